This is an optimization exercise on Yosys and OpenROAD, whose aim is small area, not a production implementation. At most, simulation tests tie the RTL to the original design; equivalence was not proved. The runs stand in the order in which they began. Some may have run side by side, so a run need not build on the results above it, and the first need not be the original design. The series may have gaps, and a smaller design here may also do less where the tests do not look. No functional check of the RTL was part of run 3. Power figures rest on the tool's default switching activity, not on a simulated workload.

## flow/constraint.sdc

```tcl
create_clock -name core_clock -period 10.0 [get_ports {CLK}]
set_input_delay 2.0000 -clock core_clock [delete_from_list [all_inputs] [get_ports {CLK}]]
set_output_delay 2.0000 -clock core_clock [all_outputs]
set_load 0.01 [all_outputs]
```

## flow/config.mk

```make
export PLATFORM = sky130hd
export DESIGN_NAME = top
export DESIGN_NICKNAME = top
export VERILOG_FILES = /design/flow/design.v
export SDC_FILE = /design/flow/constraint.sdc
export NUM_CORES = 4
export LEC_CHECK = 0
export CAP_MARGIN = 20
export CORE_MARGIN = 2
export CORE_UTILIZATION = 40
export SLEW_MARGIN = 20
```

## flow/run.sh

```bash
#!/bin/bash
# synth_recipe.tcl (not shown) runs the flow's synth.tcl, then flattens the netlist and writes it again
# the make line also repeats each setting of config.mk as NAME=value (left out here)
make -C /OpenROAD-flow-scripts/flow DESIGN_CONFIG=/design/flow/config.mk WORK_HOME=/design/flow/orfs CLKGATE_MAP_FILE= SYNTH_SCRIPT=/design/flow/synth_recipe.tcl finish
```

## flow/design.v

```verilog
module prescaler(input clk_in, input rst, output clk_out, output tick);
reg [20:0] count3;
assign clk_out = count3[4];
assign tick = (count3[4:0] == 5'b11111);
always @(posedge(clk_in)) begin
  if (rst) count3 <= 0;
  else count3 <= count3 + 1;
end
endmodule
module tasty (CLK,rst,ce,pinin,load,gsclk1,bar);
input pinin;
input CLK;
input rst, ce;
output   load,gsclk1;
reg load, gsclk1;
output [0:31] bar ;
reg [0:31] bar ;
reg [7:0] cnt1,cntin;
always @(posedge CLK) begin
if (rst) begin
            gsclk1 <=1'b1;
            cnt1<=00;
            load<=1'b0;
            cntin<=00;
            bar <= 0;
         end
else if (ce) begin
if (cnt1 ==0) begin                       
                  gsclk1 <= 1'b0;
                  cnt1 <=cnt1+1;
                end
if (cnt1 ==1) begin
                  load<=1'b1;
                  bar[cntin]<=pinin;
                  cnt1 <=cnt1+1;
              end
if (cnt1 ==2) begin
                    gsclk1 <= 1'b1;
                    cnt1 <=cnt1+1;
                    cntin<=cntin+1;
              end
if (cnt1 ==3) begin
                    if (cntin >31) begin
                                        load<=1'b0;
                                        cntin<=00;
                                        cnt1<=00;
                                    end
                    else    cnt1<=00;
                end
end
end
endmodule
module graph(CLK, rst, ce, gsdo, gsclk, gload,val1,val2,val3,val4,val5,val6,val7,val8,str1,str2,str3,str4,str5,str6,str7,str8,tasty);
input CLK;
input rst, ce;
output gsdo,gsclk,gload;
reg gsdo,gsclk,gload;
input   [0:7] val1,val2,val3,val4,val5,val6,val7,val8;
input [8*4-1:0] str1,str2,str3,str4,str5,str6,str7,str8;
input [31:0]tasty;
reg [7:0] gcount ;
reg [31:0] regbar;
reg [7:0] cntspi,cnt,cntrl,valcnt,valcnv;
reg [0:47] barsend;
reg[7:0] ind;
reg[7:0] ser,drain,kio;
wire[0:7]val[7:0];                   
reg  [0:7] bar [0:31];
reg flag;
wire [7:0] graph1,graph2,graph3,graph4;
integer i;
always @(*) begin
  case (ind[2:0])
        0 :kio =0;
        1 :kio =4;
        2 :kio =8;
        3 :kio =12;
        4 :kio =16;
        5 :kio =20;
        6 :kio =24;
        7 :kio =28;
  endcase
end
always @(posedge CLK) begin
if (rst) begin
        ind<=00;
        gcount <=00;
        valcnt<=00;
        cntspi <=00;
        cnt <=00;
        gsclk <= 1'b0;
        gload <=1'b0;
        gsdo <= 1'b0;
        regbar <= 0;
        cntrl <= 0;
        valcnv <= 0;
        barsend <= 0;
        ser <= 0;
        drain <= 0;
        flag <= 1'b0;
        for (i = 0; i < 32; i = i + 1) bar[i] <= 0;
end
else if (ce) begin
if (flag ==1'b1)begin
                  bar[(kio)]<=graph1;
                  bar[(kio+1)]<=graph2;
                  bar[(kio+2)]<=graph3;
                  bar[(kio+3)]<=graph4;
                  flag <=1'b0;
              end
if (valcnt==0)begin
                  valcnv<=val[(ind[2:0])];
                  valcnt<=valcnt+1;
              end
if (valcnt==1)begin
                  if  (cntrl<32 )begin
                                      regbar[0] <=1'b1;
                                      if (valcnv >=cntrl) regbar[cntrl]<=1'b1;
                                      else  regbar[cntrl]<=1'b0;
                                      valcnt<=valcnt+1;
                                  end
                  else begin
                            valcnt<=3;
                            cntrl <=1;
                            flag <=1'b1;
                       end
              end
if (valcnt==2)begin
                  cntrl <=cntrl+1;
                  valcnt<=1;
              end
if(valcnt==3)begin
                  if (ind >= 7) ind <= 00;
                  else ind<=ind+1;
                  valcnt<=0;
             end
if (gcount >=4)ser<=12;
 else ser<=00;
            if (gcount==18) begin
                                gcount<=00;
                                drain <= 8'b00000001;
                            end
            if (gcount <8) begin
                    barsend[40:47]<=bar[(gcount+ser)];
                    barsend[32:39]<=bar[(gcount+4+ser)];
                    barsend[24:31]<=bar[(gcount+8+ser)];  
                    barsend[16:23]<=bar[(gcount+12+ser)];  
                    barsend[8:15] <=drain;
                    barsend[0:7]  <= 8'b00001000;  
                      end
            if (gcount ==8) begin
                            barsend[40:47]<=8'b00000000;
                            barsend[32:39]<=8'b00011111;
                            barsend[24:31]  <= 8'b01010010;
                            barsend[16:23] <=8'b01010010;
                            barsend[8:15] <= 8'b00000000;
                            barsend[0:7] <= 8'b00000000;
                    end
            if (gcount ==9) begin
                            barsend[40:47]<= str1[7:0];         
                            barsend[32:39]<= str2[7:0];         
                            barsend[24:31]<= str3[7:0];  
                            barsend[16:23] <= str4[7:0];  
                            barsend[8:15] <= 8'b00000000;
                            barsend[0:7] <= 8'b00000100;
                    end                       
            if (gcount ==10) begin
                            barsend[40:47]<= str5[7:0];                    
                            barsend[32:39]<= str6[7:0];
                            barsend[24:31]<= str7[7:0];
                            barsend[16:23]<= str8[7:0];
                            barsend[8:15] <= 8'b00000000;
                            barsend[0:7] <= 8'b00000000;
                    end
            if (gcount ==11) begin
                            barsend[40:47]<= str1[15:8];                   
                            barsend[32:39]<= str2[15:8];  
                            barsend[24:31]<= str3[15:8];  
                            barsend[16:23]<= str4[15:8];
                            barsend[8:15] <= 8'b00000000;
                            barsend[0:7]  <= 8'b00000101;
                    end
            if (gcount ==12) begin
                            barsend[40:47]<= str5[15:8];                    
                            barsend[32:39]<= str6[15:8];
                            barsend[24:31]<= str7[15:8];
                            barsend[16:23]<= str8[15:8];
                            barsend[8:15] <= 8'b00000000;
                            barsend[0:7]  <= 8'b00000001;
                    end
            if (gcount ==13) begin
                                barsend[40:47]<= {7'b 0011000,tasty[25]};    
                                barsend[32:39]<= str2[23:16];   
                                barsend[24:31]<= str3[23:16];   
                                barsend[16:23]<= str4[23:16];
                                barsend[8:15] <= 8'b00000000;
                                barsend[0:7]  <= 8'b00000110;
                        end
            if (gcount ==14) begin
                                  barsend[40:47]<= str5[23:16];                       
                                  barsend[32:39]<= str6[23:16];
                                  barsend[24:31]<= str7[23:16];
                                  barsend[16:23]<= str8[23:16];
                                  barsend[8:15] <= 8'b00000000;
                                  barsend[0:7]  <= 8'b00000010;
                          end
             if (gcount ==15) begin
                                   barsend[40:47]<={7'b 0011000,tasty[24]};    
                                   barsend[32:39]<= str2[31:24];    
                                   barsend[24:31]<= str3[31:24];  
                                   barsend[16:23] <= str4[31:24];
                                   barsend[8:15] <= 8'b00000000;
                                   barsend[0:7]  <= 8'b00000111;
                            end
            if (gcount ==16) begin
                                  barsend[40:47]<= str5[31:24];             
                                  barsend[32:39]<= str6[31:24];
                                  barsend[24:31]<= str7[31:24];
                                  barsend[16:23]<= str8[31:24];
                                  barsend[8:15] <= 8'b00000000;
                                  barsend[0:7]  <= 8'b00000011;
                          end
            if (gcount ==17) begin                                   
                                  barsend[8:15] <= 8'b00000000;
                                  barsend[0:7]  <= 8'b00001000;
                          end
              if (cnt ==0) begin                       
                                gsclk <= 1'b0;
                                cnt <=cnt+1;
                              end
              if (cnt==1) begin
                               gsdo <=    {barsend[cntspi]};
                               cnt <=cnt+1;
                            end
              if (cnt ==2) begin
                                gsclk <= 1'b1;
                                cnt <=cnt+1;
                            end
                if (cnt ==3) begin
                                    cntspi <=cntspi +1;
                                    if (cntspi ==47) begin
                                                          gload <=1'b0;
                                                          cnt <=cnt+1;
                                                      end
                                    else cnt <=00;
                              end
                if (cnt ==4) begin                       
                                  gload <=1'b1;
                                  cnt <= cnt+1;
                                  gcount <=gcount+1;
                                  cntspi <=00;
                                  drain<= drain<<1;
                              end
                  if (cnt ==5) begin                       
                                    gload <=1'b1;
                                    cnt <= 00;
                                    cntspi <=00;
                                end
      end
end
      assign graph1[0] =regbar[0]; 
      assign graph2[0] =regbar[1]; 
      assign graph3[0] =regbar[2];
      assign graph4[0] =regbar[3];
      assign graph1[1] =regbar[4];
      assign graph2[1] =regbar[5];
      assign graph3[1] =regbar[6];
      assign graph4[1] =regbar[7]; 
      assign graph1[2] =regbar[8];
      assign graph2[2] =regbar[9];
      assign graph3[2] =regbar[10];
      assign graph4[2] =regbar[11];
      assign graph1[3] =regbar[12];
      assign graph2[3] =regbar[13];
      assign graph3[3] =regbar[14];
      assign graph4[3] =regbar[15];
      assign graph1[4] =regbar[16];
      assign graph2[4] =regbar[17];
      assign graph3[4] =regbar[18];
      assign graph4[4] =regbar[19];
      assign graph1[5] =regbar[20];
      assign graph2[5] =regbar[21];
      assign graph3[5] =regbar[22];
      assign graph4[5] =regbar[23];
      assign graph1[6] =regbar[24];
      assign graph2[6] =regbar[25];
      assign graph3[6] =regbar[26];
      assign graph4[6] =regbar[27];
      assign graph1[7] =regbar[28];
      assign graph2[7] =regbar[29];
      assign graph3[7] =regbar[30];
      assign graph4[7] =regbar[31];
assign val[0] =val1;
assign val[1] =val2;
assign val[2] =val3;
assign val[3] =val4;
assign val[4] =val5;
assign val[5] =val6;
assign val[6] =val7;
assign val[7] =val8;
endmodule
module quad(clk, rst, quadA, quadB, count);
input clk, rst, quadA, quadB;
output [7:0] count;
reg [2:0] quadA_delayed, quadB_delayed;
always @(posedge clk) if (rst) quadA_delayed <= 0; else quadA_delayed <= {quadA_delayed[1:0], quadA};
always @(posedge clk) if (rst) quadB_delayed <= 0; else quadB_delayed <= {quadB_delayed[1:0], quadB};
wire count_enable = quadA_delayed[1] ^ quadA_delayed[2] ^ quadB_delayed[1] ^ quadB_delayed[2];
wire count_direction = quadA_delayed[1] ^ quadB_delayed[2];
reg [9:0] count1;
reg [7:0] count;
always @(posedge clk)
begin
  if (rst) begin
    count <= 7;
    count1 <= 100;
  end
  else begin
  if(count_enable)
  begin
    if(count_direction) count1<=count1+1; else count1<=count1-1;
  end
  count[7:0]<=count1[9:2];
  end
end
endmodule
module scopp(clk, quadA, quadB, tast);
input clk;
output quadA, quadB;
input [31:0] tast;
assign quadA =tast[25];
assign quadB =tast[24];
endmodule
module SPI_slave(CLK, RST, SCK, MOSI, MISO, SSEL, LED, VAL);
input CLK;
input RST;
input  [7:0] VAL;
input SCK, SSEL, MOSI;
output MISO;
output LED;
reg [2:0] SCKr;  always @(posedge CLK) if (RST) SCKr <= 0; else SCKr <= {SCKr[1:0], SCK};
wire SCK_risingedge = (SCKr[2:1]==2'b01);   
wire SCK_fallingedge = (SCKr[2:1]==2'b10);   
reg [2:0] SSELr;  always @(posedge CLK) if (RST) SSELr <= 0; else SSELr <= {SSELr[1:0], SSEL};
wire SSEL_active = ~SSELr[1];   
wire SSEL_startmessage = (SSELr[2:1]==2'b10);   
wire SSEL_endmessage = (SSELr[2:1]==2'b01);   
reg [1:0] MOSIr;  always @(posedge CLK) if (RST) MOSIr <= 0; else MOSIr <= {MOSIr[0], MOSI};
wire MOSI_data = MOSIr[1];
reg [2:0] bitcnt0;
reg [1:0] cnt0;
reg [1:0] cnt1;
reg byte_received;   
reg [7:0] byte_data_received;
reg [7:0] reg_data_rec0, reg_data_rec1;
always @(posedge CLK)
begin
  if (RST) begin
    bitcnt0 <= 3'b000;
    cnt0 <= 2'b00;
    byte_data_received <= 8'h00;
    byte_received <= 1'b0;
    reg_data_rec0 <= 8'h00;
    reg_data_rec1 <= 8'h00;
  end
  else begin
  if(~SSEL_active)begin
    bitcnt0 <= 3'b000;
    cnt0 <= 2'b00;
      end
  else
  if(SCK_risingedge)
  begin
    bitcnt0 <= bitcnt0 + 3'b001;
    byte_data_received <= {byte_data_received[6:0], MOSI_data};
  end
 byte_received <= SSEL_active && SCK_risingedge && (bitcnt0==3'b111);
 if (byte_received) begin
                          cnt0 <= cnt0 +8'h01;
                          if (cnt0 ==8'h00)reg_data_rec0 <= byte_data_received;
                            if (cnt0 ==8'h01)reg_data_rec1 <= byte_data_received;
                      end
  end
end
reg LED;
always @(posedge CLK) if (RST) LED <= 1'b0; else if(byte_received) LED <= byte_data_received[0];
reg [7:0] byte_data_sent;
always @(posedge CLK)
begin
  if (RST) begin
    byte_data_sent <= 8'h00;
    cnt1 <= 2'b00;
  end
  else
  if(SSEL_active)
                begin
                    if(SSEL_startmessage) byte_data_sent <=8'hce;
                    if(SSEL_startmessage) cnt1<=8'h00;
                    else
                        if(SCK_fallingedge)
                                          begin
                                              if(bitcnt0==3'b000) begin
                                                                        cnt1 <= cnt1 +8'h01;
                                                                        if (cnt1 ==8'h00)   byte_data_sent <=8'haa;
                                                                        if (cnt1 ==8'h01)   byte_data_sent <=reg_data_rec0 ;
                                                                        if (cnt1 ==8'h02)   byte_data_sent <=VAL;
                                                                  end
                                              else     byte_data_sent <= {byte_data_sent[6:0], 1'b0};
                                          end
                  end
end
assign MISO = byte_data_sent[7];   
endmodule
module top(CLK, RST, SCK, MOSI, MISO, SSEL,PIN_14,PIN_15,PIN_16,PIN_17,PIN_18,LED,PIN_13,PIN_12,PIN_20,PIN_10,PIN_8,PIN_9,PIN_7);
input CLK,PIN_8;
input RST;
output LED;
output PIN_10,PIN_20,PIN_12,PIN_13,PIN_14,PIN_15,PIN_16,PIN_17,PIN_18,PIN_9,PIN_7;
input SCK, SSEL, MOSI;
output MISO;
wire clkpresc;
wire tick;
assign PIN_18 = clkpresc;
assign LED =clkpresc;
assign PIN_10 = 1'b0;
assign PIN_14 = 1'b0;
assign PIN_15 = 1'b0;
assign PIN_16 = 1'b0;
assign PIN_17 = 1'b0;
wire   [0:31] intasty;
wire [7:0]bar2;
wire [7:0]bar3;
wire [7:0]bar4;
wire [7:0]bar5;
wire [7:0]bar6;
wire [7:0]bar7;
wire [0:8*4-1] st1;
wire [0:8*4-1] st2;
wire [0:8*4-1] st3;
wire [0:8*4-1] st4;
wire [0:8*4-1] st5;
wire [0:8*4-1] st6;
wire [0:8*4-1] st7;
wire [0:8*4-1] st8;
wire quadA,quadB;
wire [7:0] conn;
assign  bar2 =31;
assign  bar3 =2;
assign  bar4 =0;
assign  bar5 =0;
assign  bar6 =1;
assign  bar7 =22;
assign st1 ={"A","B",7'b 0011000,quadA,7'b 0011000,quadB};
assign st2 ={"A","B",7'b 0011000,quadA,7'b 0011000,quadB};
assign st3 ="ff#4";
assign st4 ="%$#4";
assign st5 ="Sen5";
assign st6 ="c@A6";
assign st7 ="^*{7";
assign st8 ="Pip8";
tasty miatastiera(.CLK(CLK), .rst(RST), .ce(tick), .pinin(PIN_8),.load(PIN_9),.gsclk1(PIN_7),.bar(intasty));
prescaler mioclk(.clk_in(CLK),.rst(RST),.clk_out(clkpresc),.tick(tick));
  graph miograph (.CLK(CLK), .rst(RST), .ce(tick), .gsdo(PIN_20), .gsclk(PIN_12), .gload(PIN_13),.val1(conn),.val2(conn),.val3(bar2),.val4(bar3),.val5(bar4),.val6(bar5),
  .val7(bar6),.val8(bar7),.str1(st1),.str2(st2),.str3(st3),.str4(st4),.str5(st5),.str6(st6),.str7(st7),.str8(st8) ,.tasty(intasty));
quad mio_quad(.clk(CLK), .rst(RST), .quadA(quadB), .quadB(quadA), .count(conn));
scopp mioscopp(.clk(CLK), .quadA(quadA), .quadB(quadB), .tast(intasty));
SPI_slave mio_spi(.CLK(CLK), .RST(RST), .SCK(SCK), .MOSI(MOSI), .MISO(MISO), .SSEL(SSEL), .LED(), .VAL(conn));
endmodule
```

==> reports/qor.yml, run 1 <==
sta:
  fin_crit_ns: 4.29
  hold_viol: 0
  setup_viol: 0
  final.setup_skew_ns: 0.0309
  hold_slack_ns: 0.440
  rsz0062_at_grt: "no"
  fin_crit_sh: 0.429
  setup_tns_ns: 0
  slew_headroom: 0.292
  worst_slew_pin_slew_ns: 1.06
  slew_violations: 0
  fmax_mhz: 233
final_layout:
  final_core_util: 0.444
  area_delta_synth_final_pct: 9.90
  layout_common_cells: "and2_1, edfxtp_1, dfxtp_1"
  final_common_cell: "and2_1"
  drive_above_1_share: 0.154
  nets: 2298
  nFillCells: 5829
critical_path:
  crit_top_cell: "ha_1"
  required_ns: 10.22
  r2r_end: "miograph.bar[7][7]"
  worstPathMaxFanout: 33
  reg2reg_slack_ns: 5.71
  slowest_delay_ns: 0.77
  path_class: "reg -> reg"
  start_kind: "flop"
  cp.arrival_ns: 4.51
  r2r-start: "mioclk.count3[0]"
  cp_cell_sequence: "ha_1 > and3_1 > ha_1 > inv_1 > nor2_1 > nand3_1 > nor3_2 > buf_4 > or2_2"
  crit_path_end_kind: "flop"
  slowest_stage: "ha_1"
  r2r_cells: 9
synthesis:
  synth_edf_count: 256
  ys_seq_elements: 493
  syn_area_um2: 26100
  yosysSeqAreaShare: 0.477
  synth-async-reset-ratio: 0
  yosysWarningCount: 5
  ys.flop_type: "edfxtp_1"
  synth_cell_types: 92
  syn_inst: 2270
  synth.avg_cell_area_um2: 11.5
die:
  num_rows: 93
  die-area_um2: 67200
  io_pins: 19
  start_util: 0.404
  core_um2: 64500
  die_h_um: 259
  die_w_um: 259
clocking:
  htree_levels: 2
  cts_post_setup_buffers_inserted: 0
  clk_path_buf_depth: 3
  numClockSinks: 493
  clk_pin_slew_worst_paths_ns: 0.06
  hold_buffers: 0
  cts_resized: 0
  cts_tree: "built"
  cts_made_buffers: 51
  root_buffer: "clkbuf_16"
  clk_latency_ns: 0.61
min_path:
  hold_path_class: "reg -> reg"
  min_to: "mio_spi.SSELr[1]"
  worstHoldPathCells: 1
  hp-start: "mio_spi.SSELr[0]"
global_routing:
  grt_pass1_vias: 17800
  grt_pass1_wl_mm: 105
  overflow: 0
  grt_usage: 0.200
  antenna_found_initial: 1
  grt_start_max_net_pins: 76
run:
  cap_violations: 0
placed_design:
  io_buffers: 13
  place_hpwl_mm: 46.5
  gp_congestion: 0.957
drt:
  routed-wl-met2_mm: 32.9
  first_pass_iters: 5
  wl_mm: 67.0
  drt_iter0_drc: 1551
  viasPerCell: 5.77
  avgRoutedWirePerCell_um: 21.5
  drc: 0
  wl_met3_mm: 4.08
  wirelength_met1_mm: 28.0
  ant_nets: 0
  vias: 18000
  highest_layer: "met4"
power:
  p_per_area_nw_per_um2: 148
  leakagePower_uw: 0.00962
  vdd_ir_drop_max_mv: 0.127
outcome:
  status: "timing/DRC/antenna clean"
==> sequential cells by signal (all words and copies together) (netlist names), 3 cells and up, named ones only <==
| register | cells |
|---|---|
| miograph.gcount | 8 |
| miograph.cntrl | 8 |
| mio_quad.count | 8 |
| miatastiera.cnt1 | 8 |
| mio_spi.byte_data_sent | 8 |
| miograph.barsend | 44 |
| miograph.ind | 8 |
| miograph.cnt | 8 |
| miograph.cntspi | 8 |
| mio_quad.count1 | 10 |
| miograph.valcnt | 8 |
| miatastiera.cntin | 8 |
| miograph.valcnv | 8 |
| mioclk.count3 | 5 |
| miograph.kio | 3 |
| mio_spi.byte_data_received | 8 |
| miograph.drain | 8 |
| mio_quad.quadB_delayed | 3 |
| mio_spi.SSELr | 3 |
| mio_quad.quadA_delayed | 3 |
| miograph.bar | 256 |
| mio_spi.SCKr | 3 |
| mio_spi.bitcnt0 | 3 |
| mio_spi.reg_data_rec0 | 8 |
==> final cells by class <==
class                      count  area (um2)  area share
timing repair buffer          47         427      0.0149
clock buffer                  70        1450      0.0505
tap                          855        1070      0.0374
sequential                   493       12400       0.434
clock inverter                24         225     0.00786
inverter                      58         218     0.00760
antenna                        1        2.50   0.0000874
multi-input combinational   1566       12800       0.447
==> stage by stage <==
| step | area [um2] | instances | total power (uW) | worst slack (ns) |
|---|---|---|---|---|
| after floorplan | 26100 | 2274 | 2330 | 4.72 |
| after global placement | 26900 | 3017 | 2370 | 5.63 |
| after detailed placement | 27000 | 3019 | 2380 | 5.52 |
| after CTS | 28600 | 3113 | 4280 | 5.64 |
| after global routing | 28600 | 3113 | 4370 | 5.35 |
| final | 28600 | 3114 | 4240 | 5.71 |
==> worst max-delay path by stage <==
stage                     cells after the start                   end          startpoint  slack (ns)
after floorplan                               4   miograph.bar[10][0]                 RST        4.72
after global placement                        6    miograph.bar[4][5]                 RST        5.63
after detailed placement                      6    miograph.bar[1][1]                 RST        5.52
after CTS                                     8  miograph.barsend[17]  miograph.gcount[1]        5.64
after global routing                          8  miograph.barsend[17]  miograph.gcount[1]        5.35
final                                         9    miograph.bar[7][7]    mioclk.count3[0]        5.71
==> Yosys cell counts (all sizes together) (8+ instances only) <==
cell / instances / share of area
or2: 10 / 0.0024
xnor2: 34 / 0.011
buf: 49 / 0.011
a211oi: 25 / 0.0080
nand4: 12 / 0.0029
nand2b: 13 / 0.0031
and3: 17 / 0.0041
inv: 57 / 0.0082
nor4: 15 / 0.0044
o21ai: 63 / 0.012
nand2: 123 / 0.018
o211ai: 17 / 0.0051
nor3: 56 / 0.012
nor2: 165 / 0.024
clkbuf: 107 / 0.017
edfxtp: 256 / 0.30
ha: 73 / 0.035
nand3: 67 / 0.013
nor2b: 48 / 0.012
a2111oi: 10 / 0.0056
a311oi: 28 / 0.0097
and2: 275 / 0.066
a22oi: 10 / 0.0029
a31oi: 11 / 0.0026
mux2: 14 / 0.0061
a21oi: 134 / 0.026
mux4: 159 / 0.14
o21bai: 8 / 0.0023
mux2i: 47 / 0.018
xor2: 15 / 0.0050
dfxtp: 237 / 0.18
==> worst max-delay path, delay by kind of cell, from the launching register on <==
kind,cells,cell delay (ns)
buf+inv,2,0.73
fa+ha+maj,2,0.96
simple gates,5,1.85
flops,1,0.36
==> per-layer routing <==
metal,up-vias,GRT usage
li1,8298,-
met2,553,0.341
met3,117,0.0359
met1,9007,0.257
met4,0,0.0677
met5,-,0
==> kinds of logic (layout without fill, tap and decap cells) <==
family | Yosys count | count (layout) | share of synthesized area
xor+xnor | 52 | 52 | 0.0191
buf+inv | 215 | 199 | 0.0365
simple gates | 833 | 833 | 0.171
compound gates | 381 | 381 | 0.0984
other cells | 1 | 6 | 0.000144
fa+ha+maj | 75 | 75 | 0.0366
flops | 493 | 493 | 0.477
mux | 220 | 220 | 0.162
==> report_power, final <==
part | switching (uW) | internal [uW] | leakage, uW
clock | 809 | 1090 | 0.000826
combinational | 80.7 | 57.2 | 0.00439
sequential | 26.4 | 2180 | 0.00440
==> inputs of run 2 (changes only) <==
==> flow/design.v (replaced) <==
module top(CLK, RST, SCK, MOSI, MISO, SSEL,PIN_14,PIN_15,PIN_16,PIN_17,PIN_18,LED,PIN_13,PIN_12,PIN_20,PIN_10,PIN_8,PIN_9,PIN_7);
input CLK,PIN_8;
input RST;
output LED;
output PIN_10,PIN_20,PIN_12,PIN_13,PIN_14,PIN_15,PIN_16,PIN_17,PIN_18,PIN_9,PIN_7;
input SCK, SSEL, MOSI;
output MISO;
assign PIN_10 = 1'b0;
assign PIN_14 = 1'b0;
assign PIN_15 = 1'b0;
assign PIN_16 = 1'b0;
assign PIN_17 = 1'b0;
reg [11:0] tc;
always @(posedge CLK) if (RST) tc <= 0; else tc <= tc + 1'b1;
wire tick = &tc[4:0];
assign LED = tc[4];
assign PIN_18 = tc[4];
assign PIN_7 = ~(tc[5] ^ tc[6]);
assign PIN_9 = |tc[11:6];
reg k6, k7, kold;
wire kwr = tick & (tc[6:5] == 2'b01);
always @(posedge CLK) begin
  if (RST) begin
    k6 <= 1'b0;
    k7 <= 1'b0;
  end else if (kwr) begin
    if (tc[11:7] == 5'd6) k6 <= PIN_8;
    if (tc[11:7] == 5'd7) k7 <= PIN_8;
  end
end
always @(posedge CLK) if (kwr) kold <= tc[7] ? k7 : k6;
reg [9:0] count1;
wire qapply = (tc[4:0] == 5'd1) & (tc[6:5] == 2'b10) & (tc[11:8] == 4'd3);
wire q_en  = tc[7] ? (k7 ^ kold) : (k6 ^ kold);
wire q_dir = tc[7] ? (k7 ^ k6) : (k7 ^ kold);
always @(posedge CLK) begin
  if (RST) count1 <= 10'd100;
  else if (qapply & q_en) count1 <= q_dir ? count1 + 1'b1 : count1 - 1'b1;
end
wire [7:0] conn = count1[9:2];
reg [6:0] s;
reg [2:0] ind;
reg R;
reg [4:0] V, B0, B1;
wire [4:0] connsat = (conn[7:5] != 0) ? 5'd31 : conn[4:0];
always @(posedge CLK) begin
  if (RST) begin
    s <= 7'd126;
    ind <= 3'd0;
    R <= 1'b0;
  end else if (tick) begin
    if (s == 7'd64) begin
      s <= 7'd0;
      ind <= ind + 1'b1;
      if (ind == 3'd7) R <= 1'b1;
    end else s <= s + 1'b1;
  end
end
always @(posedge CLK) begin
  if (tick & (s == 7'd0)) V <= connsat;
  if (tick & (s == 7'd64) & (ind == 3'd0)) B0 <= V;
  if (tick & (s == 7'd64) & (ind == 3'd1)) B1 <= V;
end
function [31:0] thermo(input [4:0] v);
  integer n;
  begin
    thermo[0] = 1'b1;
    for (n = 1; n < 32; n = n + 1) thermo[n] = (v >= n);
  end
endfunction
wire [31:0] rb0 = (R | (ind > 3'd0)) ? thermo(B0) : 32'd0;
wire [31:0] rb1 = (R | (ind > 3'd1)) ? thermo(B1) : 32'd0;
wire [31:0] rb2 = (R | (ind > 3'd2)) ? thermo(5'd31) : 32'd0;
wire [31:0] rb3 = (R | (ind > 3'd3)) ? thermo(5'd2) : 32'd0;
wire [31:0] rb4 = (R | (ind > 3'd4)) ? thermo(5'd0) : 32'd0;
wire [31:0] rb5 = (R | (ind > 3'd5)) ? thermo(5'd0) : 32'd0;
wire [31:0] rb6 = (R | (ind > 3'd6)) ? thermo(5'd1) : 32'd0;
wire [31:0] rb7 = R ? thermo(5'd22) : 32'd0;
function [0:7] barbyte(input [31:0] rb, input [1:0] j);
  begin
    barbyte = {rb[28+j], rb[24+j], rb[20+j], rb[16+j], rb[12+j], rb[8+j], rb[4+j], rb[j]};
  end
endfunction
reg [7:0] pos;
reg [4:0] gcount;
reg F;
reg nextbit;
reg gsdo;
always @(posedge CLK) begin
  if (RST) begin
    pos <= 8'd0;
    gcount <= 5'd0;
    F <= 1'b0;
    gsdo <= 1'b0;
  end else if (tick) begin
    if (pos == 8'd193) pos <= 8'd0;
    else pos <= pos + 1'b1;
    if (pos == 8'd192) begin
      if (gcount == 5'd17) begin
        gcount <= 5'd0;
        F <= 1'b1;
      end else gcount <= gcount + 1'b1;
    end
    if ((pos[1:0] == 2'd1) & ~(pos[7] & pos[6])) gsdo <= nextbit;
  end
end
wire first_word = (gcount == 5'd0) & ~F;
assign PIN_12 = ((pos[1] ~^ pos[0]) | (pos[7] & pos[6])) & ~(first_word & (pos == 8'd0));
assign PIN_13 = (pos != 8'd192) & ~first_word;
assign PIN_20 = gsdo;
reg [0:47] word;
wire [1:0] row = gcount[1:0];
wire [7:0] drain = (F & ~gcount[3]) ? (8'd1 << gcount[2:0]) : 8'd0;
wire [7:0] chA = {7'b0011000, k6};
wire [7:0] chB = {7'b0011000, k7};
always @(*) begin
  word = 48'd0;
  if (gcount < 5'd8) begin
    if (gcount[2]) begin
      word[40:47] = barbyte(rb4, row);
      word[32:39] = barbyte(rb5, row);
      word[24:31] = barbyte(rb6, row);
      word[16:23] = barbyte(rb7, row);
    end else begin
      word[40:47] = barbyte(rb0, row);
      word[32:39] = barbyte(rb1, row);
      word[24:31] = barbyte(rb2, row);
      word[16:23] = barbyte(rb3, row);
    end
    word[8:15] = drain;
    word[0:7]  = 8'b00001000;
  end else begin
    case (gcount)
      5'd8:  word = {8'b00000000, 8'b00000000, 8'b01010010, 8'b01010010, 8'b00011111, 8'b00000000};
      5'd9:  word = {8'b00000100, 8'b00000000, "4", "4", chB, chB};
      5'd10: word = {8'b00000000, 8'b00000000, "8", "7", "6", "5"};
      5'd11: word = {8'b00000101, 8'b00000000, "#", "#", chA, chA};
      5'd12: word = {8'b00000001, 8'b00000000, "p", "{", "A", "n"};
      5'd13: word = {8'b00000110, 8'b00000000, "$", "f", "B", chA};
      5'd14: word = {8'b00000010, 8'b00000000, "i", "*", "@", "e"};
      5'd15: word = {8'b00000111, 8'b00000000, "%", "f", "A", chB};
      5'd16: word = {8'b00000011, 8'b00000000, "P", "^", "c", "S"};
      default: word = {8'b00001000, 8'b00000000, "P", "^", "c", "S"};
    endcase
  end
end
always @(posedge CLK)
  if (tick & (pos[1:0] == 2'd0) & ~(pos[7] & pos[6])) nextbit <= word[pos[7:2]];
reg sck_q, ssel_q;
always @(posedge CLK) begin
  if (RST) begin
    sck_q <= 1'b0;
    ssel_q <= 1'b0;
  end else begin
    sck_q <= SCK;
    ssel_q <= SSEL;
  end
end
wire SCK_risingedge  = ~sck_q & SCK;
wire SCK_fallingedge = sck_q & ~SCK;
wire SSEL_active = ~SSEL;
wire SSEL_startmessage = ssel_q & ~SSEL;
wire MOSI_data = MOSI;
reg [2:0] bitcnt0;
reg [1:0] cnt0;
reg [1:0] cnt1;
reg byte_received;
reg [7:0] byte_data_received;
reg [7:0] reg_data_rec0;
reg [7:0] byte_data_sent;
reg miso1, miso2;
always @(posedge CLK) begin
  if (RST) begin
    bitcnt0 <= 3'b000;
    cnt0 <= 2'b00;
    byte_data_received <= 8'h00;
    byte_received <= 1'b0;
    reg_data_rec0 <= 8'h00;
  end else begin
    if (~SSEL_active) begin
      bitcnt0 <= 3'b000;
      cnt0 <= 2'b00;
    end else if (SCK_risingedge) begin
      bitcnt0 <= bitcnt0 + 3'b001;
      byte_data_received <= {byte_data_received[6:0], MOSI_data};
    end
    byte_received <= SSEL_active && SCK_risingedge && (bitcnt0 == 3'b111);
    if (byte_received) begin
      cnt0 <= cnt0 + 2'b01;
      if (cnt0 == 2'b00) reg_data_rec0 <= byte_data_received;
    end
  end
end
always @(posedge CLK) begin
  if (RST) begin
    byte_data_sent <= 8'h00;
    cnt1 <= 2'b00;
  end else if (SSEL_active) begin
    if (SSEL_startmessage) begin
      byte_data_sent <= 8'hce;
      cnt1 <= 2'b00;
    end else if (SCK_fallingedge) begin
      if (bitcnt0 == 3'b000) begin
        cnt1 <= cnt1 + 2'b01;
        if (cnt1 == 2'b00) byte_data_sent <= 8'haa;
        if (cnt1 == 2'b01) byte_data_sent <= reg_data_rec0;
        if (cnt1 == 2'b10) byte_data_sent <= conn;
      end else byte_data_sent <= {byte_data_sent[6:0], 1'b0};
    end
  end
end
always @(posedge CLK) begin
  if (RST) begin
    miso1 <= 1'b0;
    miso2 <= 1'b0;
  end else begin
    miso1 <= byte_data_sent[7];
    miso2 <= miso1;
  end
end
assign MISO = miso2;
endmodule
==> run 2 against run 1 <==
Still clean. Final area is 76% lower. Clock skew is 0.022 ns lower. Sequential power is 81% lower. Global-route usage is 1.6 points lower. Non-clock buffer count is 30 lower. Final cell count is 69% lower. Hold slack better by 0.0077 ns. Power is 80% lower. Clock-buffer cell count is 58 lower. Routed wire length is 77% lower. Highest routed layer unchanged.
==> reports/qor.yml, run 2 <==
clocking:
  cts_tree: "built"
  root_buffer: "clkbuf_16"
  clk_path_buf_depth: 2  # -1
  htree_levels: 3  # +1
  clk_latency_ns: 0.35  # -0.26 ns
  cts_resized: 0  # unchanged
  numClockSinks: 103  # -79%
  cts_post_setup_buffers_inserted: 0  # unchanged
  clk_pin_slew_worst_paths_ns: 0.07  # about the same
  hold_buffers: 0  # unchanged
  cts_made_buffers: 9  # -82%
drt:
  wl_mm: 15.4  # -77%
  drt_iter0_drc: 401  # -74%
  drc: 0  # unchanged
  ant_nets: 0  # unchanged
  vias: 5447  # -70%
  viasPerCell: 5.57  # -3.5%
  avgRoutedWirePerCell_um: 15.7  # -27%
  first_pass_iters: 5  # unchanged
die:
  die_w_um: 131  # -50%
  die_h_um: 131  # -50%
  io_pins: 19  # unchanged
  start_util: 0.407  # +0.00288
  num_rows: 46  # -51%
  die-area_um2: 17100  # -75%
  core_um2: 15800  # -76%
critical_path:
  cp.arrival_ns: 2.69  # -1.82 ns
  r2r_cells: 10  # +1
  reg2reg_slack_ns: 6.50  # +0.79 ns
  path_class: "reg -> out"
  start_kind: "flop"
  worstPathMaxFanout: 15  # -55%
  crit_path_end_kind: "output port"
  r2r-start: "gcount[1]"
  r2r_end: "nextbit"
  required_ns: 8.00  # -2.22 ns
min_path:
  worstHoldPathCells: 0  # -1
  min_to: "B0[1]"
  hp-start: "V[1]"
  hold_path_class: "reg -> reg"
synthesis:
  yosys.area.top_type: "dfxtp_1"
  synth_edf_count: 17  # -93%
  synth.avg_cell_area_um2: 8.27  # -28%
  synth_cell_types: 87  # -5.4%
  syn_area_um2: 6420  # -75%
  synth-async-reset-ratio: 0  # unchanged
  yosysWarningCount: 1  # -4
  synth.most_common_cell: "nor2_1"
  syn_inst: 776  # -66%
  synth_top_cell_area_share: 0.268  # -0.0268
  synthTopCellsByArea: "dfxtp_1, ha_1, edfxtp_1"
  yosysSeqAreaShare: 0.348  # -0.129
  ys_seq_elements: 103  # -79%
  ys.flop_type: "dfxtp_1"
  synth.top_cells.by_count: "nor2_1, dfxtp_1, nand2_1, a21oi_1, inv_1"
global_routing:
  overflow: 0  # unchanged
  antenna_found_initial: 0  # -1
  grt_pass1_wl_mm: 25.1  # -76%
  grt_start_max_net_pins: 70  # -7.9%
  grt_usage: 0.184  # -0.0161
  grt_pass1_vias: 5073  # -72%
placed_design:
  gp_congestion: 0.936  # -2.2%
  dpl_cell_area_um2: 6600  # -76%
  io_buffers: 13  # unchanged
  pre_cts_ws_ns: 5.57  # +0.0522 ns
  place_hpwl_mm: 11.0  # -76%
sta:
  setup_viol: 0  # unchanged
  hold_viol: 0  # unchanged
  worst_slew_pin_slew_ns: 1.08  # +0.0182 ns
  final.setup_skew_ns: 0.00842  # -0.0225 ns
  fin_crit_ns: 4.69  # +0.404 ns
  rsz0062_at_grt: "no"
  slew_violations: 0  # unchanged
  fin_crit_sh: 0.469  # +0.0404
  layout_setup_ws_ns: 5.31  # -0.404 ns
  setup_tns_ns: 0  # unchanged
  slew_headroom: 0.280  # -0.0122
  fmax_mhz: 213  # -8.6%
power:
  leakagePower_uw: 0.00251  # -74%
  vdd_ir_drop_max_mv: 0.118  # -6.9%
  p_per_area_nw_per_um2: 121  # -18%
final_layout:
  drive_above_1_share: 0.0512  # -0.103
  design_area_um2: 6920  # -76%
  diodes: 0  # -1
  layout_common_cells: "nor2_1, dfxtp_1, nand2_1"
  regArea_um2: 2230  # -82%
  nets: 805  # -65%
  multiInputGateArea_um2: 3770  # -71%
  largest_reg_flops: 12  # -95%
  area_delta_synth_final_pct: 7.80
  largest-register: "tc"
  reg_top3: "tc x12, count1 x10"
  final_common_cell: "nor2_1"
  nFillCells: 1562  # -73%
run:
  cap_violations: 0  # unchanged
outcome:
  status: "timing/DRC/antenna clean"
-- run 2: cell count changes after synthesis, moves of 34 or more --
cell	previous run	this run
and2_1	271	2
edfxtp_1	256	17
mux4_2	159	0
dfxtp_1	237	86
clkbuf_1	103	17
a21oi_1	133	60
nor2_1	164	94
nand2_1	123	64
nand3_1	67	26
o21ai_0	62	26
nor2b_1	48	14
nor3_1	53	19
-- run 2: critical path: stages (launching register included) --
cell and delay (ns):
dfxtp_1 0.43, inv_1 0.19, ha_1 0.57, nand2b_1 0.19
nor3_1 0.30, a41oi_1 0.16, clkdlybuf4s50_1 0.50
-- run 2: report_power, final --
group | internal [uW] | switching (uW) | total, uW
Clock | 228 | 153 | 381
Combinational | 11.0 | 19.8 | 30.9
Sequential | 424 | 3.12 | 427
-- run 2: worst max-delay path by stage --
| stage | start | endpoint | slack [ns] | depth (start not counted) |
|---|---|---|---|---|
| floorplan | SSEL | byte_data_sent[5] | 6.65 | 7 |
| global placement | SSEL | byte_data_sent[7] | 5.70 | 7 |
| detailed placement | SSEL | byte_data_sent[0] | 5.57 | 7 |
| CTS | gcount[1] | PIN_12 | 5.26 | 6 |
| global route | gcount[1] | PIN_12 | 5.13 | 6 |
| finish | gcount[1] | PIN_12 | 5.31 | 6 |
-- run 2: logic make-up (layout without fill, tap and decap cells) --
family	count (synthesis)	after routing	share of synthesized area
other	1	5	0.000584
adder cells (fa/ha/maj)	43	43	0.0846
flip-flops	103	103	0.348
AO/OA/AOI/OAI	193	193	0.203
XOR/XNOR	26	26	0.0355
multiplexers	22	22	0.0347
buffers and inverters	95	77	0.0668
AND/OR/NAND/NOR	293	293	0.227
-- run 2: cell type report --
cell class,count,area share
clock inverter,4,0.0112
multi-input combinational,582,0.545
sequential,103,0.323
clock buffer,12,0.0356
inverter,44,0.0239
tap,216,0.0391
timing repair buffer,17,0.0224
-- run 2: metal layers --
layer,global-route usage,vias to the layer above,routed length [um]
met5,0,-,0
met4,0.0613,0,294
met3,0.0257,25,663
met2,0.303,135,7160
met1,0.249,2563,7280
li1,-,2724,-
-- run 2: through the flow --
| step | utilization | hold slack, ns | cells | total power, uW |
|---|---|---|---|---|
| global route | 0.439 | 0.463 | 978 | 869 |
| detailed placement | 0.418 | 0.431 | 962 | 467 |
| floorplan | - | 0.414 | 780 | 461 |
| finish | 0.439 | 0.448 | 978 | 839 |
| CTS | 0.439 | 0.441 | 978 | 849 |
| global placement | 0.418 | 0.426 | 962 | 466 |
==> inputs of run 3 (changes only) <==
--- a/flow/design.v
+++ b/flow/design.v
@@ -63,22 +63,2 @@
 end
-function [31:0] thermo(input [4:0] v);
-  integer n;
-  begin
-    thermo[0] = 1'b1;
-    for (n = 1; n < 32; n = n + 1) thermo[n] = (v >= n);
-  end
-endfunction
-wire [31:0] rb0 = (R | (ind > 3'd0)) ? thermo(B0) : 32'd0;
-wire [31:0] rb1 = (R | (ind > 3'd1)) ? thermo(B1) : 32'd0;
-wire [31:0] rb2 = (R | (ind > 3'd2)) ? thermo(5'd31) : 32'd0;
-wire [31:0] rb3 = (R | (ind > 3'd3)) ? thermo(5'd2) : 32'd0;
-wire [31:0] rb4 = (R | (ind > 3'd4)) ? thermo(5'd0) : 32'd0;
-wire [31:0] rb5 = (R | (ind > 3'd5)) ? thermo(5'd0) : 32'd0;
-wire [31:0] rb6 = (R | (ind > 3'd6)) ? thermo(5'd1) : 32'd0;
-wire [31:0] rb7 = R ? thermo(5'd22) : 32'd0;
-function [0:7] barbyte(input [31:0] rb, input [1:0] j);
-  begin
-    barbyte = {rb[28+j], rb[24+j], rb[20+j], rb[16+j], rb[12+j], rb[8+j], rb[4+j], rb[j]};
-  end
-endfunction
 reg [7:0] pos;
@@ -110,40 +90,49 @@
 assign PIN_20 = gsdo;
-reg [0:47] word;
-wire [1:0] row = gcount[1:0];
-wire [7:0] drain = (F & ~gcount[3]) ? (8'd1 << gcount[2:0]) : 8'd0;
-wire [7:0] chA = {7'b0011000, k6};
-wire [7:0] chB = {7'b0011000, k7};
+wire [2:0] bi = pos[4:2];
+wire [2:0] by = pos[7:5];
+wire [2:0] grp = {gcount[2], by[1:0] ^ 2'b01};
+wire [4:0] nidx = {~bi, gcount[1:0]};
+reg [4:0] gv;
 always @(*) begin
-  word = 48'd0;
-  if (gcount < 5'd8) begin
-    if (gcount[2]) begin
-      word[40:47] = barbyte(rb4, row);
-      word[32:39] = barbyte(rb5, row);
-      word[24:31] = barbyte(rb6, row);
-      word[16:23] = barbyte(rb7, row);
-    end else begin
-      word[40:47] = barbyte(rb0, row);
-      word[32:39] = barbyte(rb1, row);
-      word[24:31] = barbyte(rb2, row);
-      word[16:23] = barbyte(rb3, row);
-    end
-    word[8:15] = drain;
-    word[0:7]  = 8'b00001000;
-  end else begin
-    case (gcount)
-      5'd8:  word = {8'b00000000, 8'b00000000, 8'b01010010, 8'b01010010, 8'b00011111, 8'b00000000};
-      5'd9:  word = {8'b00000100, 8'b00000000, "4", "4", chB, chB};
-      5'd10: word = {8'b00000000, 8'b00000000, "8", "7", "6", "5"};
-      5'd11: word = {8'b00000101, 8'b00000000, "#", "#", chA, chA};
-      5'd12: word = {8'b00000001, 8'b00000000, "p", "{", "A", "n"};
-      5'd13: word = {8'b00000110, 8'b00000000, "$", "f", "B", chA};
-      5'd14: word = {8'b00000010, 8'b00000000, "i", "*", "@", "e"};
-      5'd15: word = {8'b00000111, 8'b00000000, "%", "f", "A", chB};
-      5'd16: word = {8'b00000011, 8'b00000000, "P", "^", "c", "S"};
-      default: word = {8'b00001000, 8'b00000000, "P", "^", "c", "S"};
-    endcase
-  end
+  case (grp)
+    3'd0: gv = B0;
+    3'd1: gv = B1;
+    3'd2: gv = 5'd31;
+    3'd3: gv = 5'd2;
+    3'd4: gv = 5'd0;
+    3'd5: gv = 5'd0;
+    3'd6: gv = 5'd1;
+    default: gv = 5'd22;
+  endcase
+end
+wire gvalid = R | (ind > grp);
+wire barbit = gvalid & (nidx <= gv);
+reg [0:7] ctl;
+reg [0:31] chars;
+always @(*) begin
+  ctl = 8'b00001000;
+  chars = 32'd0;
+  case (gcount)
+    5'd8:  begin ctl = 8'b00000000; chars = {8'b01010010, 8'b01010010, 8'b00011111, 8'b00000000}; end
+    5'd9:  begin ctl = 8'b00000100; chars = {"4", "4", 7'b0011000, k7, 7'b0011000, k7}; end
+    5'd10: begin ctl = 8'b00000000; chars = {"8", "7", "6", "5"}; end
+    5'd11: begin ctl = 8'b00000101; chars = {"#", "#", 7'b0011000, k6, 7'b0011000, k6}; end
+    5'd12: begin ctl = 8'b00000001; chars = {"p", "{", "A", "n"}; end
+    5'd13: begin ctl = 8'b00000110; chars = {"$", "f", "B", 7'b0011000, k6}; end
+    5'd14: begin ctl = 8'b00000010; chars = {"i", "*", "@", "e"}; end
+    5'd15: begin ctl = 8'b00000111; chars = {"%", "f", "A", 7'b0011000, k7}; end
+    5'd16: begin ctl = 8'b00000011; chars = {"P", "^", "c", "S"}; end
+    5'd17: begin ctl = 8'b00001000; chars = {"P", "^", "c", "S"}; end
+    default: ;
+  endcase
+end
+reg wbit;
+always @(*) begin
+  if (by == 3'd0) wbit = ctl[bi];
+  else if (by == 3'd1) wbit = F & ~gcount[4] & ~gcount[3] & (bi == ~gcount[2:0]);
+  else if (gcount[4] | gcount[3]) wbit = chars[{by[1:0] ^ 2'b10, bi}];
+  else wbit = barbit;
 end
 always @(posedge CLK)
-  if (tick & (pos[1:0] == 2'd0) & ~(pos[7] & pos[6])) nextbit <= word[pos[7:2]];
+  if (tick & (pos[1:0] == 2'd0) & ~(pos[7] & pos[6])) nextbit <= wbit;
 reg sck_q, ssel_q;
==> flow/flow/run.sh (new file) <==
#!/bin/bash
# Layout flow: the standard synthesis, then an area-oriented re-mapping of the
# combinational logic only (every register instance is kept as synthesis made it),
# then the standard layout steps on the re-mapped netlist.
set -euo pipefail
WORK=$(pwd)
R=$WORK/orfs/results/${FLOW_PLATFORM}/top/base
LIB=$FLOW_HOME/platforms/${FLOW_PLATFORM}/lib/sky130_fd_sc_hd__tt_025C_1v80.lib
YOSYS=$FLOW_HOME/../tools/install/yosys/bin/yosys
[[ -x $YOSYS ]] || YOSYS=yosys

# 1. standard synthesis
bash standard.sh synth > $WORK/flow_1_synth.log 2>&1

# 2. re-map the combinational logic for area
cp $R/1_2_yosys.v $WORK/1_2_yosys.std.v
LIB=$LIB IN=$WORK/1_2_yosys.std.v OUT=$WORK/1_2_yosys.remap.v \
  ABCSCRIPT=$WORK/flow/area.abc \
  $YOSYS -c $WORK/flow/remap.tcl > $WORK/flow_2_remap.log 2>&1
LIB=$LIB OUT=$WORK/1_2_yosys.remap.v $YOSYS -c $WORK/flow/check.tcl > $WORK/flow_2_check.log 2>&1
cp $WORK/1_2_yosys.remap.v $R/1_2_yosys.v
rm -f $R/1_synth.odb $R/1_synth.sdc

# 3. standard layout from the re-mapped netlist
bash standard.sh finish > $WORK/flow_3_layout.log 2>&1
==> flow/flow/area.abc (new file) <==
strash
&get -n
&deepsyn -T 60
&put
dch -f
amap
topo
==> flow/flow/check.tcl (new file) <==
# Sanity check of the re-mapped netlist, read back with the cells as black boxes.
yosys read_liberty -lib $::env(LIB)
yosys read_verilog $::env(OUT)
yosys hierarchy -check -top top
yosys check -assert -mapped
==> flow/flow/remap.tcl (new file) <==
# Re-map the combinational logic of a mapped netlist; registers stay as they are.
yosys read_liberty -ignore_miss_func $::env(LIB)
yosys read_verilog $::env(IN)
yosys hierarchy -top top
# sequential cells stay black boxes, so their instances and names are untouched
yosys blackbox sky130_fd_sc_hd__df* sky130_fd_sc_hd__edf* sky130_fd_sc_hd__sdf* sky130_fd_sc_hd__sedf* sky130_fd_sc_hd__dlx* sky130_fd_sc_hd__dlr* sky130_fd_sc_hd__dlclkp* sky130_fd_sc_hd__sdlclkp* sky130_fd_sc_hd__lpflow_inputisolatch*
yosys flatten
yosys opt_clean
yosys tee -o $::env(OUT).before.stat stat -liberty $::env(LIB)
yosys abc -liberty $::env(LIB) -dont_use sky130_fd_sc_hd__lpflow_* -dont_use sky130_fd_sc_hd__probe* -script $::env(ABCSCRIPT)
yosys opt_clean -purge
yosys hilomap -singleton -hicell sky130_fd_sc_hd__conb_1 HI -locell sky130_fd_sc_hd__conb_1 LO
yosys splitnets
yosys opt_clean -purge
yosys insbuf -buf sky130_fd_sc_hd__buf_4 A X
yosys tee -o $::env(OUT).stat stat -liberty $::env(LIB)
yosys write_verilog -noattr -nohex -nodec $::env(OUT)
==> flow/standard.sh (new file) <==
#!/bin/bash
# synth_recipe.tcl (not shown) runs the flow's synth.tcl, then flattens the netlist and writes it again
# the make line also repeats each setting of config.mk as NAME=value (left out here)
make -C /OpenROAD-flow-scripts/flow DESIGN_CONFIG=/design/flow/config.mk WORK_HOME=/design/flow/orfs CLKGATE_MAP_FILE= SYNTH_SCRIPT=/design/flow/synth_recipe.tcl "${@:-finish}"
removed: flow/run.sh
==> run 3 against run 2 <==
Sequential share of layout area up 12 points. Setup slack better by 0.32 ns. Non-clock buffer count down 3. First-iteration DRC count down 37%. Clock-buffer cell count down 2. Largest cell class is now sequential cells.
==> reports/qor.yml, run 3 <==
outcome:
  status: "timing/DRC/antenna clean"
final_layout:
  final_core_util: 0.460  # +0.0212
  diodes: 0  # unchanged
  drive_above_1_share: 0.0276  # -0.0235
  reg_top3: "tc x12, count1 x10"
  largest_reg_flops: 12  # unchanged
  nets: 580  # -28%
  final_common_cell: "nor2_1"
  instances_no_fill: 719  # -26%
  area_delta_synth_final_pct: 11.4
  layout_common_cells: "nor2_1, dfxtp_1, clkinv_1"
  largest-register: "tc"
  nFillCells: 1074  # -31%
critical_path:
  cp.arrival_ns: 2.38  # -0.31 ns
  crit_path_end_kind: "output port"
  start_kind: "flop"
  critPathLaunch: "pos[2]"
  r2r-start: "tc[0]"
  path_class: "reg -> out"
  required_ns: 8.00  # about the same
  worstPathMaxFanout: 9  # -6
global_routing:
  antenna_found_initial: 0  # unchanged
  grt_start_max_net_pins: 37  # -47%
  overflow: 0  # unchanged
  grt_pass1_wl_mm: 16.5  # -34%
  grt_pass1_vias: 3506  # -31%
  grt_usage: 0.172  # -0.0116
clocking:
  cts_tree: "built"
  hold_buffers: 0  # unchanged
  cts_post_setup_buffers_inserted: 0  # unchanged
  cts_made_buffers: 9  # unchanged
  cts_resized: 0  # unchanged
  root_buffer: "clkbuf_8"
  clk_latency_ns: 0.35  # about the same
  numClockSinks: 103  # unchanged
  htree_levels: 3  # unchanged
  clk_path_buf_depth: 2  # unchanged
  clk_pin_slew_worst_paths_ns: 0.10  # +0.03 ns
sta:
  worst_slew_pin_slew_ns: 0.929  # -0.147 ns
  setup_tns_ns: 0  # unchanged
  hold_viol: 0  # unchanged
  fin_crit_sh: 0.438  # -0.0317
  fin_crit_ns: 4.38  # -0.317 ns
  slew_violations: 0  # unchanged
  hold_slack_ns: 0.425  # -0.0228 ns
  fmax_mhz: 228  # +7.2%
  rsz0062_at_grt: "no"
  layout_setup_ws_ns: 5.62  # +0.317 ns
  final.setup_skew_ns: 0.0127  # +0.00427 ns
  slew_headroom: 0.365  # +0.0847
  setup_viol: 0  # unchanged
die:
  die-area_um2: 12100  # -29%
  start_util: 0.413  # +0.00592
  die_h_um: 110  # -16%
  num_rows: 38  # -17%
  die_w_um: 110  # -16%
  core_um2: 10900  # -31%
  io_pins: 19  # unchanged
drt:
  wl_mm: 9.60  # -38%
  avgRoutedWirePerCell_um: 13.3  # -15%
  viasPerCell: 5.41  # -2.9%
  vias: 3889  # -29%
  drt_iter0_drc: 253  # -37%
  ant_nets: 0  # unchanged
  drc: 0  # unchanged
  first_pass_iters: 5  # unchanged
synthesis:
  syn_area_um2: 4500  # -30%
  synth.avg_cell_area_um2: 8.18  # -1.2%
  yosysWarningCount: 1  # unchanged
  syn_inst: 550  # -29%
min_path:
  hold_path_class: "reg -> reg"
  hp-start: "byte_data_sent[7]"
placed_design:
  dp_cells: 703  # -27%
  pre_cts_ws_ns: 5.37  # -0.196 ns
  io_buffers: 13  # unchanged
  gp_congestion: 0.944  # +0.89%
  place_hpwl_mm: 7.01  # -36%
run:
  cap_violations: 0  # unchanged
power:
  p_per_area_nw_per_um2: 144  # +19%
  leakagePower_uw: 0.00166  # -34%
  vdd_ir_drop_max_mv: 0.0792  # -33%
## run 3: final timing paths
path | cells past startpoint | end | slack (ns)
setup / recovery | 7 | PIN_13 | 5.62
hold reg to reg | 2 | miso1 | 0.43
hold / removal | 2 | miso1 | 0.43
setup reg to reg | 10 | B1[0] | 6.59
## run 3: final cells by class
cell class	count	area (um2)	share of cell area
Inverter	82	308	0.0615
Timing Repair Buffer	14	138	0.0275
Sequential cell	103	2230	0.446
Tap cell	140	175	0.0350
Clock buffer	10	149	0.0297
Multi-Input combinational cell	364	1940	0.387
Clock inverter	6	66.3	0.0132
## run 3: through the flow
step / power [uW] / instance area (um2)
2_1_floorplan: 448 / 4510
3_3_place_gp: 455 / 4790
3_5_place_dp: 456 / 4790
4_1_cts: 730 / 5000
5_1_grt: 750 / 5010
6_report: 720 / 5010
## run 3: worst max-delay path, cell delays in order, from the launching register on
cell and delay (ns):
dfxtp_1 0.43, nor2_1 0.19, clkinv_1 0.14, nor4_1 0.44
nand2_1 0.12, nor2_1 0.16, nor2_1 0.07, clkdlybuf4s50_1 0.48
## run 3: per-layer routing
layer  GRT usage  up-vias  routed length (um)
met4      0.0615        0                  89
met2       0.267       70                4360
met1       0.242     1778                4840
li1            -     2033                   -
met5           0        -                   0
met3      0.0282        8                 300
## run 3: power by group
group	switching [uW]	internal (uW)	total, uW
registers	2.21	423	425
logic	14.0	6.80	20.8
clock network	142	132	274
==> inputs of run 4 (changes only) <==
--- a/flow/design.v
+++ b/flow/design.v
@@ -19,4 +19,5 @@
 assign PIN_9 = |tc[11:6];
-reg k6, k7, kold;
+reg k6, k7, kpend;
 wire kwr = tick & (tc[6:5] == 2'b01);
+wire kupd = tick & (tc[6:5] == 2'b10) & (tc[11:8] == 4'd3);
 always @(posedge CLK) begin
@@ -25,12 +26,12 @@
     k7 <= 1'b0;
-  end else if (kwr) begin
-    if (tc[11:7] == 5'd6) k6 <= PIN_8;
-    if (tc[11:7] == 5'd7) k7 <= PIN_8;
-  end
-end
-always @(posedge CLK) if (kwr) kold <= tc[7] ? k7 : k6;
+  end else if (kupd) begin
+    if (tc[7]) k7 <= kpend;
+    else k6 <= kpend;
+  end
+end
+always @(posedge CLK) if (kwr) kpend <= PIN_8;
 reg [9:0] count1;
 wire qapply = (tc[4:0] == 5'd1) & (tc[6:5] == 2'b10) & (tc[11:8] == 4'd3);
-wire q_en  = tc[7] ? (k7 ^ kold) : (k6 ^ kold);
-wire q_dir = tc[7] ? (k7 ^ k6) : (k7 ^ kold);
+wire q_en  = tc[7] ? (k7 ^ kpend) : (k6 ^ kpend);
+wire q_dir = tc[7] ? (kpend ^ k6) : (k7 ^ k6);
 always @(posedge CLK) begin
@@ -47,3 +48,3 @@
   if (RST) begin
-    s <= 7'd126;
+    s <= 7'd125;
     ind <= 3'd0;
@@ -59,3 +60,4 @@
 always @(posedge CLK) begin
-  if (tick & (s == 7'd0)) V <= connsat;
+  if (RST) V <= 5'd25;
+  else if (tick & (s == 7'd64)) V <= connsat;
   if (tick & (s == 7'd64) & (ind == 3'd0)) B0 <= V;
@@ -66,3 +68,2 @@
 reg F;
-reg nextbit;
 reg gsdo;
@@ -73,3 +74,2 @@
     F <= 1'b0;
-    gsdo <= 1'b0;
   end else if (tick) begin
@@ -83,3 +83,2 @@
     end
-    if ((pos[1:0] == 2'd1) & ~(pos[7] & pos[6])) gsdo <= nextbit;
   end
@@ -135,4 +134,6 @@
 end
-always @(posedge CLK)
-  if (tick & (pos[1:0] == 2'd0) & ~(pos[7] & pos[6])) nextbit <= wbit;
+always @(posedge CLK) begin
+  if (RST) gsdo <= 1'b0;
+  else if (tick & (pos[1:0] == 2'd1) & ~(pos[7] & pos[6])) gsdo <= wbit;
+end
 reg sck_q, ssel_q;
--- a/flow/flow/run.sh
+++ b/flow/flow/run.sh
@@ -24,2 +24,3 @@
 # 3. standard layout from the re-mapped netlist
-bash standard.sh finish > $WORK/flow_3_layout.log 2>&1
+CTS="-sink_clustering_enable -repair_clock_nets -dont_use_dummy_load -buf_list sky130_fd_sc_hd__clkbuf_8"
+bash standard.sh finish "CTS_ARGS=$CTS" > $WORK/flow_3_layout.log 2>&1
==> run 4 against run 3 <==
Via count increased by 2.4%. Clock-buffer cell count shrank 1. Final area fell by 2.0%. Clock skew grew 0.029 ns. Sequential share of layout area decreased by 0.72 points. Hold slack gained 0.023 ns. Global-route usage rose by 0.77 points. Final cell count grew 1.4%. Core utilization shrank 0.92 points. Synthesized cell count rose by 3.1%. Largest cell class unchanged.
==> reports/qor.yml, run 4 <==
outcome:
  status: "timing/DRC/antenna clean"
critical_path:
  cp.arrival_ns: 2.53  # +0.15 ns
  path_class: "reg -> out"
  r2r_cells: 16  # +6
  reg2reg_slack_ns: 6.75  # +0.16 ns
  start_kind: "flop"
  required_ns: 8.00  # about the same
  r2r-start: "gcount[2]"
  worstPathMaxFanout: 13  # +4
  r2r_end: "gsdo"
  crit_path_end_kind: "output port"
sta:
  fin_crit_sh: 0.453  # +0.0154
  final.setup_skew_ns: 0.0416  # +0.0289 ns
  worst_slew_pin_slew_ns: 0.936  # +0.00675 ns
  fin_crit_ns: 4.53  # +0.154 ns
  fmax_mhz: 221  # -3.4%
  hold_viol: 0  # unchanged
  setup_tns_ns: 0  # unchanged
  rsz0062_at_grt: "no"
  slew_headroom: 0.370  # +0.00576
  setup_viol: 0  # unchanged
  slew_violations: 0  # unchanged
  layout_setup_ws_ns: 5.47  # -0.154 ns
run:
  cap_violations: 0  # unchanged
clocking:
  root_buffer: "clkbuf_8"
  cts_made_buffers: 9  # unchanged
  numClockSinks: 102  # -0.97%
  cts_post_setup_buffers_inserted: 0  # unchanged
  clk_pin_slew_worst_paths_ns: 0.09  # about the same
  cts_tree: "built"
  clk_latency_ns: 0.38  # +0.03 ns
  cts_resized: 0  # unchanged
  hold_buffers: 0  # unchanged
  clk_path_buf_depth: 2  # unchanged
  htree_levels: 3  # unchanged
global_routing:
  grt_start_max_net_pins: 48  # +30%
  antenna_found_initial: 0  # unchanged
  grt_pass1_vias: 3779  # +7.8%
  overflow: 0  # unchanged
  grt_pass1_wl_mm: 17.5  # +5.5%
  grt_usage: 0.180  # +0.00767
final_layout:
  area_delta_synth_final_pct: 9.09
  layout_common_cells: "nor2_1, dfxtp_1, clkinv_1"
  diodes: 0  # unchanged
  reg_top3: "tc x12, count1 x10"
  final_common_cell: "nor2_1"
  largest_reg_flops: 12  # unchanged
  instances_no_fill: 729  # +1.4%
  nFillCells: 1130  # +5.2%
  nets: 597  # +2.9%
  largest-register: "tc"
  final_core_util: 0.451  # -0.00919
  drive_above_1_share: 0.0187  # -0.00896
  design_area_um2: 4910  # -2.0%
min_path:
  min_to: "miso2"
  hp-start: "miso1"
  worstHoldPathCells: 1  # -1
  hold_path_class: "reg -> reg"
synthesis:
  syn_area_um2: 4500  # about the same
  syn_inst: 567  # +3.1%
  synth.avg_cell_area_um2: 7.94  # -2.9%
  yosysWarningCount: 1  # unchanged
die:
  die_w_um: 110  # about the same
  core_um2: 10900  # unchanged
  die-area_um2: 12100  # about the same
  die_h_um: 110  # about the same
  num_rows: 38  # unchanged
  start_util: 0.413  # about the same
  io_pins: 19  # unchanged
power:
  leakagePower_uw: 0.00154  # -7.2%
  p_per_area_nw_per_um2: 130  # -9.5%
  vdd_ir_drop_max_mv: 0.0782  # -1.3%
drt:
  vias: 3983  # +2.4%
  viasPerCell: 5.46  # +1.0%
  ant_nets: 0  # unchanged
  first_pass_iters: 4  # -1
  drc: 0  # unchanged
  drt_iter0_drc: 293  # +16%
  avgRoutedWirePerCell_um: 13.6  # +1.6%
  wl_mm: 9.89  # +3.0%
placed_design:
  pre_cts_ws_ns: 5.31  # -0.0664 ns
  io_buffers: 13  # unchanged
  dp_cells: 720  # +2.4%
  gp_congestion: 0.898  # -4.9%
  dpl_cell_area_um2: 4780  # about the same
  place_hpwl_mm: 7.21  # +2.9%
## run 4: cell type report
cell class	count	area, um2	area share
clock buffer	9	124	0.0252
timing repair buffer	14	133	0.0270
multi-input combinational	384	2020	0.412
inverter	80	300	0.0612
tap	140	175	0.0357
sequential	102	2150	0.438
## run 4: how the worst max path moves through the flow
stage               startpoint  cells past startpoint               endpoint  slack [ns]
floorplan                  RST                      7       reg_data_rec0[7]        6.69
global placement           RST                      5  byte_data_received[0]        5.40
detailed placement         RST                      5  byte_data_received[6]        5.31
CTS                     pos[3]                      7                 PIN_13        5.49
global route            pos[3]                      7                 PIN_13        5.27
finish                  pos[3]                      7                 PIN_13        5.47
## run 4: worst max-delay path: stages, from the launching register on
cell,delay [ns]
dfxtp_1,0.62
clkinv_1,0.36
nand2_1,0.19
nor3_1,0.08
nand3_1,0.12
nor2_1,0.07
nor2_1,0.16
clkdlybuf4s50_1,0.57
## run 4: per-layer routing
| metal | GRT usage | vias to the layer above | wire length (um) |
|---|---|---|---|
| met5 | 0 | - | 0 |
| met4 | 0.0741 | 0 | 181 |
| met3 | 0.0270 | 16 | 273 |
| met2 | 0.291 | 57 | 4580 |
| met1 | 0.240 | 1841 | 4860 |
| li1 | - | 2069 | - |
## run 4: where the power goes
group	internal (uW)	leakage, uW	switching [uW]	total (uW)
clock network	81.0	0.0000647	120	201
registers	416	0.000825	2.37	418
logic	6.08	0.000653	12.8	18.9
## run 4: metrics by stage
stage / total power [uW] / hold WS [ns]
after floorplan: 440 / 0.414
after global placement: 446 / 0.442
after detailed placement: 447 / 0.435
after CTS: 646 / 0.455
after global routing: 665 / 0.466
final: 638 / 0.448
==> inputs of run 5 (changes only) <==
==> flow/flow/run.sh (replaced) <==
#!/bin/bash
# Layout flow: the standard synthesis, then an area-oriented re-mapping of the
# combinational logic only (every register instance is kept as synthesis made it),
# then the standard layout steps on the re-mapped netlist.
set -euo pipefail
WORK=$(pwd)
R=$WORK/orfs/results/${FLOW_PLATFORM}/top/base
LIB=$FLOW_HOME/platforms/${FLOW_PLATFORM}/lib/sky130_fd_sc_hd__tt_025C_1v80.lib
YOSYS=$FLOW_HOME/../tools/install/yosys/bin/yosys
[[ -x $YOSYS ]] || YOSYS=yosys

# 1. standard synthesis
bash standard.sh synth > $WORK/flow_1_synth.log 2>&1

# 2. re-map the combinational logic for area: a few ABC runs with different
#    seeds, keeping the smallest result
cp $R/1_2_yosys.v $WORK/1_2_yosys.std.v
SEEDS="1 2 3 4"
for s in $SEEDS; do
  sed "s/@SEED@/$s/" $WORK/flow/area.abc > $WORK/area_$s.abc
  LIB=$LIB IN=$WORK/1_2_yosys.std.v OUT=$WORK/remap_$s.v ABCSCRIPT=$WORK/area_$s.abc \
    $YOSYS -c $WORK/flow/remap.tcl > $WORK/flow_2_remap_$s.log 2>&1 &
done
wait
best=""
bestarea=""
for s in $SEEDS; do
  if LIB=$LIB OUT=$WORK/remap_$s.v $YOSYS -c $WORK/flow/check.tcl > $WORK/flow_2_check_$s.log 2>&1; then
    a=$(awk '/Chip area/ {print $NF}' $WORK/remap_$s.v.stat)
    echo "seed $s area $a" >> $WORK/flow_2_remap_pick.log
    if [[ -z $best ]] || awk -v a=$a -v b=$bestarea 'BEGIN{exit !(a<b)}'; then best=$s; bestarea=$a; fi
  fi
done
echo "picked seed $best area $bestarea" >> $WORK/flow_2_remap_pick.log
[[ -n $best ]]
cp $WORK/remap_$best.v $R/1_2_yosys.v
rm -f $R/1_synth.odb $R/1_synth.sdc

# 3. standard layout from the re-mapped netlist, with a lighter clock tree and
#    small port buffers
CTS="-sink_clustering_enable -repair_clock_nets -dont_use_dummy_load -buf_list sky130_fd_sc_hd__clkbuf_8"
bash standard.sh finish "CTS_ARGS=$CTS" "BUFFER_PORTS_ARGS=-buffer_cell sky130_fd_sc_hd__buf_1" > $WORK/flow_3_layout.log 2>&1
==> flow/flow/area.abc (replaced) <==
strash
&get -n
&deepsyn -T 60 -S @SEED@
&put
dch -f
amap
topo
==> run 5 against run 4 <==
Setup slack gained 0.41 ns. Synthesized cell count fell by 3.0%. Sequential share of layout area increased by 1.2 points. Sequential cell count unchanged. Critical path type unchanged. Critical endpoint is now PIN_12.
==> reports/qor.yml, run 5 <==
final_layout:
  multiInputGateArea_um2: 1980  # -2.1%
  largest_reg_flops: 12  # unchanged
  final_core_util: 0.441  # -0.00991
  diodes: 0  # unchanged
  area_delta_synth_final_pct: 7.70
  largest-register: "tc"
  nFillCells: 1127  # -0.27%
  layout_common_cells: "nor2_1, dfxtp_1, clkinv_1"
  regArea_um2: 2150  # unchanged
  design_area_um2: 4780  # -2.6%
  final_common_cell: "nor2_1"
  drive_above_1_share: 0.0209  # +0.00227
  nets: 581  # -2.7%
  reg_top3: "tc x12, count1 x10"
min_path:
  hold_path_class: "reg -> reg"
die:
  core_um2: 10800  # -0.44%
  io_pins: 19  # unchanged
  start_util: 0.409  # -0.00384
  die-area_um2: 12000  # -1.3%
  die_w_um: 109  # -0.66%
  die_h_um: 109  # -0.66%
  num_rows: 38  # unchanged
power:
  switching_share: 0.210  # -0.00198
  vdd_ir_drop_max_mv: 0.0895  # +14%
  clockPowerShare: 0.312  # -0.003
  seq_power_share: 0.658  # +0.003
  power.switching_uw: 133  # -1.3%
  leakagePower_uw: 0.00150  # -2.8%
  p_int_uw: 502  # about the same
  p_comb_frac: 0.030  # about the same
  p_per_area_nw_per_um2: 133  # +2.3%
sta:
  fin_crit_ns: 4.12  # -0.414 ns
  fin_crit_sh: 0.412  # -0.0414
  setup_viol: 0  # unchanged
  rsz0062_at_grt: "no"
  fmax_mhz: 243  # +10%
  final.setup_skew_ns: 0.0214  # -0.0202 ns
  setup_tns_ns: 0  # unchanged
  layout_setup_ws_ns: 5.88  # +0.414 ns
  slew_violations: 0  # unchanged
  hold_viol: 0  # unchanged
  worst_slew_pin_slew_ns: 0.995  # +0.0591 ns
  slew_headroom: 0.331  # -0.0398
critical_path:
  start_kind: "flop"
  path_class: "reg -> out"
  crit_path_end_kind: "output port"
  required_ns: 8.00  # about the same
  worstPathMaxFanout: 12  # -1
  cp.arrival_ns: 2.12  # -0.41 ns
clocking:
  cts_made_buffers: 9  # unchanged
  clk_pin_slew_worst_paths_ns: 0.09  # about the same
  cts_post_setup_buffers_inserted: 0  # unchanged
  root_buffer: "clkbuf_8"
  clk_path_buf_depth: 2  # unchanged
  numClockSinks: 102  # unchanged
  hold_buffers: 0  # unchanged
  clk_latency_ns: 0.35  # -0.03 ns
  cts_resized: 0  # unchanged
  htree_levels: 3  # unchanged
  cts_tree: "built"
outcome:
  status: "timing/DRC/antenna clean"
synthesis:
  syn_inst: 550  # -3.0%
  syn_area_um2: 4440  # -1.4%
  yosysWarningCount: 1  # unchanged
  synth.avg_cell_area_um2: 8.07  # +1.7%
global_routing:
  antenna_found_initial: 0  # unchanged
  grt_use_met1: 0.244  # +0.00418
  grt.busiest_layer: "met2"
  overflow: 0  # unchanged
  use_met3: 0.0385  # +0.0115
  grt_pass1_vias: 3524  # -6.7%
  grt_usage: 0.179  # -0.00141
  grt_pass1_wl_mm: 16.9  # -3.3%
  grt_use_met2: 0.282  # -0.00967
  grt_start_max_net_pins: 42  # -13%
drt:
  wl_mm: 10.1  # +2.2%
  first_pass_iters: 5  # +1
  viasPerCell: 5.56  # +1.8%
  ant_nets: 0  # unchanged
  drt_iter0_drc: 245  # -16%
  vias: 3967  # -0.40%
  drc: 0  # unchanged
  avgRoutedWirePerCell_um: 14.2  # +4.5%
placed_design:
  place_hpwl_mm: 7.42  # +2.8%
  pre_cts_ws_ns: 6.15  # +0.839 ns
  gp_congestion: 0.896  # -0.20%
  dpl_cell_area_um2: 4660  # -2.7%
  io_buffers: 13  # unchanged
run:
  cap_violations: 0  # unchanged
[run 5: layout make-up]
class                   instances  share of cell area
clock buffers                   9              0.0259
inverters                      75              0.0589
multi-input cells             372               0.415
flip-flops and latches        102               0.450
well taps                     140              0.0366
repair buffers                 15              0.0136
[run 5: worst max-delay path, cell delays in order, from the launching register on]
cell and delay [ns]:
dfxtp_1 0.61, clkinv_1 0.35, nor2_1 0.30, a221oi_1 0.09, a31oi_1 0.23, buf_1 0.18
[run 5: path summary, 6_finish.rpt]
kind	startpoint	end	slack [ns]	depth (start not counted)
worst max-delay path	pos[6]	PIN_12	5.88	5
worst max register to register	tc[7]	count1[9]	6.92	14
worst min-delay path	miso1	miso2	0.46	1
worst min register to register	miso1	miso2	0.46	1
[run 5: metal layers]
layer	share of wire	vias up	routed length [um]
li1	-	2009	-
met1	0.48	1856	4840
met2	0.46	87	4630
met3	0.049	15	500
met4	0.014	0	139
met5	0	-	0
[run 5: power by group through the flow]
| stage | clock network, uW | logic, uW | registers, uW |
|---|---|---|---|
| final | 199 | 18.9 | 418 |
| after global routing | 222 | 21.5 | 419 |
| after CTS | 206 | 18.9 | 418 |
| after detailed placement | 0 | 18.8 | 428 |
| after global placement | 0 | 18.3 | 428 |
| after floorplan | 0 | 12.7 | 427 |
[run 5: through the flow]
stage	instances	power (uW)	hold slack (ns)
6_report	713	636	0.456
5_1_grt	713	662	0.468
4_1_cts	713	644	0.456
3_5_place_dp	704	447	0.423
3_3_place_gp	704	446	0.432
2_1_floorplan	554	440	0.414
==> inputs of run 6 (changes only) <==
--- a/flow/design.v
+++ b/flow/design.v
@@ -48,3 +48,3 @@
   if (RST) begin
-    s <= 7'd125;
+    s <= 7'd80;
     ind <= 3'd0;
@@ -52,7 +52,7 @@
   end else if (tick) begin
-    if (s == 7'd64) begin
-      s <= 7'd0;
+    if (s == 7'd127) begin
+      s <= 7'd7;
       ind <= ind + 1'b1;
       if (ind == 3'd7) R <= 1'b1;
-    end else s <= s + 1'b1;
+    end else s <= {s[5:0], s[6] ^ s[5]};
   end
@@ -61,5 +61,5 @@
   if (RST) V <= 5'd25;
-  else if (tick & (s == 7'd64)) V <= connsat;
-  if (tick & (s == 7'd64) & (ind == 3'd0)) B0 <= V;
-  if (tick & (s == 7'd64) & (ind == 3'd1)) B1 <= V;
+  else if (tick & (s == 7'd127)) V <= connsat;
+  if (tick & (s == 7'd127) & (ind == 3'd0)) B0 <= V;
+  if (tick & (s == 7'd127) & (ind == 3'd1)) B1 <= V;
 end
--- a/flow/flow/run.sh
+++ b/flow/flow/run.sh
@@ -14,10 +14,17 @@
 
-# 2. re-map the combinational logic for area: a few ABC runs with different
-#    seeds, keeping the smallest result
+# 2. re-map the combinational logic for area: ABC runs with different seeds,
+#    each fed back into the next round, keeping the smallest result
 cp $R/1_2_yosys.v $WORK/1_2_yosys.std.v
 SEEDS="1 2 3 4"
+ROUNDS="1 2 3"
 for s in $SEEDS; do
-  sed "s/@SEED@/$s/" $WORK/flow/area.abc > $WORK/area_$s.abc
-  LIB=$LIB IN=$WORK/1_2_yosys.std.v OUT=$WORK/remap_$s.v ABCSCRIPT=$WORK/area_$s.abc \
-    $YOSYS -c $WORK/flow/remap.tcl > $WORK/flow_2_remap_$s.log 2>&1 &
+  (
+    in=$WORK/1_2_yosys.std.v
+    for r in $ROUNDS; do
+      sed "s/@SEED@/$((s * 10 + r))/" $WORK/flow/area.abc > $WORK/area_${s}_$r.abc
+      LIB=$LIB IN=$in OUT=$WORK/remap_${s}_$r.v ABCSCRIPT=$WORK/area_${s}_$r.abc \
+        $YOSYS -c $WORK/flow/remap.tcl > $WORK/flow_2_remap_${s}_$r.log 2>&1 || break
+      in=$WORK/remap_${s}_$r.v
+    done
+  ) &
 done
@@ -27,9 +34,12 @@
 for s in $SEEDS; do
-  if LIB=$LIB OUT=$WORK/remap_$s.v $YOSYS -c $WORK/flow/check.tcl > $WORK/flow_2_check_$s.log 2>&1; then
-    a=$(awk '/Chip area/ {print $NF}' $WORK/remap_$s.v.stat)
-    echo "seed $s area $a" >> $WORK/flow_2_remap_pick.log
-    if [[ -z $best ]] || awk -v a=$a -v b=$bestarea 'BEGIN{exit !(a<b)}'; then best=$s; bestarea=$a; fi
-  fi
+  for r in $ROUNDS; do
+    [[ -f $WORK/remap_${s}_$r.v.stat ]] || continue
+    if LIB=$LIB OUT=$WORK/remap_${s}_$r.v $YOSYS -c $WORK/flow/check.tcl > $WORK/flow_2_check_${s}_$r.log 2>&1; then
+      a=$(awk '/Chip area/ {print $NF}' $WORK/remap_${s}_$r.v.stat)
+      echo "seed $s round $r area $a" >> $WORK/flow_2_remap_pick.log
+      if [[ -z $best ]] || awk -v a=$a -v b=$bestarea 'BEGIN{exit !(a<b)}'; then best=${s}_$r; bestarea=$a; fi
+    fi
+  done
 done
-echo "picked seed $best area $bestarea" >> $WORK/flow_2_remap_pick.log
+echo "picked $best area $bestarea" >> $WORK/flow_2_remap_pick.log
 [[ -n $best ]]
==> run 6 against run 5 <==
Fmax decreased by 2.6%. Clock-buffer cell count unchanged. Largest power group unchanged. Synthesized cell count is 0.73% lower. Sequential cell count unchanged. Still clean. First-iteration DRC count decreased by 27%. Routed wire length shrank 2.6%. Register-to-register slack got worse by 0.03 ns.
==> reports/qor.yml, run 6 <==
global_routing:
  grt_use_met1: 0.234  # -0.0104
  grt_use_met2: 0.293  # +0.0115
  grt.busiest_layer: "met2"
  overflow: 0  # unchanged
  grt_pass1_wl_mm: 16.8  # -0.28%
  antenna_found_initial: 0  # unchanged
  grt_pass1_vias: 3569  # +1.3%
  grt_start_max_net_pins: 47  # +12%
  grt_usage: 0.179  # +0.000658
  use_met3: 0.0287  # -0.00984
drt:
  wl_mm: 9.84  # -2.6%
  drc: 0  # unchanged
  vias: 3878  # -2.2%
  drt_iter0_drc: 179  # -27%
  ant_nets: 0  # unchanged
  viasPerCell: 5.48  # -1.6%
  first_pass_iters: 4  # -1
  avgRoutedWirePerCell_um: 13.9  # -1.9%
final_layout:
  nets: 576  # -0.86%
  reg_top3: "tc x12, count1 x10"
  area_delta_synth_final_pct: 7.57
  largest-register: "tc"
  layout_common_cells: "nor2_1, dfxtp_1, clkinv_1"
  final_common_cell: "nor2_1"
  largest_reg_flops: 12  # unchanged
  diodes: 0  # unchanged
  drive_above_1_share: 0.0194  # -0.00158
placed_design:
  place_hpwl_mm: 7.20  # -3.0%
  gp_congestion: 0.928  # +3.6%
  pre_cts_ws_ns: 5.49  # -0.657 ns
  io_buffers: 13  # unchanged
critical_path:
  start_kind: "flop"
  critPathTopFamily: "simple AND/OR/NAND/NOR gates"
  slowest_delay_ns: 0.44  # -0.17 ns
  crit_top_cell: "clkinv_1"
  worstPathMaxFanout: 11  # -1
  slowest_stage: "dfxtp_1"
  cp.arrival_ns: 2.23  # +0.11 ns
  path_class: "reg -> out"
  crit_path_end_kind: "output port"
  cp_cell_sequence: "clkinv_1 > nand2_1 > nor2_1 > clkinv_1 > nor3_1 > a31oi_1 > buf_1"
  crit_buf_inv: 3  # +1
  required_ns: 8.00  # about the same
synthesis:
  syn_area_um2: 4410  # -0.54%
  yosysWarningCount: 1  # unchanged
  synth.avg_cell_area_um2: 8.08  # +0.19%
  syn_inst: 546  # -0.73%
outcome:
  status: "timing/DRC/antenna clean"
clocking:
  clk_latency_ns: 0.37  # +0.02 ns
  numClockSinks: 102  # unchanged
  cts_post_setup_buffers_inserted: 0  # unchanged
  clk_pin_slew_worst_paths_ns: 0.10  # about the same
  clk_path_buf_depth: 2  # unchanged
  root_buffer: "clkbuf_8"
  cts_tree: "built"
  hold_buffers: 0  # unchanged
  cts_resized: 0  # unchanged
  htree_levels: 3  # unchanged
  cts_made_buffers: 9  # unchanged
sta:
  rsz0062_at_grt: "no"
  hold_viol: 0  # unchanged
  worst_slew_pin_slew_ns: 1.03  # +0.0329 ns
  setup_tns_ns: 0  # unchanged
  fmax_mhz: 237  # -2.6%
  slew_headroom: 0.309  # -0.0222
  setup_viol: 0  # unchanged
  final.setup_skew_ns: 0.0278  # +0.00637 ns
  slew_violations: 0  # unchanged
  fin_crit_ns: 4.23  # +0.108 ns
  fin_crit_sh: 0.423  # +0.0108
  layout_setup_ws_ns: 5.77  # -0.108 ns
die:
  die-area_um2: 11900  # -0.51%
  io_pins: 19  # unchanged
  die_h_um: 109  # -0.26%
  die_w_um: 109  # -0.26%
  core_um2: 10800  # -0.44%
  num_rows: 38  # unchanged
  start_util: 0.409  # about the same
min_path:
  hold_path_class: "reg -> reg"
power:
  vdd_ir_drop_max_mv: 0.0709  # -21%
  leakagePower_uw: 0.00150  # -0.12%
  p_per_area_nw_per_um2: 134  # +0.80%
run:
  cap_violations: 0  # unchanged
run 6: final cells by class:
type	instances	area [um2]
inverters	77	289
multi-input cells	366	1950
repair buffers	14	57.6
fillers	1095	6040
clock buffers	9	124
flip-flops and latches	102	2150
well taps	140	175
run 6: worst paths after layout:
kind	start	to	slack (ns)	cells after the start
min reg2reg	miso1	miso2	0.44	1
max reg2reg	tc[6]	count1[9]	6.89	12
max	gcount[2]	PIN_12	5.77	7
min	miso1	miso2	0.44	1
run 6: report_power, final:
group / internal (uW) / switching, uW / leakage (uW)
combinational: 4.96 / 13.3 / 0.000608
clock: 81.0 / 120 / 0.0000647
sequential: 416 / 2.10 / 0.000824
total: 502 / 135 / 0.00150
run 6: per-stage QoR:
stage | hold WS [ns] | total power [uW] | utilization | area, um2 | instances
CTS | 0.447 | 644 | 0.440 | 4750 | 708
global placement | 0.421 | 445 | 0.428 | 4620 | 699
finish | 0.444 | 637 | 0.440 | 4750 | 708
global route | 0.464 | 662 | 0.440 | 4750 | 708
detailed placement | 0.422 | 446 | 0.428 | 4620 | 699
floorplan | 0.414 | 440 | - | 4430 | 550
run 6: metal layers:
layer / up-vias / part of all wire
li1: 2014 / -
met1: 1771 / 0.48
met3: 17 / 0.034
met5: - / 0
met2: 76 / 0.47
met4: 0 / 0.019
==> inputs of run 7 (changes only) <==
--- a/flow/design.v
+++ b/flow/design.v
@@ -41,6 +41,8 @@
 wire [7:0] conn = count1[9:2];
-reg [6:0] s;
-reg [2:0] ind;
+reg [5:0] e;
+reg cp;
 reg R;
 reg [4:0] V, B0, B1;
+wire [2:0] ind = e[2:0] - 3'd3;
+wire cend = tick & (tc[10:5] == e) & ~cp & (tc[11] | R | (e != 6'd3));
 wire [4:0] connsat = (conn[7:5] != 0) ? 5'd31 : conn[4:0];
@@ -48,11 +50,11 @@
   if (RST) begin
-    s <= 7'd80;
-    ind <= 3'd0;
+    e <= 6'd3;
+    cp <= 1'b0;
     R <= 1'b0;
-  end else if (tick) begin
-    if (s == 7'd127) begin
-      s <= 7'd7;
-      ind <= ind + 1'b1;
+  end else begin
+    if (tick) cp <= cend;
+    if (cend) begin
+      e <= e + 1'b1;
       if (ind == 3'd7) R <= 1'b1;
-    end else s <= {s[5:0], s[6] ^ s[5]};
+    end
   end
@@ -61,7 +63,7 @@
   if (RST) V <= 5'd25;
-  else if (tick & (s == 7'd127)) V <= connsat;
-  if (tick & (s == 7'd127) & (ind == 3'd0)) B0 <= V;
-  if (tick & (s == 7'd127) & (ind == 3'd1)) B1 <= V;
-end
-reg [7:0] pos;
+  else if (cend) V <= connsat;
+  if (cend & (ind == 3'd0)) B0 <= V;
+  if (cend & (ind == 3'd1)) B1 <= V;
+end
+reg [5:0] q;
 reg [4:0] gcount;
@@ -69,5 +71,8 @@
 reg gsdo;
-always @(posedge CLK) begin
-  if (RST) begin
-    pos <= 8'd0;
+wire [1:0] ph = {tc[6] ^ gcount[0], tc[5]};
+wire qlast = q[5] & q[4];
+wire latch1 = qlast & (ph == 2'd0);
+always @(posedge CLK) begin
+  if (RST) begin
+    q <= 6'd0;
     gcount <= 5'd0;
@@ -75,5 +80,4 @@
   end else if (tick) begin
-    if (pos == 8'd193) pos <= 8'd0;
-    else pos <= pos + 1'b1;
-    if (pos == 8'd192) begin
+    if (ph == 2'd3) q <= qlast ? 6'd0 : q + 1'b1;
+    if (latch1) begin
       if (gcount == 5'd17) begin
@@ -86,7 +90,7 @@
 wire first_word = (gcount == 5'd0) & ~F;
-assign PIN_12 = ((pos[1] ~^ pos[0]) | (pos[7] & pos[6])) & ~(first_word & (pos == 8'd0));
-assign PIN_13 = (pos != 8'd192) & ~first_word;
+assign PIN_12 = (ph[1] ~^ ph[0]) & ~(first_word & (q == 6'd0) & (ph == 2'd0));
+assign PIN_13 = ~latch1 & ~first_word;
 assign PIN_20 = gsdo;
-wire [2:0] bi = pos[4:2];
-wire [2:0] by = pos[7:5];
+wire [2:0] bi = q[2:0];
+wire [2:0] by = q[5:3];
 wire [2:0] grp = {gcount[2], by[1:0] ^ 2'b01};
@@ -136,3 +140,3 @@
   if (RST) gsdo <= 1'b0;
-  else if (tick & (pos[1:0] == 2'd1) & ~(pos[7] & pos[6])) gsdo <= wbit;
+  else if (tick & (ph == 2'd1) & ~qlast) gsdo <= wbit;
 end
==> run 7 against run 6 <==
Sequential power decreased by 5%. Still clean. Synthesized cell count up 0.73%. Critical path depth up 3. Global-route usage increased by 1.2 points.
==> reports/qor.yml, run 7 <==
drt:
  first_pass_iters: 5  # +1
  ant_nets: 0  # unchanged
  drc: 0  # unchanged
  vias: 3940  # +1.6%
  wl_mm: 10.6  # +7.9%
  drt_iter0_drc: 369  # +110%
  avgRoutedWirePerCell_um: 14.9  # +7.4%
  viasPerCell: 5.54  # +1.2%
die:
  die-area_um2: 11700  # -1.6%
  num_rows: 38  # unchanged
  die_w_um: 108  # -0.82%
  die_h_um: 108  # -0.82%
  io_pins: 19  # unchanged
  start_util: 0.406  # -0.00338
  core_um2: 10700  # -0.88%
final_layout:
  reg_top3: "tc x12, count1 x10"
  area_delta_synth_final_pct: 7.53  # about the same
  largest_reg_flops: 12  # unchanged
  nets: 579  # +0.52%
  diodes: 0  # unchanged
  largest-register: "tc"
  instances_no_fill: 711  # +0.42%
  drive_above_1_share: 0.0175  # -0.00185
  design_area_um2: 4670  # -1.7%
  multiInputGateArea_um2: 2000  # +2.4%
  layout_common_cells: "nor2_1, dfxtp_1, clkinv_1"
  regArea_um2: 2050  # -4.7%
  nFillCells: 1117  # +2.0%
  final_common_cell: "nor2_1"
sta:
  hold_viol: 0  # unchanged
  fin_crit_ns: 4.98  # +0.758 ns
  worst_slew_pin_slew_ns: 0.849  # -0.179 ns
  slew_headroom: 0.431  # +0.122
  rsz0062_at_grt: "no"
  setup_tns_ns: 0  # unchanged
  slew_violations: 0  # unchanged
  fin_crit_sh: 0.498  # +0.0758
  setup_viol: 0  # unchanged
  final.setup_skew_ns: 0.0397  # +0.0119 ns
  fmax_mhz: 201  # -15%
power:
  power_uw: 618  # -3.0%
  p_per_area_nw_per_um2: 132  # -1.3%
  leakagePower_uw: 0.00155  # +3.3%
  vdd_ir_drop_max_mv: 0.0716  # +1.1%
global_routing:
  grt_pass1_vias: 3728  # +4.5%
  antenna_found_initial: 0  # unchanged
  grt_pass1_wl_mm: 17.7  # +5.4%
  overflow: 0  # unchanged
  grt_usage: 0.191  # +0.0120
  grt_start_max_net_pins: 37  # -21%
run:
  cap_violations: 0  # unchanged
synthesis:
  syn_inst: 550  # +0.73%
  yosysWarningCount: 1  # unchanged
  syn_area_um2: 4340  # -1.7%
  synth.avg_cell_area_um2: 7.89  # -2.4%
critical_path:
  required_ns: 8.00  # about the same
  crit_path_end_kind: "output port"
  start_kind: "flop"
  cp.arrival_ns: 2.98  # +0.75 ns
  worstPathMaxFanout: 11  # unchanged
  path_class: "reg -> out"
clocking:
  numClockSinks: 97  # -4.9%
  cts_made_buffers: 9  # unchanged
  clk_pin_slew_worst_paths_ns: 0.10  # about the same
  clk_latency_ns: 0.38  # about the same
  htree_levels: 3  # unchanged
  cts_tree: "built"
  cts_post_setup_buffers_inserted: 0  # unchanged
  clk_path_buf_depth: 2  # unchanged
  hold_buffers: 0  # unchanged
  cts_resized: 0  # unchanged
  root_buffer: "clkbuf_8"
placed_design:
  place_hpwl_mm: 7.81  # +8.6%
  gp_congestion: 0.905  # -2.5%
  dp_cells: 702  # +0.43%
  io_buffers: 13  # unchanged
  dpl_cell_area_um2: 4540  # -1.8%
outcome:
  status: "timing/DRC/antenna clean"
min_path:
  hold_path_class: "reg -> reg"
run 7: path summary, 6_finish.rpt:
kind | from | to | slack (ns) | cells after the start
setup / recovery | q[0] | PIN_12 | 5.02 | 10
hold / removal | miso1 | miso2 | 0.45 | 1
setup reg to reg | gcount[2] | gsdo | 6.96 | 13
hold reg to reg | miso1 | miso2 | 0.45 | 1
run 7: per-layer routing:
metal  part of all wire  track usage  vias up
met5                  0            0        -
met4              0.026       0.0815        0
met3              0.041       0.0338       24
met2               0.48        0.323       96
met1               0.46        0.241     1821
li1                   -            -     1999
run 7: power breakdown:
part / internal [uW] / switching, uW / leakage (uW)
combinational: 5.71 / 14.0 / 0.000688
clock: 80.8 / 119 / 0.0000647
sequential: 396 / 2.19 / 0.000794
total: 483 / 135 / 0.00155
run 7: through the flow:
stage               utilization  hold WS, ns  setup slack, ns
floorplan                     -        0.407             6.12
global placement          0.425        0.429             5.06
detailed placement        0.425        0.428             4.90
CTS                       0.436        0.452             5.12
global route              0.436        0.469             4.69
finish                    0.436        0.447             5.02
run 7: layout make-up:
cell class / instances / share of cell area
clock buffers: 9 / 0.0265
inverters: 71 / 0.0571
multi-input cells: 381 / 0.428
flip-flops and latches: 97 / 0.440
well taps: 140 / 0.0375
repair buffers: 13 / 0.0107
run 7: critical path, stage by stage (launching register included):
cell	delay, ns
dfxtp_1	0.47
clkinv_1	0.36
nor2_1	0.30
clkinv_1	0.18
nand4_1	0.15
o21a_1	0.14
nor2_1	0.05
o31ai_1	0.41
nor2_1	0.12
o32ai_1	0.26
buf_1	0.18
==> inputs of run 8 (changes only) <==
--- a/flow/flow/run.sh
+++ b/flow/flow/run.sh
@@ -17,4 +17,4 @@
 cp $R/1_2_yosys.v $WORK/1_2_yosys.std.v
-SEEDS="1 2 3 4"
-ROUNDS="1 2 3"
+SEEDS="1"
+ROUNDS="1"
 for s in $SEEDS; do
@@ -50,3 +50,3 @@
 #    small port buffers
-CTS="-sink_clustering_enable -repair_clock_nets -dont_use_dummy_load -buf_list sky130_fd_sc_hd__clkbuf_8"
+CTS="-sink_clustering_enable -repair_clock_nets -dont_use_dummy_load -buf_list sky130_fd_sc_hd__clkbuf_4 -root_buf sky130_fd_sc_hd__clkbuf_16"
 bash standard.sh finish "CTS_ARGS=$CTS" "BUFFER_PORTS_ARGS=-buffer_cell sky130_fd_sc_hd__buf_1" > $WORK/flow_3_layout.log 2>&1
==> flow/flow/area.abc (replaced) <==
strash
&get -n
&deepsyn -T 10 -S @SEED@
&put
dch -f
amap
topo
==> run 8 against run 7 <==
Still clean on timing, DRC and antenna. Combinational power rose by 5%. Die area up 1.0%. Final area grew 3.3%. Sequential power hardly changed. Clock power rose by 43%. Critical path depth increased by 1. Final cell count is 0.28% higher. Synthesized cell count up 0.18%. Setup slack gained 0.077 ns. Global-route usage is 0.45 points lower. Largest cell class unchanged.
==> reports/qor.yml, run 8 <==
drt:
  viasPerCell: 5.66  # +2.2%
  vias: 4039  # +2.5%
  drc: 0  # unchanged
  drt_iter0_drc: 363  # -1.6%
  ant_nets: 0  # unchanged
  avgRoutedWirePerCell_um: 15.0  # +0.23%
  wl_mm: 10.7  # +0.51%
  first_pass_iters: 5  # unchanged
power:
  p_int_uw: 561  # +16%
  clockPowerShare: 0.405  # +0.082
  switching_share: 0.204  # -0.0140
  p_per_area_nw_per_um2: 146  # +10%
  seq_power_share: 0.566  # -0.079
  leakagePower_uw: 0.00157  # +1.7%
  power.switching_uw: 144  # +6.8%
  power_uw: 705  # +14%
  vdd_ir_drop_max_mv: 0.0817  # +14%
  p_comb_frac: 0.029  # -0.003
sta:
  fin_crit_ns: 4.91  # -0.0774 ns
  final.setup_skew_ns: 0.0140  # -0.0257 ns
  slew_headroom: 0.274  # -0.157
  hold_slack_ns: 0.435  # -0.0122 ns
  setup_tns_ns: 0  # unchanged
  fmax_mhz: 204  # +1.6%
  worst_slew_pin_slew_ns: 1.06  # +0.213 ns
  hold_viol: 0  # unchanged
  setup_viol: 0  # unchanged
  rsz0062_at_grt: "no"
  fin_crit_sh: 0.491  # -0.00774
  slew_violations: 0  # unchanged
final_layout:
  nets: 581  # +0.35%
  diodes: 0  # unchanged
  design_area_um2: 4820  # +3.3%
  final_common_cell: "nor2_1"
  largest-register: "tc"
  area_delta_synth_final_pct: 9.90
  layout_common_cells: "nor2_1, clkinv_1, dfxtp_1"
  drive_above_1_share: 0.0175  # -0.0000611
  largest_reg_flops: 12  # unchanged
  reg_top3: "tc x12, count1 x10"
clocking:
  cts_made_buffers: 9  # unchanged
  root_buffer: "clkbuf_16"
  clk_pin_slew_worst_paths_ns: 0.06  # -0.04 ns
  numClockSinks: 97  # unchanged
  htree_levels: 3  # unchanged
  clk_latency_ns: 0.34  # -0.04 ns
  cts_tree: "built"
  cts_resized: 0  # unchanged
  cts_post_setup_buffers_inserted: 0  # unchanged
  clk_path_buf_depth: 2  # unchanged
  hold_buffers: 0  # unchanged
synthesis:
  syn_area_um2: 4390  # +1.1%
  syn_inst: 551  # +0.18%
  synth.avg_cell_area_um2: 7.96  # +0.91%
  yosysWarningCount: 1  # unchanged
critical_path:
  crit_buf_inv: 3  # unchanged
  start_kind: "flop"
  r2r-start: "tc[7]"
  cp.arrival_ns: 2.91  # -0.07 ns
  r2r_cells: 13  # unchanged
  slowest_stage: "dfxtp_1"
  critPathTopFamily: "simple AND/OR/NAND/NOR gates"
  crit_path_end_kind: "output port"
  path_class: "reg -> out"
  worstPathMaxFanout: 15  # +4
  reg2reg_slack_ns: 6.35  # -0.61 ns
  r2r_end: "count1[9]"
  slowest_delay_ns: 0.62  # +0.15 ns
  cp_cell_sequence: "clkinv_1 > nand3_1 > nor2_1 > clkinv_1 > nor2_1 > nor3_1 > o2111ai_1 > o2111ai_1 > nand3b_1 > a31o_1 > buf_1"
  required_ns: 8.00  # about the same
global_routing:
  grt_start_max_net_pins: 38  # +2.7%
  antenna_found_initial: 0  # unchanged
  grt_pass1_wl_mm: 17.1  # -3.3%
  grt_pass1_vias: 3555  # -4.6%
  overflow: 0  # unchanged
  grt_usage: 0.187  # -0.00446
die:
  start_util: 0.406  # +0.000832
  die_w_um: 109  # +0.52%
  io_pins: 19  # unchanged
  num_rows: 38  # unchanged
  die-area_um2: 11800  # +1.0%
  core_um2: 10800  # +0.89%
  die_h_um: 109  # +0.52%
min_path:
  hp-start: "byte_data_sent[7]"
  worstHoldPathCells: 2  # +1
  min_to: "miso1"
  hold_path_class: "reg -> reg"
run:
  cap_violations: 0  # unchanged
placed_design:
  place_hpwl_mm: 7.81  # -0.11%
  dpl_cell_area_um2: 4600  # +1.2%
  io_buffers: 13  # unchanged
  gp_congestion: 0.922  # +1.8%
outcome:
  status: "timing/DRC/antenna clean"
[run 8: worst reg2reg max path: cells and delay by family (launching register included)]
kind | cells | cell delay, ns
flip-flops | 1 | 0.44
AO/OA/AOI/OAI | 9 | 2.32
AND/OR/NAND/NOR | 2 | 0.53
buffers and inverters | 2 | 0.30
[run 8: area by class of cell]
type                            count  area [um2]
Clock buffer                        9         225
Timing Repair Buffer               14        56.3
Fill cell                        1089        5970
Multi-Input combinational cell    365        1980
Sequential cell                    97        2050
Tap cell                          140         175
Inverter                           88         330
[run 8: how the worst max path moves through the flow]
| stage | start | to | slack, ns | cells past startpoint |
|---|---|---|---|---|
| floorplan | gcount[2] | PIN_12 | 6.04 | 10 |
| global placement | gcount[2] | PIN_12 | 5.56 | 11 |
| detailed placement | gcount[2] | PIN_12 | 5.51 | 11 |
| CTS | gcount[2] | PIN_12 | 5.16 | 11 |
| global route | gcount[2] | PIN_12 | 4.81 | 11 |
| finish | gcount[2] | PIN_12 | 5.09 | 11 |
[run 8: power groups by stage]
stage               clock network (uW)  logic (uW)  registers [uW]
global placement                     0        20.2             407
floorplan                            0        14.5             407
CTS                                292        20.7             399
global route                       307        23.4             399
finish                             286        20.7             399
detailed placement                   0        20.7             407
[run 8: stage by stage]
stage          worst slack, ns  cells   util
3_5_place_dp              5.51    704  0.426
4_1_cts                   5.16    713  0.447
6_report                  5.09    713  0.447
3_3_place_gp              5.56    704  0.426
2_1_floorplan             6.04    555      -
5_1_grt                   4.81    713  0.447
[run 8: layer usage]
layer / track usage / routed length (um) / vias to the layer above
met3: 0.0305 / 557 / 27
li1: - / - / 2031
met4: 0.0879 / 282 / 0
met1: 0.255 / 5000 / 1847
met5: 0 / 0 / -
met2: 0.289 / 4830 / 134
==> inputs of run 9 (changes only) <==
--- a/flow/design.v
+++ b/flow/design.v
@@ -32,11 +32,8 @@
 always @(posedge CLK) if (kwr) kpend <= PIN_8;
-reg [9:0] count1;
-wire qapply = (tc[4:0] == 5'd1) & (tc[6:5] == 2'b10) & (tc[11:8] == 4'd3);
-wire q_en  = tc[7] ? (k7 ^ kpend) : (k6 ^ kpend);
-wire q_dir = tc[7] ? (kpend ^ k6) : (k7 ^ k6);
-always @(posedge CLK) begin
-  if (RST) count1 <= 10'd100;
-  else if (qapply & q_en) count1 <= q_dir ? count1 + 1'b1 : count1 - 1'b1;
-end
-wire [7:0] conn = count1[9:2];
+reg [7:0] conn;
+wire qapply = (tc[4:0] == 5'd1) & (tc[6:5] == 2'b10) & (tc[11:7] == 5'd6);
+always @(posedge CLK) begin
+  if (RST) conn <= 8'd25;
+  else if (qapply & ~k7 & (k6 ^ kpend)) conn <= k6 ? conn + 1'b1 : conn - 1'b1;
+end
 reg [5:0] e;
@@ -112,19 +109,15 @@
 wire barbit = gvalid & (nidx <= gv);
-reg [0:7] ctl;
-reg [0:31] chars;
+reg [0:47] cw;
 always @(*) begin
-  ctl = 8'b00001000;
-  chars = 32'd0;
   case (gcount)
-    5'd8:  begin ctl = 8'b00000000; chars = {8'b01010010, 8'b01010010, 8'b00011111, 8'b00000000}; end
-    5'd9:  begin ctl = 8'b00000100; chars = {"4", "4", 7'b0011000, k7, 7'b0011000, k7}; end
-    5'd10: begin ctl = 8'b00000000; chars = {"8", "7", "6", "5"}; end
-    5'd11: begin ctl = 8'b00000101; chars = {"#", "#", 7'b0011000, k6, 7'b0011000, k6}; end
-    5'd12: begin ctl = 8'b00000001; chars = {"p", "{", "A", "n"}; end
-    5'd13: begin ctl = 8'b00000110; chars = {"$", "f", "B", 7'b0011000, k6}; end
-    5'd14: begin ctl = 8'b00000010; chars = {"i", "*", "@", "e"}; end
-    5'd15: begin ctl = 8'b00000111; chars = {"%", "f", "A", 7'b0011000, k7}; end
-    5'd16: begin ctl = 8'b00000011; chars = {"P", "^", "c", "S"}; end
-    5'd17: begin ctl = 8'b00001000; chars = {"P", "^", "c", "S"}; end
-    default: ;
+    5'd8:  cw = {8'b00000000, 8'b00000000, 8'b01010010, 8'b01010010, 8'b00011111, 8'b00000000};
+    5'd9:  cw = {8'b00000100, 8'b00000000, "4", "4", 7'b0011000, k7, 7'b0011000, k7};
+    5'd10: cw = {8'b00000000, 8'b00000000, "8", "7", "6", "5"};
+    5'd11: cw = {8'b00000101, 8'b00000000, "#", "#", 7'b0011000, k6, 7'b0011000, k6};
+    5'd12: cw = {8'b00000001, 8'b00000000, "p", "{", "A", "n"};
+    5'd13: cw = {8'b00000110, 8'b00000000, "$", "f", "B", 7'b0011000, k6};
+    5'd14: cw = {8'b00000010, 8'b00000000, "i", "*", "@", "e"};
+    5'd15: cw = {8'b00000111, 8'b00000000, "%", "f", "A", 7'b0011000, k7};
+    5'd16: cw = {8'b00000011, 8'b00000000, "P", "^", "c", "S"};
+    default: cw = {8'b00001000, 8'b00000000, "P", "^", "c", "S"};
   endcase
@@ -133,5 +126,5 @@
 always @(*) begin
-  if (by == 3'd0) wbit = ctl[bi];
-  else if (by == 3'd1) wbit = F & ~gcount[4] & ~gcount[3] & (bi == ~gcount[2:0]);
-  else if (gcount[4] | gcount[3]) wbit = chars[{by[1:0] ^ 2'b10, bi}];
+  if (gcount[4] | gcount[3]) wbit = cw[q];
+  else if (by == 3'd0) wbit = (bi == 3'd4);
+  else if (by == 3'd1) wbit = F & (bi == ~gcount[2:0]);
   else wbit = barbit;
--- a/flow/flow/run.sh
+++ b/flow/flow/run.sh
@@ -17,4 +17,4 @@
 cp $R/1_2_yosys.v $WORK/1_2_yosys.std.v
-SEEDS="1"
-ROUNDS="1"
+SEEDS="1 2 3 4"
+ROUNDS="1 2 3 4"
 for s in $SEEDS; do
@@ -50,3 +50,3 @@
 #    small port buffers
-CTS="-sink_clustering_enable -repair_clock_nets -dont_use_dummy_load -buf_list sky130_fd_sc_hd__clkbuf_4 -root_buf sky130_fd_sc_hd__clkbuf_16"
+CTS="-sink_clustering_enable -repair_clock_nets -dont_use_dummy_load -buf_list sky130_fd_sc_hd__clkbuf_8"
 bash standard.sh finish "CTS_ARGS=$CTS" "BUFFER_PORTS_ARGS=-buffer_cell sky130_fd_sc_hd__buf_1" > $WORK/flow_3_layout.log 2>&1
==> flow/flow/area.abc (replaced) <==
strash
&get -n
&deepsyn -T 60 -S @SEED@
&put
dch -f
amap
topo
==> run 9 against run 8 <==
Sequential cell count shrank 2. Setup slack improved by 0.83 ns. Sequential share of layout area up 1.6 points. Critical path depth fell by 2. Sequential power shrank 2%. Hold slack better by 0.0027 ns. Register-to-register slack better by 0.70 ns. Critical endpoint unchanged.
==> reports/qor.yml, run 9 <==
placed_design:
  place_hpwl_mm: 7.31  # -6.4%
  io_buffers: 13  # unchanged
  gp_congestion: 0.947  # +2.8%
drt:
  drc: 0  # unchanged
  viasPerCell: 5.53  # -2.4%
  drt_iter0_drc: 251  # -31%
  ant_nets: 0  # unchanged
  avgRoutedWirePerCell_um: 14.5  # -2.9%
  vias: 3800  # -5.9%
  first_pass_iters: 5  # unchanged
  wl_mm: 9.98  # -6.5%
die:
  num_rows: 37  # -2.6%
  die-area_um2: 11400  # -3.8%
  io_pins: 19  # unchanged
  start_util: 0.410  # +0.00346
  die_h_um: 107  # -1.9%
  die_w_um: 107  # -1.9%
  core_um2: 10300  # -4.8%
global_routing:
  grt_pass1_vias: 3409  # -4.1%
  grt_pass1_wl_mm: 17.0  # -0.76%
  overflow: 0  # unchanged
  antenna_found_initial: 0  # unchanged
  grt_start_max_net_pins: 31  # -18%
  grt_usage: 0.187  # +0.000243
final_layout:
  final_common_cell: "nor2_1"
  largest_reg_flops: 12  # unchanged
  area_delta_synth_final_pct: 8.14
  nets: 559  # -3.8%
  drive_above_1_share: 0.0218  # +0.00433
  nFillCells: 1046  # -3.9%
  multiInputGateArea_um2: 1890  # -4.7%
  final_core_util: 0.443  # -0.00340
  largest-register: "tc"
  regArea_um2: 2010  # -2.0%
  diodes: 0  # unchanged
  layout_common_cells: "nor2_1, dfxtp_1, clkinv_1"
power:
  p_per_area_nw_per_um2: 134  # -8.1%
  vdd_ir_drop_max_mv: 0.0730  # -11%
  leakagePower_uw: 0.00147  # -6.7%
clocking:
  clk_latency_ns: 0.37  # +0.03 ns
  clk_path_buf_depth: 2  # unchanged
  cts_made_buffers: 9  # unchanged
  root_buffer: "clkbuf_8"
  cts_resized: 0  # unchanged
  hold_buffers: 0  # unchanged
  numClockSinks: 95  # -2.1%
  htree_levels: 3  # unchanged
  cts_post_setup_buffers_inserted: 0  # unchanged
  clk_pin_slew_worst_paths_ns: 0.07  # about the same
  cts_tree: "built"
synthesis:
  synth.avg_cell_area_um2: 7.99  # +0.41%
  syn_area_um2: 4210  # -4.0%
  yosysWarningCount: 1  # unchanged
  syn_inst: 527  # -4.4%
sta:
  slew_violations: 0  # unchanged
  hold_viol: 0  # unchanged
  final.setup_skew_ns: 0.0347  # +0.0207 ns
  fin_crit_sh: 0.408  # -0.0827
  setup_viol: 0  # unchanged
  worst_slew_pin_slew_ns: 0.690  # -0.372 ns
  rsz0062_at_grt: "no"
  setup_tns_ns: 0  # unchanged
  slew_headroom: 0.535  # +0.261
  hold_slack_ns: 0.437  # +0.00269 ns
  fin_crit_ns: 4.08  # -0.827 ns
  fmax_mhz: 245  # +20%
critical_path:
  start_kind: "flop"
  required_ns: 8.00  # about the same
  worstPathMaxFanout: 9  # -6
  crit_path_end_kind: "output port"
  r2r_cells: 17  # +4
  path_class: "reg -> out"
  cp.arrival_ns: 2.08  # -0.83 ns
outcome:
  status: "timing/DRC/antenna clean"
min_path:
  worstHoldPathCells: 1  # -1
  hold_path_class: "reg -> reg"
run:
  cap_violations: 0  # unchanged
==> run 9: worst max-delay path, cell delays in order (launching register included) <==
cell	delay, ns
dfxtp_1	0.42
nor2_1	0.29
clkinv_1	0.18
nor2_1	0.17
nand3_1	0.14
nor2_1	0.15
nand2_1	0.07
nand3_1	0.09
o21ai_0	0.08
buf_1	0.14
==> run 9: final timing paths <==
check	startpoint	to	slack (ns)
worst min register to register	miso1	miso2	0.44
worst min-delay path	miso1	miso2	0.44
worst max-delay path	q[4]	PIN_12	5.92
worst max register to register	gcount[0]	gsdo	7.05
==> run 9: cell type report <==
class	count	share of cell area
tap	136	0.0374
inverter	77	0.0634
clock buffer	9	0.0272
timing repair buffer	16	0.0157
sequential	95	0.442
multi-input combinational	354	0.415
==> run 9: layer usage <==
layer  GRT usage  share of wire  vias up
li1            -              -     1937
met1       0.280           0.51     1757
met2       0.268           0.43       97
met3      0.0383          0.048        9
met4      0.0612          0.012        0
met5           0              0        -
==> run 9: stage by stage <==
step	cell area, um2	worst slack, ns	std cells	total power (uW)
global placement	4430	6.17	678	425
CTS	4560	5.94	687	616
floorplan	4230	6.72	531	418
finish	4560	5.92	687	613
global route	4560	5.79	687	638
detailed placement	4430	6.11	678	425
==> run 9: where the power goes <==
part	switching [uW]	internal, uW
sequential	2.69	389
combinational	16.8	7.61
clock	115	80.8
total	135	478
==> inputs of run 10 (changes only) <==
--- a/flow/design.v
+++ b/flow/design.v
@@ -40,3 +40,4 @@
 reg cp;
-reg R;
+reg F;
+wire R = F | (e >= 6'd11);
 reg [4:0] V, B0, B1;
@@ -49,3 +50,2 @@
     cp <= 1'b0;
-    R <= 1'b0;
   end else begin
@@ -54,3 +54,2 @@
       e <= e + 1'b1;
-      if (ind == 3'd7) R <= 1'b1;
     end
@@ -66,3 +65,2 @@
 reg [4:0] gcount;
-reg F;
 reg gsdo;
==> run 10 against run 9 <==
Fmax increased by 1.7%. Via count shrank 1.0%. Synthesized cell count is 1.7% lower. Power decreased by 2.2%. Largest cell class unchanged. Hold slack improved by 0.00082 ns. Still clean on timing, DRC and antenna.
==> reports/qor.yml, run 10 <==
clocking:
  cts_tree: "built"
  htree_levels: 3  # unchanged
  clk_pin_slew_worst_paths_ns: 0.07  # about the same
  cts_post_setup_buffers_inserted: 0  # unchanged
  clk_latency_ns: 0.36  # about the same
  clk_path_buf_depth: 2  # unchanged
  root_buffer: "clkbuf_8"
  cts_resized: 0  # unchanged
  hold_buffers: 0  # unchanged
  numClockSinks: 94  # -1.1%
  cts_made_buffers: 9  # unchanged
sta:
  fin_crit_sh: 0.401  # -0.00672
  fin_crit_ns: 4.01  # -0.0672 ns
  final.setup_skew_ns: 0.0248  # -0.00987 ns
  layout_setup_ws_ns: 5.99  # +0.0672 ns
  setup_tns_ns: 0  # unchanged
  worst_slew_pin_slew_ns: 0.787  # +0.0966 ns
  fmax_mhz: 249  # +1.7%
  setup_viol: 0  # unchanged
  hold_slack_ns: 0.438  # +0.000824 ns
  slew_violations: 0  # unchanged
  rsz0062_at_grt: "no"
  hold_viol: 0  # unchanged
  slew_headroom: 0.471  # -0.0636
final_layout:
  instances_no_fill: 676  # -1.6%
  nFillCells: 1007  # -3.7%
  regArea_um2: 1990  # -1.0%
  nets: 548  # -2.0%
  area_delta_synth_final_pct: 7.86
  drive_above_1_share: 0.0204  # -0.00141
  design_area_um2: 4510  # -0.93%
  final_common_cell: "nor2_1"
  largest-register: "tc"
  layout_common_cells: "nor2_1, dfxtp_1, clkinv_1"
  largest_reg_flops: 12  # unchanged
  multiInputGateArea_um2: 1940  # +2.9%
  diodes: 0  # unchanged
global_routing:
  grt_start_max_net_pins: 42  # +35%
  grt_pass1_vias: 3392  # -0.50%
  grt_pass1_wl_mm: 16.0  # -5.6%
  antenna_found_initial: 0  # unchanged
  grt_usage: 0.177  # -0.00996
  overflow: 0  # unchanged
die:
  start_util: 0.409  # -0.000958
  die-area_um2: 11300  # -0.66%
  core_um2: 10200  # -0.45%
  die_h_um: 106  # -0.33%
  io_pins: 19  # unchanged
  die_w_um: 106  # -0.33%
  num_rows: 37  # unchanged
critical_path:
  r2r_cells: 12  # -5
  required_ns: 8.00  # about the same
  crit_buf_inv: 2  # unchanged
  cp.arrival_ns: 2.01  # -0.07 ns
  cp_cell_sequence: "clkinv_1 > nand3_1 > nor3_1 > nand2_1 > a21oi_1 > a21oi_1 > buf_1"
  critPathTopFamily: "buffers and inverters"
  start_kind: "flop"
  crit_path_end_kind: "output port"
  path_class: "reg -> out"
  slowest_stage: "dfxtp_1"
  worstPathMaxFanout: 12  # +3
  slowest_delay_ns: 0.50  # +0.08 ns
  crit_top_cell: "a21oi_1"
  cp.depth: 7  # -2
  reg2reg_slack_ns: 7.00  # -0.05 ns
min_path:
  hold_path_class: "reg -> reg"
  worstHoldPathCells: 1  # unchanged
power:
  leakagePower_uw: 0.00153  # +4.0%
  vdd_ir_drop_max_mv: 0.0829  # +14%
  p_int_uw: 470  # -1.7%
  p_comb_frac: 0.029  # -0.011
  p_per_area_nw_per_um2: 133  # -1.2%
  clockPowerShare: 0.327  # +0.007
  seq_power_share: 0.644  # +0.004
  power.switching_uw: 130  # -3.9%
  switching_share: 0.216  # -0.00384
synthesis:
  syn_area_um2: 4180  # -0.68%
  yosysWarningCount: 1  # unchanged
  synth.avg_cell_area_um2: 8.08  # +1.0%
  syn_inst: 518  # -1.7%
run:
  cap_violations: 0  # unchanged
placed_design:
  io_buffers: 13  # unchanged
  dp_cells: 667  # -1.6%
  gp_congestion: 0.910  # -3.9%
  pre_cts_ws_ns: 5.68  # -0.431 ns
  dpl_cell_area_um2: 4390  # -0.96%
  place_hpwl_mm: 7.05  # -3.5%
drt:
  avgRoutedWirePerCell_um: 14.1  # -2.7%
  drc: 0  # unchanged
  vias: 3762  # -1.0%
  drt_iter0_drc: 240  # -4.4%
  first_pass_iters: 5  # unchanged
  viasPerCell: 5.57  # +0.61%
  ant_nets: 0  # unchanged
  wl_mm: 9.55  # -4.3%
outcome:
  status: "timing/DRC/antenna clean"
run 10: cell type report:
class / instances / area share
flip-flops and latches: 94 / 0.441
clock buffers: 9 / 0.0274
repair buffers: 14 / 0.0128
well taps: 136 / 0.0377
multi-input cells: 363 / 0.431
inverters: 60 / 0.0499
run 10: power by group through the flow:
stage / clock, uW / combinational (uW) / sequential, uW
detailed placement: 0 / 17.6 / 395
global placement: 0 / 17.1 / 395
floorplan: 0 / 12.1 / 394
finish: 196 / 17.4 / 386
CTS: 200 / 17.6 / 386
global route: 216 / 19.9 / 387
run 10: stage by stage:
step           utilization  power, uW
2_1_floorplan            -        406
3_3_place_gp         0.429        412
3_5_place_dp         0.429        412
4_1_cts              0.441        604
5_1_grt              0.441        622
6_report             0.441        600
run 10: worst paths after layout:
check / to / from
hold reg to reg: miso2 / miso1
setup / recovery: PIN_12 / gcount[2]
setup reg to reg: gsdo / q[3]
hold / removal: miso2 / miso1
run 10: worst register-to-register path, cell delays in order, from the launching register on:
cell and delay [ns]:
dfxtp_1 0.58, clkinv_1 0.35, nor2_1 0.36, clkinv_1 0.20
nor2_1 0.13, a21oi_1 0.07, a222oi_1 0.32, nor2_1 0.09
a211oi_1 0.24, a2111oi_0 0.11, a31oi_1 0.23, nor2_1 0.07
a211oi_1 0.17
run 10: per-layer routing:
metal  wire [um]  global-route usage
met2        4280               0.273
met1        4720               0.242
met4         112              0.0780
met3         437              0.0325
met5           0                   0
==> inputs of run 11 (changes only) <==
==> flow/flow/run.sh (replaced) <==
#!/bin/bash
# Layout flow: the standard synthesis, then an area-oriented re-mapping of the
# combinational logic only (every register instance is kept as synthesis made it),
# then the standard layout steps on the re-mapped netlist.
set -euo pipefail
WORK=$(pwd)
R=$WORK/orfs/results/${FLOW_PLATFORM}/top/base
LIB=$FLOW_HOME/platforms/${FLOW_PLATFORM}/lib/sky130_fd_sc_hd__tt_025C_1v80.lib
YOSYS=$FLOW_HOME/../tools/install/yosys/bin/yosys
[[ -x $YOSYS ]] || YOSYS=yosys

# 1. standard synthesis
bash standard.sh synth > $WORK/flow_1_synth.log 2>&1

# 2. re-map the combinational logic for area.  Each round runs ABC with four
#    seeds from the best netlist so far and keeps the smallest result.
cp $R/1_2_yosys.v $WORK/1_2_yosys.std.v
SEEDS="1 2 3 4"
ROUNDS="1 2 3 4 5 6"
cur=$WORK/1_2_yosys.std.v
curarea=""
for r in $ROUNDS; do
  for s in $SEEDS; do
    sed "s/@SEED@/$((r * 10 + s))/" $WORK/flow/area.abc > $WORK/area_${r}_$s.abc
    LIB=$LIB IN=$cur OUT=$WORK/remap_${r}_$s.v ABCSCRIPT=$WORK/area_${r}_$s.abc \
      $YOSYS -c $WORK/flow/remap.tcl > $WORK/flow_2_remap_${r}_$s.log 2>&1 &
  done
  wait
  for s in $SEEDS; do
    [[ -f $WORK/remap_${r}_$s.v.stat ]] || continue
    if LIB=$LIB OUT=$WORK/remap_${r}_$s.v $YOSYS -c $WORK/flow/check.tcl > $WORK/flow_2_check_${r}_$s.log 2>&1; then
      a=$(awk '/Chip area/ {print $NF}' $WORK/remap_${r}_$s.v.stat)
      echo "round $r seed $s area $a" >> $WORK/flow_2_remap_pick.log
      if [[ -z $curarea ]] || awk -v a=$a -v b=$curarea 'BEGIN{exit !(a<b)}'; then
        cur=$WORK/remap_${r}_$s.v; curarea=$a
      fi
    fi
  done
  echo "after round $r: $cur area $curarea" >> $WORK/flow_2_remap_pick.log
done
[[ -n $curarea ]]
cp $cur $R/1_2_yosys.v
rm -f $R/1_synth.odb $R/1_synth.sdc

# 3. standard layout from the re-mapped netlist, with a lighter clock tree and
#    small port buffers
CTS="-sink_clustering_enable -repair_clock_nets -dont_use_dummy_load -buf_list sky130_fd_sc_hd__clkbuf_8"
bash standard.sh finish "CTS_ARGS=$CTS" "BUFFER_PORTS_ARGS=-buffer_cell sky130_fd_sc_hd__buf_1" > $WORK/flow_3_layout.log 2>&1
==> run 11 against run 10 <==
Die area up 0.23%. Clock skew about the same. First-iteration DRC count down 12%. Largest power group unchanged. Still clean on timing, DRC and antenna. Hold slack worse by 0.012 ns. Highest routed layer unchanged. Power up 0.77%. Area after synthesis is 0.24% higher. Non-clock buffer count is 2 higher. Global-route usage increased by 1.1 points. Final cell count grew 0.59%. Sequential cell count unchanged. Routed wire length is 4.1% higher. Combinational power rose by 29%.
==> reports/qor.yml, run 11 <==
placed_design:
  dpl_cell_area_um2: 4410  # +0.54%
  place_hpwl_mm: 7.25  # +2.9%
  pre_cts_ws_ns: 5.69  # +0.0141 ns
  gp_congestion: 0.938  # +3.1%
  io_buffers: 13  # unchanged
critical_path:
  reg2reg_slack_ns: 7.02  # +0.02 ns
  r2r_cells: 11  # -1
  r2r_end: "gsdo"
  r2r-start: "q[3]"
  crit_path_end_kind: "output port"
  path_class: "reg -> out"
  required_ns: 8.00  # about the same
  worstPathMaxFanout: 14  # +2
  cp.arrival_ns: 2.18  # +0.17 ns
  start_kind: "flop"
global_routing:
  antenna_found_initial: 0  # unchanged
  grt_usage: 0.188  # +0.0112
  grt_pass1_vias: 3636  # +7.2%
  overflow: 0  # unchanged
  grt_pass1_wl_mm: 17.1  # +6.6%
  grt_start_max_net_pins: 32  # -24%
final_layout:
  diodes: 0  # unchanged
  final_core_util: 0.443  # +0.00232
  final_common_cell: "nor2_1"
  largest-register: "tc"
  nFillCells: 1026  # +1.9%
  area_delta_synth_final_pct: 8.17
  drive_above_1_share: 0.0221  # +0.00169
  layout_common_cells: "nor2_1, dfxtp_1, clkinv_1"
  nets: 552  # +0.73%
  largest_reg_flops: 12  # unchanged
  design_area_um2: 4540  # +0.53%
die:
  die-area_um2: 11300  # +0.23%
  start_util: 0.410  # +0.000978
  die_h_um: 106  # +0.11%
  io_pins: 19  # unchanged
  core_um2: 10200  # unchanged
  num_rows: 37  # unchanged
  die_w_um: 106  # +0.11%
clocking:
  hold_buffers: 0  # unchanged
  cts_made_buffers: 9  # unchanged
  htree_levels: 3  # unchanged
  clk_path_buf_depth: 2  # unchanged
  numClockSinks: 94  # unchanged
  cts_post_setup_buffers_inserted: 0  # unchanged
  clk_pin_slew_worst_paths_ns: 0.08  # about the same
  cts_tree: "built"
  cts_resized: 0  # unchanged
  clk_latency_ns: 0.37  # about the same
  root_buffer: "clkbuf_8"
drt:
  first_pass_iters: 5  # unchanged
  drc: 0  # unchanged
  drt_iter0_drc: 211  # -12%
  avgRoutedWirePerCell_um: 14.6  # +3.5%
  viasPerCell: 5.55  # -0.24%
  wl_mm: 9.94  # +4.1%
  ant_nets: 0  # unchanged
  vias: 3775  # +0.35%
sta:
  layout_setup_ws_ns: 5.82  # -0.164 ns
  hold_viol: 0  # unchanged
  fin_crit_sh: 0.418  # +0.0164
  slew_violations: 0  # unchanged
  final.setup_skew_ns: 0.0243  # -0.000472 ns
  setup_tns_ns: 0  # unchanged
  fin_crit_ns: 4.18  # +0.164 ns
  setup_viol: 0  # unchanged
  slew_headroom: 0.395  # -0.0759
  worst_slew_pin_slew_ns: 0.901  # +0.114 ns
  fmax_mhz: 239  # -3.9%
  rsz0062_at_grt: "no"
power:
  leakagePower_uw: 0.00148  # -2.8%
  p_per_area_nw_per_um2: 133  # +0.24%
  vdd_ir_drop_max_mv: 0.105  # +27%
outcome:
  status: "timing/DRC/antenna clean"
synthesis:
  synth.avg_cell_area_um2: 8.07  # -0.15%
  syn_inst: 520  # +0.39%
  syn_area_um2: 4190  # +0.24%
  yosysWarningCount: 1  # unchanged
min_path:
  hold_path_class: "reg -> reg"
  hp-start: "miso1"
  worstHoldPathCells: 1  # unchanged
  min_to: "miso2"
run:
  cap_violations: 0  # unchanged
==> run 11: routing by layer <==
layer  routed length [um]  track usage
met5                    0            0
met4                  159       0.0836
met3                  409       0.0349
met2                 4470        0.299
met1                 4900        0.250
==> run 11: worst max path at each step <==
| stage | startpoint | to | slack (ns) |
|---|---|---|---|
| 6_report | gcount[2] | PIN_12 | 5.82 |
| 5_1_grt | gcount[2] | PIN_12 | 5.64 |
| 4_1_cts | gcount[2] | PIN_12 | 5.86 |
| 3_5_place_dp | RST | reg_data_rec0[5] | 5.69 |
| 3_3_place_gp | RST | reg_data_rec0[7] | 5.81 |
| 2_1_floorplan | RST | byte_data_sent[4] | 6.58 |
==> run 11: stage by stage <==
| stage | std cells | total power (uW) | hold WS [ns] |
|---|---|---|---|
| after CTS | 680 | 611 | 0.435 |
| after global placement | 671 | 418 | 0.424 |
| final | 680 | 604 | 0.426 |
| after floorplan | 524 | 410 | 0.414 |
| after global routing | 680 | 627 | 0.441 |
| after detailed placement | 671 | 418 | 0.428 |
==> run 11: final cells by class <==
class                   count  area, um2  share of cell area
repair buffers             16       71.3              0.0157
well taps                 136        170              0.0375
inverters                  68        255              0.0563
multi-input cells         357       1920               0.424
flip-flops and latches     94       1990               0.439
clock buffers               9        124              0.0273
==> run 11: power breakdown <==
group	total (uW)	leakage (uW)	internal, uW	switching [uW]
combinational	22.5	0.000649	6.88	15.6
clock	195	0.0000647	80.8	114
sequential	386	0.000769	384	2.18
total	604	0.00148	472	132
==> run 11: worst max-delay path: stages (launching register included) <==
cell and delay (ns):
dfxtp_1 0.68, clkinv_1 0.40, nand2_1 0.21, nor3_1 0.08
nand2_1 0.07, a21oi_1 0.07, a21oi_1 0.15, buf_1 0.16
==> inputs of run 12 (changes only) <==
--- a/flow/design.v
+++ b/flow/design.v
@@ -44,3 +44,3 @@
 wire [2:0] ind = e[2:0] - 3'd3;
-wire cend = tick & (tc[10:5] == e) & ~cp & (tc[11] | R | (e != 6'd3));
+wire cend = tick & (tc[10:5] == e) & ~cp;
 wire [4:0] connsat = (conn[7:5] != 0) ? 5'd31 : conn[4:0];
@@ -48,3 +48,3 @@
   if (RST) begin
-    e <= 6'd3;
+    e <= 6'd2;
     cp <= 1'b0;
==> run 12 against run 11 <==
Final area decreased by 0.74%. Routed wire length decreased by 2.2%. Global-route usage decreased by 0.28 points. Register-to-register slack got worse by 0.93 ns. Critical endpoint unchanged. Clock skew decreased by 0.0060 ns. Hold slack improved by 0.014 ns. Final cell count decreased by 1.0%. Largest cell class unchanged. Still clean on timing, DRC and antenna. Sequential share of layout area increased by 0.33 points. Core utilization decreased by 0.33 points. Sequential power about the same.
==> reports/qor.yml, run 12 <==
clocking:
  clk_pin_slew_worst_paths_ns: 0.07  # about the same
  cts_resized: 0  # unchanged
  root_buffer: "clkbuf_8"
  clk_latency_ns: 0.35  # -0.02 ns
  clk_path_buf_depth: 2  # unchanged
  hold_buffers: 0  # unchanged
  numClockSinks: 94  # unchanged
  htree_levels: 3  # unchanged
  cts_post_setup_buffers_inserted: 0  # unchanged
  cts_made_buffers: 9  # unchanged
  cts_tree: "built"
final_layout:
  nets: 545  # -1.3%
  diodes: 0  # unchanged
  design_area_um2: 4500  # -0.74%
  largest-register: "tc"
  area_delta_synth_final_pct: 8.05
  largest_reg_flops: 12  # unchanged
  drive_above_1_share: 0.0223  # +0.000288
  final_common_cell: "nor2_1"
  layout_common_cells: "nor2_1, dfxtp_1, clkinv_1"
critical_path:
  slowest_stage: "dfxtp_1"
  start_kind: "flop"
  crit_top_cell: "nand2_1"
  cp_cell_sequence: "clkinv_1 > a222oi_1 > nand2_1 > a21oi_1 > nand2_1 > o311ai_0 > o21ai_0 > buf_1"
  r2r-start: "tc[6]"
  crit_path_end_kind: "output port"
  r2r_end: "V[4]"
  path_class: "reg -> out"
  cp.arrival_ns: 2.59  # +0.41 ns
  critPathLaunch: "q[1]"
  required_ns: 8.00  # about the same
  r2r_cells: 10  # -1
  slowest_delay_ns: 0.52  # -0.16 ns
  worstPathMaxFanout: 13  # -1
  reg2reg_slack_ns: 6.09  # -0.93 ns
sta:
  rsz0062_at_grt: "no"
  setup_tns_ns: 0  # unchanged
  final.setup_skew_ns: 0.0183  # -0.00600 ns
  setup_viol: 0  # unchanged
  worst_slew_pin_slew_ns: 0.862  # -0.0392 ns
  fmax_mhz: 218  # -9.0%
  hold_viol: 0  # unchanged
  fin_crit_ns: 4.59  # +0.414 ns
  fin_crit_sh: 0.459  # +0.0414
  slew_violations: 0  # unchanged
  slew_headroom: 0.421  # +0.0254
power:
  vdd_ir_drop_max_mv: 0.0887  # -16%
  p_per_area_nw_per_um2: 133  # -0.34%
  leakagePower_uw: 0.00144  # -2.8%
placed_design:
  io_buffers: 13  # unchanged
  gp_congestion: 0.888  # -5.4%
  place_hpwl_mm: 7.09  # -2.2%
  dpl_cell_area_um2: 4380  # -0.77%
die:
  start_util: 0.407  # -0.00257
  io_pins: 19  # unchanged
  num_rows: 37  # unchanged
  die_w_um: 106  # -0.30%
  die_h_um: 106  # -0.30%
  core_um2: 10200  # unchanged
  die-area_um2: 11300  # -0.60%
global_routing:
  grt_pass1_vias: 3531  # -2.9%
  grt_pass1_wl_mm: 16.8  # -2.0%
  grt_usage: 0.186  # -0.00278
  grt_start_max_net_pins: 39  # +22%
  antenna_found_initial: 0  # unchanged
  overflow: 0  # unchanged
min_path:
  hold_path_class: "reg -> reg"
  min_to: "miso2"
  hp-start: "miso1"
  worstHoldPathCells: 1  # unchanged
drt:
  first_pass_iters: 5  # unchanged
  ant_nets: 0  # unchanged
  drc: 0  # unchanged
  viasPerCell: 5.56  # about the same
  drt_iter0_drc: 228  # +8.1%
  wl_mm: 9.72  # -2.2%
  avgRoutedWirePerCell_um: 14.4  # -1.2%
  vias: 3739  # -0.95%
synthesis:
  syn_inst: 515  # -0.96%
  synth.avg_cell_area_um2: 8.09  # +0.34%
  yosysWarningCount: 1  # unchanged
  syn_area_um2: 4170  # -0.63%
run:
  cap_violations: 0  # unchanged
outcome:
  status: "timing/DRC/antenna clean"
run 12: worst max-delay path by stage:
stage	cells after the start	slack, ns	to
floorplan	7	6.19	PIN_12
global placement	8	5.85	PIN_12
detailed placement	10	5.79	reg_data_rec0[5]
CTS	8	5.44	PIN_12
global route	8	5.24	PIN_12
finish	8	5.41	PIN_12
run 12: layer usage:
metal  vias to the layer above  track usage  part of all wire
met4                         0       0.0780             0.020
met2                        68        0.283              0.43
met5                         -            0                 0
met1                      1732        0.260              0.51
li1                       1919            -                 -
met3                        20       0.0313             0.035
run 12: critical path, delay by kind of cell, from the launching register on:
family,cells,cell delay [ns]
flops,1,0.52
compound gates,4,1.02
simple gates,2,0.19
buf+inv,2,0.52
run 12: metrics by stage:
| stage | cells | total power [uW] | utilization | worst slack (ns) | hold slack, ns |
|---|---|---|---|---|---|
| global placement | 664 | 412 | 0.427 | 5.85 | 0.430 |
| floorplan | 519 | 407 | - | 6.19 | 0.414 |
| CTS | 673 | 606 | 0.440 | 5.44 | 0.447 |
| detailed placement | 664 | 412 | 0.428 | 5.79 | 0.431 |
| finish | 673 | 598 | 0.440 | 5.41 | 0.440 |
| global route | 673 | 624 | 0.440 | 5.24 | 0.462 |
run 12: final cells by class:
class | count | area [um2]
Fill cell | 1033 | 5730
Sequential cell | 94 | 1990
Multi-Input combinational cell | 358 | 1930
Inverter | 62 | 233
Tap cell | 136 | 170
Clock buffer | 9 | 124
Timing Repair Buffer | 14 | 57.6
run 12: power breakdown:
group / internal, uW / switching, uW / leakage, uW
combinational: 4.96 / 12.1 / 0.000607
clock: 80.9 / 113 / 0.0000647
sequential: 384 / 2.21 / 0.000770
total: 470 / 128 / 0.00144
==> inputs of run 13 (changes only) <==
--- a/flow/flow/run.sh
+++ b/flow/flow/run.sh
@@ -14,13 +14,14 @@
 
-# 2. re-map the combinational logic for area.  Each round runs ABC with four
-#    seeds from the best netlist so far and keeps the smallest result.
+# 2. re-map the combinational logic for area.  Round 1 runs short ABC runs
+#    from the standard netlist with sixteen seeds; each later round runs four
+#    longer ones from the best netlist so far.  The smallest result is kept.
 cp $R/1_2_yosys.v $WORK/1_2_yosys.std.v
-SEEDS="1 2 3 4"
-ROUNDS="1 2 3 4 5 6"
 cur=$WORK/1_2_yosys.std.v
 curarea=""
-for r in $ROUNDS; do
-  for s in $SEEDS; do
-    sed "s/@SEED@/$((r * 10 + s))/" $WORK/flow/area.abc > $WORK/area_${r}_$s.abc
-    LIB=$LIB IN=$cur OUT=$WORK/remap_${r}_$s.v ABCSCRIPT=$WORK/area_${r}_$s.abc \
+remap_wave() { # round, seconds, seeds...
+  local r=$1 t=$2; shift 2
+  local src=$cur
+  for s in "$@"; do
+    sed -e "s/@SEED@/$((r * 20 + s))/" -e "s/@T@/$t/" $WORK/flow/area.abc > $WORK/area_${r}_$s.abc
+    LIB=$LIB IN=$src OUT=$WORK/remap_${r}_$s.v ABCSCRIPT=$WORK/area_${r}_$s.abc \
       $YOSYS -c $WORK/flow/remap.tcl > $WORK/flow_2_remap_${r}_$s.log 2>&1 &
@@ -28,3 +29,3 @@
   wait
-  for s in $SEEDS; do
+  for s in "$@"; do
     [[ -f $WORK/remap_${r}_$s.v.stat ]] || continue
@@ -34,3 +35,3 @@
       if [[ -z $curarea ]] || awk -v a=$a -v b=$curarea 'BEGIN{exit !(a<b)}'; then
-        cur=$WORK/remap_${r}_$s.v; curarea=$a
+        best=$WORK/remap_${r}_$s.v; curarea=$a
       fi
@@ -38,6 +39,16 @@
   done
-  echo "after round $r: $cur area $curarea" >> $WORK/flow_2_remap_pick.log
+}
+best=""
+remap_wave 1 20 1 2 3 4
+remap_wave 1 20 5 6 7 8
+remap_wave 1 20 9 10 11 12
+remap_wave 1 20 13 14 15 16
+echo "after round 1: $best area $curarea" >> $WORK/flow_2_remap_pick.log
+for r in 2 3 4; do
+  cur=$best
+  remap_wave $r 60 1 2 3 4
+  echo "after round $r: $best area $curarea" >> $WORK/flow_2_remap_pick.log
 done
 [[ -n $curarea ]]
-cp $cur $R/1_2_yosys.v
+cp $best $R/1_2_yosys.v
 rm -f $R/1_synth.odb $R/1_synth.sdc
==> flow/flow/area.abc (replaced) <==
strash
&get -n
&deepsyn -T @T@ -S @SEED@
&put
dch -f
amap
topo
==> run 13 against run 12 <==
Final area about the same. Clock power up 2%. Routed wire length up 4.5%. Still clean on timing, DRC and antenna. Sequential cell count unchanged. Area after synthesis about the same. Non-clock buffer count up 1. Highest routed layer unchanged.
==> reports/qor.yml, run 13 <==
critical_path:
  crit_top_cell: "o22ai_1"
  crit_path_end_kind: "output port"
  start_kind: "flop"
  path_class: "reg -> out"
  slowest_stage: "dfxtp_1"
  slowest_delay_ns: 0.52  # about the same
  cp.arrival_ns: 2.58  # about the same
  required_ns: 8.00  # about the same
  cp_cell_sequence: "clkinv_1 > nor2_1 > o22ai_1 > nor4_1 > a311oi_1 > nor4b_1 > o22ai_1 > buf_1"
  worstPathMaxFanout: 9  # -4
  critPathLaunch: "q[3]"
  r2r-start: "tc[0]"
  r2r_cells: 10  # unchanged
  reg2reg_slack_ns: 6.97  # +0.88 ns
clocking:
  clk_pin_slew_worst_paths_ns: 0.08  # about the same
  cts_made_buffers: 9  # unchanged
  root_buffer: "clkbuf_8"
  numClockSinks: 94  # unchanged
  clk_path_buf_depth: 2  # unchanged
  cts_post_setup_buffers_inserted: 0  # unchanged
  clk_latency_ns: 0.36  # about the same
  hold_buffers: 0  # unchanged
  cts_tree: "built"
  htree_levels: 3  # unchanged
  cts_resized: 0  # unchanged
run:
  cap_violations: 0  # unchanged
sta:
  final.setup_skew_ns: 0.0278  # +0.00947 ns
  rsz0062_at_grt: "no"
  worst_slew_pin_slew_ns: 0.709  # -0.153 ns
  setup_tns_ns: 0  # unchanged
  fin_crit_sh: 0.458  # -0.00113
  setup_viol: 0  # unchanged
  hold_viol: 0  # unchanged
  slew_headroom: 0.522  # +0.102
  slew_violations: 0  # unchanged
  fin_crit_ns: 4.58  # -0.0113 ns
  fmax_mhz: 218  # +0.25%
min_path:
  hold_path_class: "reg -> reg"
  hp-start: "byte_data_received[4]"
  worstHoldPathCells: 2  # +1
synthesis:
  syn_inst: 506  # -1.7%
  syn_area_um2: 4170  # about the same
  yosysWarningCount: 1  # unchanged
  synth.avg_cell_area_um2: 8.24  # +1.9%
die:
  die_w_um: 106  # about the same
  num_rows: 37  # unchanged
  die-area_um2: 11300  # about the same
  start_util: 0.408  # about the same
  io_pins: 19  # unchanged
  die_h_um: 106  # about the same
  core_um2: 10200  # unchanged
power:
  vdd_ir_drop_max_mv: 0.0871  # -1.7%
  leakagePower_uw: 0.00148  # +2.6%
  p_per_area_nw_per_um2: 134  # +0.86%
  power_uw: 603  # +0.95%
final_layout:
  largest-register: "tc"
  nFillCells: 1007  # -2.5%
  final_common_cell: "dfxtp_1"
  diodes: 0  # unchanged
  nets: 537  # -1.5%
  largest_reg_flops: 12  # unchanged
  drive_above_1_share: 0.0208  # -0.00155
  layout_common_cells: "dfxtp_1, nor2_1, clkinv_1"
  area_delta_synth_final_pct: 8.04  # about the same
drt:
  avgRoutedWirePerCell_um: 15.3  # +5.7%
  ant_nets: 0  # unchanged
  drc: 0  # unchanged
  viasPerCell: 5.64  # +1.5%
  wl_mm: 10.2  # +4.5%
  drt_iter0_drc: 227  # -0.44%
  vias: 3751  # +0.32%
  first_pass_iters: 5  # unchanged
global_routing:
  grt_usage: 0.186  # about the same
  overflow: 0  # unchanged
  grt_start_max_net_pins: 33  # -15%
  antenna_found_initial: 0  # unchanged
  grt_pass1_vias: 3425  # -3.0%
  grt_pass1_wl_mm: 16.7  # -0.62%
outcome:
  status: "timing/DRC/antenna clean"
placed_design:
  place_hpwl_mm: 7.55  # +6.4%
  io_buffers: 13  # unchanged
  gp_congestion: 0.850  # -4.3%
## run 13: changes by cell type in the layout (fill, tap and decap cells not counted), moves of 5 or more
cell and delta:
a211oi_1 -5, a21oi_1 -8, clkinv_1 +13, nand2_1 -8
nor2_1 -10
## run 13: worst paths after layout
check | end
worst max register to register | V[0]
worst max-delay path | PIN_12
worst min-delay path | reg_data_rec0[4]
worst min register to register | reg_data_rec0[4]
## run 13: worst max-delay path, delay by kind of cell, from the launching register on
family          cells  cell delay, ns
buf+inv             2            0.47
simple gates        3            0.86
flops               1            0.52
compound gates      3            0.39
## run 13: metrics by stage
step	util	instance area [um2]	instances	hold slack (ns)	worst slack, ns
global placement	0.428	4380	656	0.443	5.85
CTS	0.441	4510	665	0.468	5.44
finish	0.441	4510	665	0.467	5.42
detailed placement	0.428	4380	656	0.437	5.82
floorplan	-	4190	510	0.414	6.27
global route	0.441	4510	665	0.484	5.16
## run 13: cell type report
cell class	count	area, um2	area share
Multi-Input combinational cell	336	1880	0.416
Tap cell	136	170	0.0378
Clock buffer	9	124	0.0275
Inverter	75	282	0.0625
Sequential cell	94	1990	0.442
Timing Repair Buffer	15	63.8	0.0142
## run 13: metal layers
layer	track usage	vias up	part of all wire
li1	-	1888	-
met2	0.280	111	0.45
met3	0.0441	19	0.054
met1	0.259	1733	0.48
met4	0.0658	0	0.020
met5	0	-	0
## run 13: report_power, final
part           switching (uW)  internal, uW  leakage, uW  total [uW]
sequential               2.33           384     0.000760         387
clock                     117          80.9    0.0000647         198
combinational            13.2          5.71     0.000654        18.9

-- what the ideal ports hide --
How much do the figures lean on ideal ports? The routed layouts below were timed once more, with nothing changed but the port constraints. Step 1 sets driving cells, clkbuf_16 on the clock port and buf_2 on the other inputs (assumed; they add their load-dependent delay and slew). Step 2 moves the port delays by t, midway between the first and last clock arrival at a register: inputs arrive t later, outputs are due t later. That takes back most of the time a late clock gives input paths. a / b / c = no drivers / after step 1 / after step 2; a / b = the first two.
| run | t, ns | setup WS [ns] | worst data-port slew with drivers (ns) | pins driven straight from the clock port |
|---|---|---|---|---|
| run 1 | 0.663 | 5.709 / 5.709 / 5.472 | 0.05 | 1 |
| run 2 | 0.380 | 5.306 / 5.268 / 5.549 | 0.04 | 1 |
| run 3 | 0.383 | 5.623 / 5.588 / 5.394 | 0.03 | 1 |
| run 4 | 0.386 | 5.469 / 5.438 / 5.344 | 0.03 | 1 |
| run 5 | 0.375 | 5.882 / 5.850 / 6.103 | 0.04 | 1 |
| run 6 | 0.390 | 5.774 / 5.739 / 5.514 | 0.03 | 1 |
| run 7 | 0.389 | 5.016 / 4.986 / 5.010 | 0.03 | 1 |
| run 8 | 0.371 | 5.094 / 5.055 / 5.426 | 0.03 | 1 |
| run 9 | 0.389 | 5.920 / 5.885 / 6.097 | 0.03 | 1 |
| run 10 | 0.382 | 5.987 / 5.956 / 5.683 | 0.04 | 1 |
| run 11 | 0.389 | 5.823 / 5.788 / 5.721 | 0.03 | 1 |
| run 12 | 0.377 | 5.409 / 5.374 / 5.751 | 0.03 | 1 |
| run 13 | 0.383 | 5.420 / 5.387 / 5.770 | 0.03 | 1 |
After both steps setup and hold are still met in every run listed. The setup slack of run 10, which loses most, moves by -0.031 ns with the drivers and by -0.304 ns with both steps.
